Source: an optimization exercise on an open RTL-to-GDS flow (aim: small area and a short achievable clock period). Production flows keep margins and buffers that such runs may drop. The RTL was checked by simulation tests, not by an equivalence proof against the original design. Order is by start time. A run may have started before the one above it ended, and the first run may already hold edits. The series may have gaps, and a smaller design here may also do less where the tests do not look. Power and IR drop assume default switching activity.

## design/flow/run.sh

```bash
#!/bin/bash
# synth_recipe.tcl (not shown) runs the flow's synth.tcl, then flattens the netlist and writes it again
# the make line also repeats each setting of config.mk as NAME=value (left out here)
make -C /OpenROAD-flow-scripts/flow DESIGN_CONFIG=/design/flow/config.mk WORK_HOME=/design/flow/orfs CLKGATE_MAP_FILE= SYNTH_SCRIPT=/design/flow/synth_recipe.tcl finish
```

## design/flow/config.mk

```make
export PLATFORM = sky130hd
export DESIGN_NAME = cpu_top
export DESIGN_NICKNAME = cpu_top
export VERILOG_FILES = /design/flow/design.v
export SDC_FILE = /design/flow/constraint.sdc
export NUM_CORES = 4
export LEC_CHECK = 0
export CAP_MARGIN = 20
export CORE_MARGIN = 2
export CORE_UTILIZATION = 40
export SLEW_MARGIN = 20
```

## design/flow/constraint.sdc

```tcl
create_clock -name core_clock -period 11.0 [get_ports {clk}]
set_input_delay 2.2000 -clock core_clock [delete_from_list [all_inputs] [get_ports {clk}]]
set_output_delay 2.2000 -clock core_clock [all_outputs]
set_load 0.01 [all_outputs]
```

## design/flow/design.v

```verilog
`timescale 1ns / 1ps
module pc(
    input   wire        clk,
    input   wire        rst,
    input   wire[31:0]  pc_i,
    output  reg[31:0]   pc_o
    );
    always @ (posedge clk) begin
        if(rst) begin
            pc_o <= 32'b0;
        end else begin
            pc_o <= pc_i;
        end
    end
endmodule
`timescale 1ns / 1ps
module reg_if_id(
    input   wire        clk,
    input   wire        rst,
    input   wire[31:0]  if_pc,
    input   wire[31:0]  if_instr,
    output  reg[31:0]   id_pc,
    output  reg[31:0]   id_instr
    );
    always @ (posedge clk) begin
        if(rst) begin
            id_pc <= 32'b0;
            id_instr <= 32'b0;
        end else begin
            id_pc <= if_pc;
            id_instr <= if_instr;
        end
    end
endmodule
`timescale 1ns / 1ps
module cu(
    input   wire[5:0]   cu_opcode,
    input   wire[5:0]   cu_func,
    output  wire[1:0]   cu_branch,       
    output  wire        cu_reg_dst,      
    output  wire        cu_reg_write,    
    output  wire        cu_alu_src,      
    output  wire[3:0]   cu_alu_op,       
    output  wire        cu_mem_write,    
    output  wire        cu_mem2reg,      
    output  wire        cu_sign_ext      
    );
    wire[4:0] instr_id = get_instr_id(cu_opcode, cu_func);
    function [4:0] get_instr_id(input[5:0] opcode, input[5:0] func);
    begin
        case(opcode)
            6'b001000 : get_instr_id = 11;
            6'b001001: get_instr_id = 12;
            6'b001100 : get_instr_id = 13;
            6'b001101  : get_instr_id = 14;
            6'b001110 : get_instr_id = 15;
            6'b001111  : get_instr_id = 16;
            6'b100011   : get_instr_id = 17;
            6'b101011   : get_instr_id = 18;
            6'b000100  : get_instr_id = 19;
            6'b000101  : get_instr_id = 20;
            6'b000010    : get_instr_id = 21;
            6'b000000 : begin
                case(func)
                    6'b100000   : get_instr_id = 1;
                    6'b100001  : get_instr_id = 2;
                    6'b100010   : get_instr_id = 3;
                    6'b100011  : get_instr_id = 4;
                    6'b100100   : get_instr_id = 5;
                    6'b100101    : get_instr_id = 6;
                    6'b100110   : get_instr_id = 7;
                    6'b100111   : get_instr_id = 8;
                    6'b101010   : get_instr_id = 9;
                    6'b101011  : get_instr_id = 10;
                    default     : get_instr_id = 0;
                endcase
            end
            default     : get_instr_id = 0;
        endcase
    end
    endfunction
    assign cu_branch = (instr_id==19) ? 2'b01 :
                        (instr_id==20) ? 2'b10 :
                        (instr_id==21) ? 2'b11 :
                        2'b00;
    assign cu_mem_write = (instr_id==18) ? 1 : 0;
    assign cu_mem2reg = (instr_id==17) ? 1 : 0;
    localparam [21:0] mask_reg_dst = 22'b0000000000011111111110;
    assign cu_reg_dst = mask_reg_dst[instr_id];
    localparam [21:0] mask_reg_write = 22'b0000111111111111111110;
    assign cu_reg_write = mask_reg_write[instr_id];
    localparam [21:0] mask_alu_src = 22'b0001111111100000000000;
    assign cu_alu_src = mask_alu_src[instr_id];
    localparam [21:0] mask_sign_ext = 22'b0111100000100000000000;
    assign cu_sign_ext = mask_sign_ext[instr_id];
    assign cu_alu_op = get_alu_op(instr_id);
    function [4:0] get_alu_op(input [4:0] instr_id);
    begin
        case(instr_id)
            1,2,
            11,12,
            17,18       : get_alu_op = 4'b0001;
            3,4    : get_alu_op = 4'b0010;
            5,13    : get_alu_op = 4'b0011;
            6,14      : get_alu_op = 4'b0100;
            7,15    : get_alu_op = 4'b0101;
            8             : get_alu_op = 4'b0110;
            9             : get_alu_op = 4'b0111;
            10            : get_alu_op = 4'b1000;
            16             : get_alu_op = 4'b1001;
            19,20     : get_alu_op = 4'b1010;
            21               : get_alu_op = 4'b0000;
            default             : get_alu_op = 4'b0000;
        endcase
    end
    endfunction
endmodule
`timescale 1ns / 1ps
module regfile(
    input   wire        clk,
    input   wire        rst,
    input   wire[4:0]   reg_ra1,     
    input   wire[4:0]   reg_ra2,
    input   wire        reg_we,      
    input   wire[4:0]   reg_wa,      
    input   wire[31:0]  reg_wd,      
    input   wire        ex_wreg,     
    input   wire[4:0]   ex_wdst,     
    input   wire[31:0]  ex_wdata,    
    input   wire        mem_wreg,    
    input   wire[4:0]   mem_wdst,    
    input   wire[31:0]  mem_wdata,   
    output  wire[31:0]  reg_rd1,     
    output  wire[31:0]  reg_rd2,
    input   wire        vga_en,      
    input   wire[1:0]   vga_dir,     
    output  wire[31:0]  vga_pos      
    );
    reg [31:0] regs[31:0];
    assign reg_rd1 = (ex_wreg && ex_wdst == reg_ra1) ? ex_wdata :
                     (mem_wreg && mem_wdst == reg_ra1) ? mem_wdata : regs[reg_ra1];
    assign reg_rd2 = (ex_wreg && ex_wdst == reg_ra2) ? ex_wdata :
                     (mem_wreg && mem_wdst == reg_ra2) ? mem_wdata : regs[reg_ra2];
    reg vga_en_d0, vga_en_d1;
    always @(negedge clk) begin
        vga_en_d1 <= vga_en;
        vga_en_d0 <= vga_en_d1;
    end
    integer i;
    always @(negedge clk) begin
        if (rst) begin
            for (i = 0; i <= 31; i = i + 1) regs[i] <= 32'b0;
        end
        else if (reg_we) regs[reg_wa] <= reg_wd;
        else if (!vga_en_d0 && vga_en_d1) regs[5'h6] <= {{14'b0},vga_dir} + 1'b1;
    end
    assign  vga_pos = regs[5'h1];
endmodule
`timescale 1ns / 1ps
module extension(
    input   wire[15:0]  ext_imm16,
    input   wire        ext_sign,
    output  wire[31:0]  ext_imm32
    );
assign ext_imm32 = (ext_sign==1) ? {{16{ext_imm16[15]}}, ext_imm16[15:0]} : {16'b0, ext_imm16[15:0]};
endmodule
`timescale 1ns / 1ps
module branch(
    input   wire[31:0]  br_pc,
    input   wire[31:0]  br_imm,
    input   wire[1:0]   br_op,
    input   wire[31:0]  br_rd1,
    input   wire[31:0]  br_rd2,
    output  wire        br_equal,
    output  wire[31:0]  br_tgt
    );
assign br_equal = (br_rd1==br_rd2) ? 1 : 0;
assign br_tgt = (br_op==2'b11) ? {br_pc[31:28], br_imm[25:0], 2'b00} : (br_pc + (br_imm<<2));
endmodule
`timescale 1ns / 1ps
module reg_id_ex(
    input   wire        clk,
    input   wire        rst,
    input   wire        id_reg_write,
    input   wire        id_alu_src,
    input   wire[3:0]   id_alu_op,
    input   wire        id_mem_write,
    input   wire        id_mem2reg,
    input   wire[31:0]  id_reg_rd1,
    input   wire[31:0]  id_reg_rd2,
    input   wire[4:0]   id_reg_wa,
    input   wire[31:0]  id_imm,
    output  reg         ex_reg_write,
    output  reg         ex_alu_src,
    output  reg[3:0]    ex_alu_op,
    output  reg         ex_mem_write,
    output  reg         ex_mem2reg,
    output  reg[31:0]   ex_reg_rd1,
    output  reg[31:0]   ex_reg_rd2,
    output  reg[4:0]    ex_reg_wa,
    output  reg[31:0]   ex_imm
    );
    always @ (posedge clk) begin
        if (rst) begin
            ex_reg_write <= 1'b0;
            ex_alu_src <= 1'b0;
            ex_alu_op <= 4'b0;
            ex_mem_write <= 1'b0;
            ex_mem2reg <= 1'b0;
            ex_reg_rd1 <= 32'b0;
            ex_reg_rd2 <= 32'b0;
            ex_reg_wa <= 5'b0;
            ex_imm <= 32'b0;
        end else begin
            ex_reg_write <= id_reg_write;
            ex_alu_src <= id_alu_src;
            ex_alu_op <= id_alu_op;
            ex_mem_write <= id_mem_write;
            ex_mem2reg <= id_mem2reg;
            ex_reg_rd1 <= id_reg_rd1;
            ex_reg_rd2 <= id_reg_rd2;
            ex_reg_wa <= id_reg_wa;
            ex_imm <= id_imm;
        end
    end    
endmodule
`timescale 1ns / 1ps
module alu(
    input   wire[3:0]   alu_op,
    input   wire[31:0]  alu_in1,
    input   wire[31:0]  alu_in2,
    output  wire[31:0]  alu_out
    );
    wire [31:0] in1   = alu_in1;
    wire [31:0] in2   = alu_in2;
    wire [31:0] in2_bu = (~alu_in2)+1;
    wire [31:0] result_sub = in1 + in2_bu;
    wire [31:0] o_add = in1+in2;
    wire [31:0] o_sub = result_sub;
    wire [31:0] o_and = in1&in2;
    wire [31:0] o_or = in1|in2;
    wire [31:0] o_xor = in1^in2;
    wire [31:0] o_nor = ~o_or;
    wire [31:0] o_slt = ((in1[31]&&!in2[31])||(!in1[31]&&!in2[31]&&result_sub[31])||(in1[31]&&in2[31]&&result_sub[31]));
    wire [31:0] o_sltu = (in1<in2) ;    
    wire [31:0] o_lui = {alu_in2[15:0], 16'b0};
    assign alu_out = (alu_op == 4'b0001) ? o_add[31:0] :
                     (alu_op == 4'b0010) ? o_sub[31:0] :
                     (alu_op == 4'b0011) ? o_and[31:0] :
                     (alu_op == 4'b0100) ? o_or[31:0] :
                     (alu_op == 4'b0101) ? o_xor[31:0] :
                     (alu_op == 4'b0110) ? o_nor[31:0] :
                     (alu_op == 4'b0111) ? o_slt[31:0] :
                     (alu_op == 4'b1000) ? o_sltu[31:0] :
                     (alu_op == 4'b1001) ? o_lui[31:0] :
                     32'b0;
endmodule
`timescale 1ns / 1ps
module reg_ex_mem(
    input   wire        clk,
    input   wire        rst,
    input   wire        ex_reg_write,
    input   wire        ex_mem_write,
    input   wire        ex_mem2reg,
    input   wire[31:0]  ex_alu_out,
    input   wire[31:0]  ex_mem_wd,
    input   wire[4:0]   ex_reg_wa,
    output  reg         mem_reg_write,
    output  reg         mem_mem_write,
    output  reg         mem_mem2reg,
    output  reg[31:0]   mem_alu_out,
    output  reg[31:0]   mem_mem_wd,
    output  reg[4:0]    mem_reg_wa
    );
    always@ (posedge clk) begin
        if(rst) begin
            mem_reg_wa <= 5'b0;
            mem_reg_write <= 1'b0;
            mem_mem_write <= 1'b0;
            mem_mem_wd <= 32'b0;
            mem_alu_out <= 32'b0;
            mem_mem2reg <= 1'b0;
        end else begin
            mem_reg_wa <= ex_reg_wa;
            mem_mem_wd <= ex_mem_wd;
            mem_reg_write <= ex_reg_write;
            mem_mem_write <= ex_mem_write;
            mem_alu_out <= ex_alu_out;
            mem_mem2reg <= ex_mem2reg;
        end
    end
endmodule
`timescale 1ns / 1ps
module reg_mem_wb(
    input   wire        clk,
    input   wire        rst,
    input   wire        mem_reg_write,
    input   wire        mem_mem2reg,
    input   wire[31:0]  mem_alu_out,
    input   wire[31:0]  mem_mem_rd,
    input   wire[4:0]   mem_reg_wa,
    output  reg         wb_reg_write,
    output  reg         wb_mem2reg,
    output  reg[31:0]   wb_alu_out,
    output  reg[31:0]   wb_mem_rd,
    output  reg[4:0]    wb_reg_wa
    );
    always@ (posedge clk) begin
         if(rst) begin
            wb_reg_write <= 1'b0;
            wb_mem2reg <= 1'b0;
            wb_alu_out <= 32'b0;
            wb_mem_rd <= 32'b0;
            wb_reg_wa <= 5'b0;
        end else begin
            wb_reg_write <= mem_reg_write;
            wb_mem2reg <= mem_mem2reg;
            wb_alu_out <= mem_alu_out;
            wb_mem_rd <= mem_mem_rd;
            wb_reg_wa <= mem_reg_wa;
        end 
    end
endmodule
`timescale 1ns / 1ps
module cpu_top(
    input   wire        clk,
    input   wire        rstn,
    input   wire        vga_en,      
    input   wire[1:0]   vga_dir,     
    output  wire[31:0]  vga_pos,      
    output  wire[9:0]   imem_addr,
    input   wire[31:0]  imem_rdata,
    output  wire[9:0]   dmem_addr,
    output  wire[31:0]  dmem_wdata,
    output  wire        dmem_we,
    output  wire        dmem_re,
    input   wire[31:0]  dmem_rdata
    );
wire rst = !rstn;
wire[31:0]  pc_i;
wire[31:0]  pc_o;
pc _pc(
    .clk(clk),
    .rst(rst),
    .pc_i(pc_i),
    .pc_o(pc_o)
);
wire[31:0]  if_instr;
assign imem_addr = pc_o[11:2];
assign if_instr = imem_rdata;
wire[31:0]  if_pc;
wire[31:0]  id_pc;
wire[31:0]  id_instr;
assign  if_pc = pc_o + 32'h4;
reg_if_id _reg_if_id(
    .clk(clk),
    .rst(rst),
    .if_pc(if_pc),
    .if_instr(if_instr),
    .id_pc(id_pc),
    .id_instr(id_instr)
);
wire[5:0]   opcode;      
wire[5:0]   func;
wire[1:0]   branch;
wire        reg_dst;
wire        id_reg_write;
wire        id_alu_src;
wire[3:0]   id_alu_op;
wire        id_mem_write;
wire        id_mem2reg;
wire        sign_ext;
assign opcode = id_instr[31:26];
assign func = id_instr[5:0];
cu _cu(
    .cu_opcode(opcode),
    .cu_func(func),
    .cu_branch(branch),
    .cu_reg_dst(reg_dst),
    .cu_reg_write(id_reg_write),
    .cu_alu_src(id_alu_src),
    .cu_alu_op(id_alu_op),
    .cu_mem_write(id_mem_write),
    .cu_mem2reg(id_mem2reg),
    .cu_sign_ext(sign_ext)
);
wire[4:0]   ra1;
wire[4:0]   ra2;
wire[4:0]   id_reg_wa;
wire[31:0]  id_reg_rd1;
wire[31:0]  id_reg_rd2;
wire        ex_reg_write;
wire[4:0]   ex_reg_wa;
wire[31:0]  ex_reg_wd;
wire        mem_reg_write;
wire[4:0]   mem_reg_wa;
wire[31:0]  mem_reg_wd;
wire        wb_reg_write;
wire[4:0]   wb_reg_wa;
wire[31:0]  wb_reg_wd;
assign ra1 = id_instr[25:21];
assign ra2 = id_instr[20:16];
assign id_reg_wa = (reg_dst==1) ? id_instr[15:11] : id_instr[20:16];
regfile _regfile(
    .clk(clk),
    .rst(rst),
    .reg_ra1(ra1),
    .reg_ra2(ra2),
    .reg_we(wb_reg_write),
    .reg_wa(wb_reg_wa),
    .reg_wd(wb_reg_wd),
    .ex_wreg(ex_reg_write),
    .ex_wdst(ex_reg_wa),
    .ex_wdata(ex_reg_wd),
    .mem_wreg(mem_reg_write),
    .mem_wdst(mem_reg_wa),
    .mem_wdata(mem_reg_wd),
    .reg_rd1(id_reg_rd1),
    .reg_rd2(id_reg_rd2),
    .vga_en(vga_en),
    .vga_dir(vga_dir),
    .vga_pos(vga_pos)
);
wire[15:0]  imm16;
wire[31:0]  id_imm;
assign imm16 = id_instr[15:0];
extension _extension(
    .ext_imm16(imm16),
    .ext_sign(sign_ext),
    .ext_imm32(id_imm)
);
wire branch_taken;
wire equal;
wire[31:0]  br_tgt;
assign branch_taken = (branch==2'b11) ? 1'b1 :
                    (branch==2'b01 && equal==1'b1) ? 1'b1 :
                    (branch==2'b10 && equal==1'b0) ? 1'b1 :
                    1'b0;
branch _branch(
    .br_pc(id_pc),
    .br_imm(id_imm),
    .br_op(branch),
    .br_rd1(id_reg_rd1),
    .br_rd2(id_reg_rd2),
    .br_equal(equal),
    .br_tgt(br_tgt)
);
assign pc_i = (branch_taken==1) ? br_tgt : if_pc;
wire        ex_alu_src;
wire[3:0]   ex_alu_op;
wire        ex_mem_write;
wire        ex_mem2reg;
wire[31:0]  ex_reg_rd1;
wire[31:0]  ex_reg_rd2;
wire[31:0]  ex_imm;
reg_id_ex _reg_id_ex(
    .clk(clk),
    .rst(rst),
    .id_reg_write(id_reg_write),
    .id_alu_src(id_alu_src),
    .id_alu_op(id_alu_op),
    .id_mem_write(id_mem_write),
    .id_mem2reg(id_mem2reg),
    .id_reg_rd1(id_reg_rd1),
    .id_reg_rd2(id_reg_rd2),
    .id_reg_wa(id_reg_wa),
    .id_imm(id_imm),
    .ex_reg_write(ex_reg_write),
    .ex_alu_src(ex_alu_src),
    .ex_alu_op(ex_alu_op),
    .ex_mem_write(ex_mem_write),
    .ex_mem2reg(ex_mem2reg),
    .ex_reg_rd1(ex_reg_rd1),
    .ex_reg_rd2(ex_reg_rd2),
    .ex_reg_wa(ex_reg_wa),
    .ex_imm(ex_imm)
);
wire[31:0]  alu_in2;
wire[31:0]  ex_alu_out;
assign alu_in2 = (ex_alu_src==1) ? ex_imm : ex_reg_rd2;
assign ex_reg_wd = ex_alu_out;
alu _alu(
    .alu_op(ex_alu_op),
    .alu_in1(ex_reg_rd1),
    .alu_in2(alu_in2),
    .alu_out(ex_alu_out)
);
wire        mem_mem_write;
wire        mem_mem2reg;
wire[31:0]  mem_mem_wd;
wire[31:0]  mem_alu_out;
reg_ex_mem _reg_ex_mem(
    .clk(clk),
    .rst(rst),
    .ex_reg_write(ex_reg_write),
    .ex_mem_write(ex_mem_write),
    .ex_mem2reg(ex_mem2reg),
    .ex_alu_out(ex_alu_out),
    .ex_mem_wd(ex_reg_rd2),
    .ex_reg_wa(ex_reg_wa),
    .mem_reg_write(mem_reg_write),
    .mem_mem_write(mem_mem_write),
    .mem_mem2reg(mem_mem2reg),
    .mem_alu_out(mem_alu_out),
    .mem_mem_wd(mem_mem_wd),
    .mem_reg_wa(mem_reg_wa)
);
wire[31:0]  mem_mem_rd;
assign dmem_addr = mem_alu_out[11:2];
assign dmem_wdata = mem_mem_wd;
assign dmem_we = mem_mem_write;
assign dmem_re = mem_mem2reg;
assign mem_mem_rd = dmem_rdata;
assign mem_reg_wd = (mem_mem2reg==1) ? mem_mem_rd : mem_alu_out;
wire        wb_mem2reg;
wire[31:0]  wb_alu_out;
wire[31:0]  wb_mem_rd;
reg_mem_wb _reg_mem_wb(
    .clk(clk),
    .rst(rst),
    .mem_reg_write(mem_reg_write),
    .mem_mem2reg(mem_mem2reg),
    .mem_alu_out(mem_alu_out),
    .mem_mem_rd(mem_mem_rd),
    .mem_reg_wa(mem_reg_wa),
    .wb_reg_write(wb_reg_write),
    .wb_mem2reg(wb_mem2reg),
    .wb_alu_out(wb_alu_out),
    .wb_mem_rd(wb_mem_rd),
    .wb_reg_wa(wb_reg_wa)
);
assign wb_reg_wd = (wb_mem2reg==1) ? wb_mem_rd : wb_alu_out;
endmodule
```

==> results of run 1 <==
## state kept, by name (all words and copies together) (netlist names), 10 cells and up
name                     count
_regfile.regs             1024
_reg_ex_mem.mem_alu_out     32
_reg_ex_mem.mem_mem_wd      32
_reg_id_ex.ex_reg_rd1       32
_reg_id_ex.ex_reg_rd2       32
_reg_if_id.id_instr         32
_reg_mem_wb.wb_alu_out      32
_reg_mem_wb.wb_mem_rd       32
_reg_id_ex.ex_imm           18
_pc.pc_o                    10
_reg_if_id.id_pc            10
## cell type report
type / instances / share of cell area (%)
inverter: 150 / 0.664
antenna: 6 / 0.0176
tap: 2340 / 3.43
sequential: 1316 / 43.0
clock buffer: 174 / 4.82
multi-input combinational: 3972 / 37.8
clock inverter: 1127 / 5.74
timing repair buffer: 358 / 4.52
## cells in the mapped netlist, types with 17 or more instances
cell	instances	area, um^2
sky130_fd_sc_hd__nand2_1	313	1170
sky130_fd_sc_hd__or3_1	17	106
sky130_fd_sc_hd__and2_1	179	1120
sky130_fd_sc_hd__a31oi_1	37	231
sky130_fd_sc_hd__nor4_1	32	200
sky130_fd_sc_hd__a32oi_1	18	158
sky130_fd_sc_hd__inv_1	147	552
sky130_fd_sc_hd__mux2_2	30	338
sky130_fd_sc_hd__o221ai_1	24	210
sky130_fd_sc_hd__nand2b_1	30	188
sky130_fd_sc_hd__edfxtp_1	1024	30700
sky130_fd_sc_hd__a22o_1	17	149
sky130_fd_sc_hd__nor2_1	1287	4830
sky130_fd_sc_hd__nand4_1	27	169
sky130_fd_sc_hd__a211oi_1	27	203
sky130_fd_sc_hd__ha_1	119	1490
sky130_fd_sc_hd__buf_1	33	124
sky130_fd_sc_hd__a221oi_1	20	175
sky130_fd_sc_hd__o31ai_1	20	150
sky130_fd_sc_hd__mux4_2	508	11400
sky130_fd_sc_hd__o211ai_1	34	255
sky130_fd_sc_hd__nor3_1	60	300
sky130_fd_sc_hd__nor2b_1	43	269
sky130_fd_sc_hd__and3_1	22	138
sky130_fd_sc_hd__a22oi_1	98	736
sky130_fd_sc_hd__a21o_1	18	135
sky130_fd_sc_hd__xor2_1	56	490
sky130_fd_sc_hd__o22ai_1	51	319
sky130_fd_sc_hd__xnor2_1	70	613
sky130_fd_sc_hd__o21ai_0	123	616
sky130_fd_sc_hd__buf_4	71	533
sky130_fd_sc_hd__buf_2	76	380
sky130_fd_sc_hd__nand3_1	68	340
sky130_fd_sc_hd__dfxtp_1	292	5850
sky130_fd_sc_hd__clkbuf_1	348	1310
sky130_fd_sc_hd__mux2i_1	177	1770
sky130_fd_sc_hd__a21oi_1	216	1080
## where the power goes
group          internal [W]  switching [W]  total, W  leakage, nW
registers           0.00561       0.000203   0.00581         13.0
clock network       0.00362        0.00320   0.00682         8.01
logic              0.000933        0.00166   0.00260         12.2
total                0.0102        0.00507    0.0152         33.3
## cells in the final DEF, fill, tap and decap left out, types with 46 or more instances in the layout
master	n
sky130_fd_sc_hd__a21oi_1	216
sky130_fd_sc_hd__a22oi_1	98
sky130_fd_sc_hd__and2_1	179
sky130_fd_sc_hd__buf_4	151
sky130_fd_sc_hd__clkbuf_16	164
sky130_fd_sc_hd__clkdlybuf4s50_1	153
sky130_fd_sc_hd__dfxtp_1	279
sky130_fd_sc_hd__edfxtp_1	1024
sky130_fd_sc_hd__ha_1	119
sky130_fd_sc_hd__inv_1	1196
sky130_fd_sc_hd__mux2i_1	145
sky130_fd_sc_hd__mux4_2	508
sky130_fd_sc_hd__nand2_1	267
sky130_fd_sc_hd__nand2_2	46
sky130_fd_sc_hd__nand3_1	65
sky130_fd_sc_hd__nor2_1	1285
sky130_fd_sc_hd__nor3_1	58
sky130_fd_sc_hd__o21ai_0	123
sky130_fd_sc_hd__o22ai_1	51
sky130_fd_sc_hd__xnor2_1	70
sky130_fd_sc_hd__xor2_1	56
## layer usage
layer  share of wire (%)  global-route usage [%]
met2                  46                    48.7
met3                  13                    10.6
met4                 6.5                    19.4
met5               0.045                   0.317
met1                  35                    37.9
## metrics by stage
stage | worst slack [ns] | area, um^2 | power, W | hold slack [ns]
final | 0.420 | 85200 | 0.0152 | 0.372
after global routing | 0.348 | 85200 | 0.0159 | 0.374
after CTS | 0.612 | 84800 | 0.0152 | 0.372
after detailed placement | 0.619 | 75800 | 0.00891 | 0.359
after global placement | 0.559 | 75600 | 0.00888 | 0.360
after floorplan | 0.811 | 71300 | 0.00790 | 0.336
## final timing paths
kind | from | to | slack [ns] | depth (start not counted)
min | _regfile.vga_en_d1 | _regfile.vga_en_d0 | 0.37 | 0
max | _regfile.regs[5][6] | _pc.pc_o[2] | 0.42 | 16
min reg2reg | _regfile.vga_en_d1 | _regfile.vga_en_d0 | 0.37 | 0
max reg2reg | _regfile.regs[5][6] | _pc.pc_o[2] | 0.42 | 16
## cell families (layout without fill, tap and decap cells)
| group | after synthesis | after routing | synth area share (%) |
|---|---|---|---|
| multiplexers | 727 | 727 | 19.4 |
| other | 0 | 6 | 0 |
| XOR/XNOR | 126 | 126 | 1.55 |
| adder cells (fa/ha/maj) | 123 | 123 | 2.20 |
| AO/OA/AOI/OAI | 859 | 859 | 8.18 |
| flip-flops | 1316 | 1316 | 51.3 |
| AND/OR/NAND/NOR | 2137 | 2137 | 13.1 |
| buffers and inverters | 687 | 1809 | 4.21 |
==> summary.txt, run 1 <==
* Via count at 58,800
* # H-tree levels at 4
* Chain of cells forming the critical path: mux2i_1 -> a22oi_1 -> mux2i_1 -> o311ai_0 -> buf_4 -> or3_1 -> o211ai_1 -> xnor2_1 -> o21ai_0 -> or4_1 -> a2111oi_0 -> and4_1 -> and4_4 -> and4_1 -> a32oi_1 -> o311ai_2
* Peak VDD IR at 0.180 mV
* Area taken by multi-input logic gates at 32,200 um^2
* Num CTS Buffers at 151
* CP arrival at 11.30 ns
* Total I/O pin count at 155
* Number of port buffers at 154
* Post-synth top flop: sky130_fd_sc_hd__edfxtp_1
* Worst Setup Start Kind: register
* Number of distinct library cells after synthesis at 99
* First drt pass iteration count at 8
* Share of final-layout standard cells stronger than drive strength 1 at 15.8%
* Maximum number of pins on one net before global-route repair at 119
* Headroom to the max-slew limit at 19.6%
* Number of slew-limit violations in the final report at 0
* Full die area at 182,000 um^2
* Cell at the root of the clock tree: sky130_fd_sc_hd__clkbuf_16
* HPWL reported at the end of detailed placement at 188 mm
* Worst-skew pair later-pin latency at 0.82 ns
* Sum of negative setup slack at 0 ns
* Wire length of the first global-routing pass at 409 mm
* # Max-Cap Violations at 0
* Count of antenna-violating nets left after detailed routing at 0
* Outcome: no timing/DRC/antenna violations
* Hold Vio Cnt, Final at 0
* Initial antenna violation count at 9
* Nets@finish at 7,167
* Final Instance Count excl. Fillers at 9,443
* Area added between synthesis and finish at 19.6%
* Initial core utilization at 40.3%
* HP Class: reg2reg
* Worst Path Max Fanout at 10
* Critical Setup Path Class: reg2reg
* Setup repair after global routing missed its margin: no
* Synthesis-stage register bit count at 1,316
* Buffer and inverter count on the worst path at 1
* CTS tree: yes
* Number of fill cells at 15,700
* Std cell rows at 154
* Total gr overflow at 0
* All-Layer GR Usage at 31.5%
* Routed len/inst at 30.8 um
* Synthesized netlist cell count at 5,975
* Width of the chip at 426 um
* Leakage at 33.3 nW
* Max Buffers Root-to-Sink at 3
* Data required time at the worst endpoint at 11.72 ns
* Starting DRT DRC Count at 8,591
* Setup clock skew after layout at 0.0566 ns
* Portion of the post-synthesis area used by sequential elements at 51.3%
* Share of the core filled with cells at 48.2%
* Core region area at 177,000 um^2
* DRC violation count after routing at 0
* Share of flip-flops with an asynchronous set or reset after synthesis at 0%
* Transition at the pin with the smallest max-transition slack at 1.20 ns
* Via count of the first global-routing pass at 58,900
* Critical Path Sink Type: register
* Warning count from the yosys run at 7
* Slowest cell on the critical path: sky130_fd_sc_hd__o311ai_0
* Maximum single-stage delay on the critical path at 0.86 ns
* Worst-path clk slew at 0.06 ns
* Syn_area_per_cell at 11.9 um^2
* Number of clock sinks seen by CTS at 1,316
* FF+latch area at 36,600 um^2
* Post-CTS Resized at 0
* Height of the die at 426 um
* RePlAce Congestion at 0.946
* Number of vias per cell at 6.23
* Cell count after placement at 8,119
* # Post-CTS Setup Buffers at 0
* Worst path top cell family by delay: compound AO/OA/AOI/OAI gates
* Post-synth design cell area at 71,300 um^2
* Detailed Route WL at 291 mm
* Number of flops mapped to enable cells by yosys at 1,024
* Pwr dens at 179 nW/um^2
* Hold buffers post-CTS at 0
* Setup violation total in the final timing report at 0
==> run 2, diff against run 1 <==
==> design/flow/design.v (replaced) <==
`timescale 1ns / 1ps
module rf_aoi6(
    input   wire[2:0]   s,       
    input   wire[2:0]   d,       
    output  wire        y
    );
    assign y = ~(|(s & d));
endmodule
module rf_aoi4(
    input   wire[1:0]   s,
    input   wire[1:0]   d,
    output  wire        y
    );
    assign y = ~(|(s & d));
endmodule
module rf_nand4(
    input   wire        a,
    input   wire        b,
    input   wire        c,
    input   wire        d,
    output  wire        y
    );
    assign y = ~(a & b & c & d);
endmodule
module rf_nand3(
    input   wire        a,
    input   wire        b,
    input   wire        c,
    output  wire        y
    );
    assign y = ~(a & b & c);
endmodule
module rf_or3(
    input   wire        a,
    input   wire        b,
    input   wire        c,
    output  wire        y
    );
    assign y = a | b | c;
endmodule
module rf_rdport(
    input   wire[31:0]      sel,
    input   wire[1023:0]    rf,      
    output  wire[31:0]      q
    );
    genvar b, j, i;
    generate
        for (b = 0; b < 32; b = b + 1) begin : g_bit
            wire [31:0] col;
            wire [10:0] p;
            wire [2:0]  n;
            for (j = 0; j < 32; j = j + 1) begin : g_col
                assign col[j] = rf[j*32 + b];
            end
            for (i = 0; i < 10; i = i + 1) begin : g_aoi
                rf_aoi6 u_aoi(.s(sel[3*i +: 3]), .d(col[3*i +: 3]), .y(p[i]));
            end
            rf_aoi4 u_aoi4(.s(sel[31:30]), .d(col[31:30]), .y(p[10]));
            rf_nand4 u_n0(.a(p[0]), .b(p[1]), .c(p[2]), .d(p[3]), .y(n[0]));
            rf_nand4 u_n1(.a(p[4]), .b(p[5]), .c(p[6]), .d(p[7]), .y(n[1]));
            rf_nand3 u_n2(.a(p[8]), .b(p[9]), .c(p[10]), .y(n[2]));
            rf_or3 u_or(.a(n[0]), .b(n[1]), .c(n[2]), .y(q[b]));
        end
    endgenerate
endmodule
`timescale 1ns / 1ps
module fwd_cmp(
    input   wire[31:0]  alu,     
    input   wire[31:0]  ld,      
    input   wire[31:0]  ma,      
    input   wire[31:0]  vv,      
    input   wire[31:0]  rf1,
    input   wire[31:0]  rf2,
    input   wire[4:0]   s1,      
    input   wire[4:0]   s2,
    output  wire[31:0]  op1,
    output  wire[31:0]  op2,
    output  wire[3:0]   eqp      
    );
    assign op1 = ({32{s1[0]}} & alu) | ({32{s1[1]}} & ld) | ({32{s1[2]}} & ma) |
                 ({32{s1[3]}} & vv)  | ({32{s1[4]}} & rf1);
    assign op2 = ({32{s2[0]}} & alu) | ({32{s2[1]}} & ld) | ({32{s2[2]}} & ma) |
                 ({32{s2[3]}} & vv)  | ({32{s2[4]}} & rf2);
    assign eqp[0] = (op1[7:0]   == op2[7:0]);
    assign eqp[1] = (op1[15:8]  == op2[15:8]);
    assign eqp[2] = (op1[23:16] == op2[23:16]);
    assign eqp[3] = (op1[31:24] == op2[31:24]);
endmodule
module pc_sel(
    input   wire[3:0]   eqp,
    input   wire[9:0]   pc_eq,
    input   wire[9:0]   pc_ne,
    output  wire[9:0]   pc
    );
    assign pc = (&eqp) ? pc_eq : pc_ne;
endmodule
`timescale 1ns / 1ps
module alu(
    input   wire[31:0]  a,
    input   wire[31:0]  in2x,
    input   wire        sub,
    input   wire[3:0]   rsel,
    input   wire[1:0]   lop,     
    input   wire        lui,
    output  wire[31:0]  y
    );
    wire [33:0] sum  = {1'b0, a, sub} + {1'b0, in2x, 1'b1};
    wire        b31  = in2x[31] ^ sub;
    wire        sltu = !sum[33];
    wire        slt  = (a[31] ^ b31) ? a[31] : sum[32];
    reg  [31:0] lres;
    always @(*) begin
        case (lop)
            2'b00: lres = a & in2x;
            2'b01: lres = a | in2x;
            2'b10: lres = a ^ in2x;
            default: lres = lui ? {in2x[15:0], 16'b0} : ~(a | in2x);
        endcase
    end
    assign y = ({32{rsel[0]}} & sum[32:1]) | ({32{rsel[1]}} & lres) |
               {31'b0, (rsel[2] & slt) | (rsel[3] & sltu)};
endmodule
`timescale 1ns / 1ps
module cpu_top(
    input   wire        clk,
    input   wire        rstn,
    input   wire        vga_en,      
    input   wire[1:0]   vga_dir,     
    output  wire[31:0]  vga_pos,     
    output  wire[9:0]   imem_addr,
    input   wire[31:0]  imem_rdata,
    output  wire[9:0]   dmem_addr,
    output  wire[31:0]  dmem_wdata,
    output  wire        dmem_we,
    output  wire        dmem_re,
    input   wire[31:0]  dmem_rdata
    );
wire rst = !rstn;
reg  [9:0]  pc_t, pc_f;      
reg  [3:0]  eqp;
wire [9:0]  pc;
wire [9:0]  pc4 = pc + 10'd1;
wire [9:0]  pc_if_eq, pc_if_ne;
wire [3:0]  eqp_d;
pc_sel u_pcsel(.eqp(eqp), .pc_eq(pc_t), .pc_ne(pc_f), .pc(pc));
assign imem_addr = pc;
always @(posedge clk) begin
    pc_t <= pc_if_eq;
    pc_f <= pc_if_ne;
    eqp  <= eqp_d;
end
reg         id_valid;
reg  [9:0]  id_pc;
reg  [31:0] id_instr;
always @(posedge clk) begin
    id_valid <= !rst;
    id_pc    <= pc4;
    id_instr <= imem_rdata;
end
wire [5:0]  opc = id_instr[31:26];
wire [5:0]  fn  = id_instr[5:0];
wire [4:0]  rs  = id_instr[25:21];
wire [4:0]  rt  = id_instr[20:16];
wire [4:0]  rd  = id_instr[15:11];
wire [15:0] imm = id_instr[15:0];
wire is_r    = (opc == 6'b000000);
wire r_logic = is_r && (fn[5:2] == 4'b1001);             
wire r_arith = is_r && (fn[5:2] == 4'b1000);             
wire r_slt   = is_r && (fn == 6'b101010);
wire r_sltu  = is_r && (fn == 6'b101011);
wire r_ok    = r_logic | r_arith | r_slt | r_sltu;
wire i_addi  = (opc == 6'b001000);
wire i_addiu = (opc == 6'b001001);
wire i_logic = (opc[5:2] == 4'b0011);                    
wire i_lui   = (opc == 6'b001111);
wire i_lw    = (opc == 6'b100011);
wire i_sw    = (opc == 6'b101011);
wire i_beq   = (opc == 6'b000100);
wire i_bne   = (opc == 6'b000101);
wire i_j     = (opc == 6'b000010);
wire d_rw    = id_valid & (r_ok | i_addi | i_addiu | i_logic | i_lw);
wire d_mw    = id_valid & i_sw;
wire d_m2r   = id_valid & i_lw;
wire d_beq   = id_valid & i_beq;
wire d_bne   = id_valid & i_bne;
wire d_j     = id_valid & i_j;
wire [4:0] d_wa = r_ok ? rd : rt;
wire d_alusrc = i_addi | i_addiu | i_logic | i_lw | i_sw;
wire d_immhi  = (i_addi | i_lw | i_sw) & imm[15];
wire d_sub    = (r_arith & fn[1]) | r_slt | r_sltu;
wire [3:0] d_rsel = {r_sltu, r_slt, r_logic | i_logic,
                     !(r_slt | r_sltu | r_logic | i_logic)};
wire [1:0] d_lop  = is_r ? fn[1:0] : opc[1:0];
wire       d_lui  = i_lui;
reg         ex_rw, ex_mw, ex_m2r;
reg  [4:0]  ex_wa;
reg         mem_rw, mem_mw, mem_m2r;
reg  [4:0]  mem_wa;
reg  [31:0] mem_alu, mem_sd;
wire [31:0] alu_out;
wire [31:0] mem_wd = mem_m2r ? dmem_rdata : mem_alu;    
reg         en_d, vga_pend;
wire [31:0] vga_val = {30'b0, vga_dir} + 32'd1;
reg           rst_q;
always @(posedge clk) rst_q <= rst;
wire [31:0]   wd = rst_q ? 32'b0 : mem_wd;
wire [1023:0] rf_flat;
genvar j;
generate
    for (j = 0; j < 32; j = j + 1) begin : g_rf
        reg  [31:0] r;
        wire wi = rst_q || (mem_rw && (mem_wa == j));
        if (j == 6) begin : g_v
            always @(posedge clk) begin
                if (wi)            r <= wd;
                else if (vga_pend) r <= vga_val;
            end
        end else begin : g_n
            always @(posedge clk) begin
                if (wi) r <= wd;
            end
        end
        assign rf_flat[j*32 +: 32] = r;
    end
endgenerate
always @(posedge clk) begin
    en_d     <= vga_en;
    vga_pend <= !en_d && vga_en && !mem_rw;
end
assign vga_pos = rf_flat[32 +: 32];
wire [31:0] sel1 = 32'b1 << rs;
wire [31:0] sel2 = 32'b1 << rt;
wire [31:0] rf1, rf2;
rf_rdport u_rd1(.sel(sel1), .rf(rf_flat), .q(rf1));
rf_rdport u_rd2(.sel(sel2), .rf(rf_flat), .q(rf2));
wire v1  = vga_pend && (rs == 5'd6);
wire v2  = vga_pend && (rt == 5'd6);
wire fe1 = ex_rw  && (ex_wa  == rs);
wire fe2 = ex_rw  && (ex_wa  == rt);
wire fm1 = mem_rw && (mem_wa == rs);
wire fm2 = mem_rw && (mem_wa == rt);
wire s1e = fe1;
wire s1d = !fe1 && fm1 && mem_m2r;
wire s1a = !fe1 && fm1 && !mem_m2r;
wire s1v = !fe1 && !fm1 && v1;
wire s1r = !fe1 && !fm1 && !v1;
wire s2e = fe2;
wire s2d = !fe2 && fm2 && mem_m2r;
wire s2a = !fe2 && fm2 && !mem_m2r;
wire s2v = !fe2 && !fm2 && v2;
wire s2r = !fe2 && !fm2 && !v2;
wire [31:0] op1, op2;
fwd_cmp u_fwd(.alu(alu_out), .ld(dmem_rdata), .ma(mem_alu), .vv(vga_val),
              .rf1(rf1), .rf2(rf2), .s1({s1r, s1v, s1a, s1d, s1e}),
              .s2({s2r, s2v, s2a, s2d, s2e}), .op1(op1), .op2(op2), .eqp(eqp_d));
wire [9:0] tgt = d_j ? imm[9:0] : (id_pc + imm[9:0]);
assign pc_if_eq = rst ? 10'd0 : (d_beq | d_j) ? tgt : pc4;
assign pc_if_ne = rst ? 10'd0 : (d_bne | d_j) ? tgt : pc4;
reg  [31:0] ex_a, ex_in2, ex_sd;
reg         ex_sub, ex_lui;
reg  [3:0]  ex_rsel;
reg  [1:0]  ex_lop;
always @(posedge clk) begin
    if (rst) begin
        ex_rw  <= 1'b0;
        ex_mw  <= 1'b0;
        ex_m2r <= 1'b0;
    end else begin
        ex_rw  <= d_rw;
        ex_mw  <= d_mw;
        ex_m2r <= d_m2r;
    end
    ex_wa     <= d_wa;
    ex_a      <= op1;
    ex_in2    <= (d_alusrc ? {{16{d_immhi}}, imm} : op2) ^ {32{d_sub}};
    ex_sd     <= op2;
    ex_sub    <= d_sub;
    ex_rsel   <= d_rsel;
    ex_lop    <= d_lop;
    ex_lui    <= d_lui;
end
alu u_alu(.a(ex_a), .in2x(ex_in2), .sub(ex_sub), .rsel(ex_rsel), .lop(ex_lop),
          .lui(ex_lui), .y(alu_out));
always @(posedge clk) begin
    if (rst) begin
        mem_rw  <= 1'b0;
        mem_mw  <= 1'b0;
        mem_m2r <= 1'b0;
    end else begin
        mem_rw  <= ex_rw;
        mem_mw  <= ex_mw;
        mem_m2r <= ex_m2r;
    end
    mem_wa  <= ex_wa;
    mem_alu <= alu_out;
    mem_sd  <= ex_sd;
end
assign dmem_addr  = mem_alu[11:2];
assign dmem_wdata = mem_sd;
assign dmem_we    = mem_mw;
assign dmem_re    = mem_m2r;
endmodule
--- a/design/flow/config.mk
+++ b/design/flow/config.mk
@@ -9,3 +9,4 @@
 export CORE_MARGIN = 2
 export CORE_UTILIZATION = 40
 export SLEW_MARGIN = 20
+export SYNTH_HIERARCHICAL = 1
==> summary.txt, run 2 <==
* Headroom to the max-slew limit at 9.35%
* Post-synth design cell area at 54,300 um^2
* Via count at 44,500
* Library cell with the largest summed area after synthesis: sky130_fd_sc_hd__edfxtp_1
* Initial antenna violation count at 9
* Max Buffers Root-to-Sink at 3
* HP Class: reg2reg
* Final worst path period share at 44.4%
* Worst hold stages at 0
* Critical Path Sink Type: output pin
* Total I/O pin count at 155
* Number of flops mapped to enable cells by yosys at 1,024
* Worst Setup Start Kind: register
* Sum of negative setup slack at 0 ns
* Share of the core filled with cells at 47.1%
* Total gr overflow at 0
* Worst-skew pair later-pin latency at 0.79 ns
* Syn_area_per_cell at 14.5 um^2
* Height of the die at 372 um
* Count of antenna-violating nets left after detailed routing at 0
* Via count of the first global-routing pass at 41,400
* Most frequent standard cell in the layout excluding fill and tap cells: sky130_fd_sc_hd__edfxtp_1
* Most common library cells after synthesis: sky130_fd_sc_hd__edfxtp_1, sky130_fd_sc_hd__a222oi_1, sky130_fd_sc_hd__dfxtp_1
* CTS tree: yes
* Hold buffers post-CTS at 0
* Full die area at 139,000 um^2
* Number of flip-flops in the largest register at 1,024
* CP arrival at 2.68 ns
* # H-tree levels at 4
* Worst Path Max Fanout at 10
* Number of vias per cell at 7.41
* Wire length of the first global-routing pass at 323 mm
* Share of flip-flops with an asynchronous set or reset after synthesis at 0%
* Reg2Reg Setup Slack at 6.34 ns
* DRC violation count after routing at 0
* Number of slew-limit violations in the final report at 0
* Num CTS Buffers at 135
* Width of the chip at 372 um
* HPWL reported at the end of detailed placement at 144 mm
* Achievable Freq at 205 MHz
* Std cell rows at 135
* First drt pass iteration count at 17
* All-Layer GR Usage at 33.8%
* Total chip power at 0.0140 W
* Final Instance Count excl. Fillers at 6,005
* Share of final-layout standard cells stronger than drive strength 1 at 13.6%
* Cell count after placement at 5,757
* Post-CTS Resized at 0
* Outcome: no timing/DRC/antenna violations
* Setup clock skew after layout at 0.0303 ns
* Peak VDD IR at 0.120 mV
* Routed len/inst at 40.4 um
* Largest register by flop count: g_rf.r
* Setup violation total in the final timing report at 0
* Portion of the post-synthesis area used by sequential elements at 66.0%
* # Post-CTS Setup Buffers at 0
* Setup repair after global routing missed its margin: no
* RePlAce Congestion at 0.973
* HP Start: ex_sd[5]
* Launch instance of the worst register-to-register path: id_instr[18]
* Nets@finish at 4,259
* Maximum number of pins on one net before global-route repair at 79
* Post-synth top area share at 56.7%
* Worst-path clk slew at 0.06 ns
* Critical Setup Path Class: reg2out
* Hold Vio Cnt, Final at 0
* Cell at the root of the clock tree: sky130_fd_sc_hd__clkbuf_16
* Number of distinct library cells after synthesis at 85
* Detailed Route WL at 243 mm
* Length in cells of the worst reg-to-reg path at 11
* Number of fill cells at 11,800
* Cell types occupying the most area after synthesis: sky130_fd_sc_hd__edfxtp_1, sky130_fd_sc_hd__a222oi_1, sky130_fd_sc_hd__dfxtp_1, sky130_fd_sc_hd__ha_1, sky130_fd_sc_hd__nand4_1
* # Max-Cap Violations at 0
* Post-synth top flop: sky130_fd_sc_hd__edfxtp_1
* Initial core utilization at 40.2%
* Core region area at 135,000 um^2
* Number of port buffers at 154
* Number of clock sinks seen by CTS at 1,278
* Post-route minimum period at 4.88 ns
* Pwr dens at 220 nW/um^2
* Endpoint with the worst hold slack: mem_sd[5]
* Data required time at the worst endpoint at 8.80 ns
* Capture point of the worst reg-to-reg path: eqp[3]
* Area added between synthesis and finish at 17.4%
* Warning count from the yosys run at 8
* Starting DRT DRC Count at 11,200
* Transition at the pin with the smallest max-transition slack at 1.36 ns
* Synthesis-stage register bit count at 1,278
* Highest-count cells in the layout ignoring fill and taps: sky130_fd_sc_hd__edfxtp_1, sky130_fd_sc_hd__a222oi_1, sky130_fd_sc_hd__dfxtp_1
* Synthesized netlist cell count at 3,746
* Leakage at 22.4 nW
* Most frequently used cell type in the post-synthesis netlist: sky130_fd_sc_hd__edfxtp_1
run 2: power breakdown:
group / internal [W] / switching, W
Sequential: 0.00642 / 0.000591
Clock: 0.00260 / 0.00196
Combinational: 0.000736 / 0.00171
run 2: worst max path at each step:
stage	slack, ns	startpoint	endpoint
final	6.12	eqp[0]	imem_addr[0]
after global routing	6.09	eqp[0]	imem_addr[0]
after floorplan	7.40	id_instr[19]	eqp[0]
after detailed placement	6.65	dmem_rdata[21]	g_rf[21].r[21]
after global placement	6.67	dmem_rdata[5]	g_rf[19].r[5]
after CTS	6.08	eqp[0]	imem_addr[0]
run 2: routing by layer:
layer	up-vias	wire (um)	global-route usage [%]	part of all wire, %
met5	-	139	0.385	0.057
met4	12	20300	22.8	8.4
met1	21800	80100	40.2	33
met2	4494	102000	49.6	42
met3	1052	40000	14.2	16
li1	17200	-	-	-
run 2: per-module statistics from Yosys, one instance, submodules excluded, excerpt:
module    times used  area [um^2]  flops+latches  cells inside
rf_aoi6          640         10.0              0             1
cpu_top            1        39800           1278          1889
rf_aoi4           64         12.5              0             1
alu                1         3800              0           620
rf_or3            64         6.26              0             1
fwd_cmp            1         1850              0           266
rf_nand4         128         6.26              0             1
rf_nand3          64         5.00              0             1
pc_sel             1          134              0            11
run 2: cell families (layout without fill, tap and decap cells):
logic type	after synthesis	after routing	synth area share, %
compound gates	1177	1177	19.5
mux	76	76	1.51
fa+ha+maj	77	77	1.80
buf+inv	230	643	1.81
xor+xnor	114	114	1.84
other cells	1	66	0.00691
flops	1278	1278	66.0
simple gates	793	793	7.52
run 2: critical path, stage by stage, from the launching register on:
cell and delay (ns):
sky130_fd_sc_hd__dfxtp_1 0.46, sky130_fd_sc_hd__nand4_4 0.38, sky130_fd_sc_hd__mux2_2 0.46, sky130_fd_sc_hd__clkdlybuf4s50_1 0.57
run 2: layout make-up:
type	instances	area (um^2)	share of cell area [%]
Sequential cell	1278	35800	56.3
Tap cell	1781	2230	3.50
Timing Repair Buffer	300	2650	4.15
Multi-Input combinational cell	2295	18300	28.7
Inverter	103	387	0.607
Clock inverter	64	564	0.886
Clock buffer	176	3760	5.91
Antenna cell	8	20.0	0.0314
run 2: stage by stage:
stage | hold WS [ns] | instance area (um^2) | setup slack, ns
after floorplan | 0.310 | 54500 | 7.40
after global placement | 0.312 | 59300 | 6.67
after detailed placement | 0.312 | 59300 | 6.65
after CTS | 0.326 | 63600 | 6.08
after global routing | 0.331 | 63700 | 6.09
final | 0.325 | 63700 | 6.12
==> run 3, diff against run 2 <==
==> design/flow/flow/run.sh (new file) <==
#!/bin/bash
set -e
export BUFFER_PORTS_ARGS="-buffer_cell sky130_fd_sc_hd__buf_2"
bash standard.sh > standard_flow.log 2>&1
==> design/flow/standard.sh (new file) <==
#!/bin/bash
# synth_recipe.tcl (not shown) runs the flow's synth.tcl, then flattens the netlist and writes it again
# the make line also repeats each setting of config.mk as NAME=value (left out here)
make -C /OpenROAD-flow-scripts/flow DESIGN_CONFIG=/design/flow/config.mk WORK_HOME=/design/flow/orfs CLKGATE_MAP_FILE= SYNTH_SCRIPT=/design/flow/synth_recipe.tcl "${@:-finish}"
removed: design/flow/run.sh
==> summary.txt, run 3 <==
* DP Area at 58,500 um^2
* Maximum number of pins on one net before global-route repair at 51
* Num CTS Buffers at 134
* Wire length of the first global-routing pass at 298 mm
* Cell types occupying the most area after synthesis: sky130_fd_sc_hd__edfxtp_1, sky130_fd_sc_hd__a222oi_1, sky130_fd_sc_hd__dfxtp_1, sky130_fd_sc_hd__ha_1, sky130_fd_sc_hd__nand4_1
* Headroom to the max-slew limit at 24.1%
* Post-CTS Resized at 0
* Routed len/inst at 36.3 um
* Number of port buffers at 154
* Initial antenna violation count at 39
* Data required time at the worst endpoint at 8.80 ns
* Detailed Route WL at 218 mm
* Outcome: no timing/DRC/antenna violations
* Height of the die at 372 um
* Synthesis-stage register bit count at 1,278
* Worst Path Max Fanout at 10
* Number of vias per cell at 7.08
* Worst Setup Start Kind: register
* Final worst path period share at 39.8%
* # H-tree levels at 4
* Achievable Freq at 229 MHz
* CTS tree: yes
* Critical Setup Path Class: reg2out
* Initial core utilization at 40.2%
* Count of antenna-violating nets left after detailed routing at 0
* HPWL reported at the end of detailed placement at 133 mm
* Library cell with the largest summed area after synthesis: sky130_fd_sc_hd__edfxtp_1
* Area added between synthesis and finish at 15.5%
* Post-synth design cell area at 54,300 um^2
* Total gr overflow at 0
* Portion of total power attributed to sequential cells at 50.6%
* Full die area at 139,000 um^2
* Internal power summed over all cells at 0.00953 W
* Setup repair after global routing missed its margin: no
* Synthesized netlist cell count at 3,746
* Adder-Cell Fraction of Synth Area at 1.80%
* Complex-gate fraction of the synthesized area at 19.5%
* Mux cell area share after synthesis at 1.51%
* Leakage at 22.4 nW
* Syn_area_per_cell at 14.5 um^2
* Number of slew-limit violations in the final report at 0
* Clock power frac at 31.9%
* CP arrival at 2.18 ns
* Std cell rows at 135
* Hold buffers post-CTS at 0
* Number of distinct library cells after synthesis at 85
* Max Buffers Root-to-Sink at 3
* Core region area at 135,000 um^2
* Number of flip-flops in the largest register at 1,024
* Post-synth top area share at 56.7%
* Sum of negative setup slack at 0 ns
* Worst-path clk slew at 0.06 ns
* HP Class: reg2reg
* Most frequent standard cell in the layout excluding fill and tap cells: sky130_fd_sc_hd__edfxtp_1
* First drt pass iteration count at 14
* Largest register by flop count: g_rf.r
* Switching Fraction at 30.9%
* Critical Path Sink Type: output pin
* DRC violation count after routing at 0
* Width of the chip at 372 um
* Via count at 42,500
* Nets@finish at 4,255
* Number of clock sinks seen by CTS at 1,278
* Combinational power share at 17.5%
* Pwr dens at 220 nW/um^2
* Cell at the root of the clock tree: sky130_fd_sc_hd__clkbuf_16
* Hold slack at 0.324 ns
* Post-synth top flop: sky130_fd_sc_hd__edfxtp_1
* Most common library cells after synthesis: sky130_fd_sc_hd__edfxtp_1, sky130_fd_sc_hd__a222oi_1, sky130_fd_sc_hd__dfxtp_1
* XOR/XNOR Fraction of Synth Area at 1.84%
* Transition at the pin with the smallest max-transition slack at 1.13 ns
* Hold Vio Cnt, Final at 0
* Post-route minimum period at 4.38 ns
* Via count of the first global-routing pass at 39,100
* Most frequently used cell type in the post-synthesis netlist: sky130_fd_sc_hd__edfxtp_1
* # Max-Cap Violations at 0
* All-Layer GR Usage at 30.4%
* Highest-count cells in the layout ignoring fill and taps: sky130_fd_sc_hd__edfxtp_1, sky130_fd_sc_hd__a222oi_1, sky130_fd_sc_hd__dfxtp_1
* Peak VDD IR at 0.154 mV
* Number of flops mapped to enable cells by yosys at 1,024
* Main combinational cell family by area after synthesis: compound AO/OA/AOI/OAI gates
* Total I/O pin count at 155
* Area of all placed cells without fillers at 62,700 um^2
* RePlAce Congestion at 0.964
* Share of flip-flops with an asynchronous set or reset after synthesis at 0%
* # Post-CTS Setup Buffers at 0
* Setup clock skew after layout at 0.0276 ns
* Setup violation total in the final timing report at 0
* Warning count from the yosys run at 8
* Fraction of the mapped netlist area in simple logic gates at 7.52%
* Switching Power at 0.00425 W
* Share of final-layout standard cells stronger than drive strength 1 at 17.1%
* Starting DRT DRC Count at 10,200
* Worst-skew pair later-pin latency at 0.80 ns
* Portion of the post-synthesis area used by sequential elements at 66.0%
* Total chip power at 0.0138 W
-- run 3: Yosys stat by module (local to each module, per instance), a selection --
module / area, um^2 / cells / flip-flops and latches
alu: 3800 / 620 / 0
cpu_top: 39800 / 1889 / 1278
fwd_cmp: 1850 / 266 / 0
pc_sel: 134 / 11 / 0
rf_aoi4: 12.5 / 1 / 0
rf_aoi6: 10.0 / 1 / 0
rf_nand3: 5.00 / 1 / 0
rf_nand4: 6.26 / 1 / 0
rf_or3: 6.26 / 1 / 0
-- run 3: layout make-up --
| type | instances | area [um^2] |
|---|---|---|
| fillers | 11900 | 72400 |
| flip-flops and latches | 1278 | 35800 |
| multi-input cells | 2295 | 18200 |
| clock buffers | 178 | 3680 |
| well taps | 1781 | 2230 |
| repair buffers | 297 | 1840 |
| clock inverters | 59 | 502 |
| inverters | 103 | 387 |
| diodes | 16 | 40.0 |
-- run 3: routing by layer --
metal | share of wire [%] | wire [um] | GRT usage (%)
met1 | 36 | 77900 | 40.3
met2 | 43 | 93100 | 44.6
met3 | 15 | 33100 | 8.99
met4 | 6.3 | 13700 | 16.8
met5 | 0.048 | 104 | 0
-- run 3: worst max-delay path, stage by stage, from the launching register on --
cell                      delay [ns]
sky130_fd_sc_hd__dfxtp_1        0.40
sky130_fd_sc_hd__nand4_4        0.32
sky130_fd_sc_hd__mux2_2         0.47
sky130_fd_sc_hd__buf_2          0.17
-- run 3: kinds of logic (layout without fill, tap and decap cells) --
group	Yosys count	count (layout)
adder cells (fa/ha/maj)	77	77
flip-flops	1278	1278
AND/OR/NAND/NOR	793	793
buffers and inverters	230	637
XOR/XNOR	114	114
other	1	74
multiplexers	76	76
AO/OA/AOI/OAI	1177	1177
-- run 3: path summary, 6_finish.rpt --
kind / start / endpoint / slack (ns) / depth (start not counted)
worst max-delay path: eqp[0] / imem_addr[0] / 6.62 / 3
worst min-delay path: ex_sd[12] / mem_sd[12] / 0.32 / 0
worst max register to register: ex_a[0] / eqp[3] / 6.76 / 14
worst min register to register: ex_sd[12] / mem_sd[12] / 0.32 / 0
-- run 3: power groups by stage --
stage	clock [W]	sequential, W	combinational [W]
final	0.00439	0.00697	0.00241
after global routing	0.00462	0.00705	0.00251
after CTS	0.00442	0.00695	0.00231
after detailed placement	0	0.00704	0.00230
after global placement	0	0.00701	0.00227
after floorplan	0	0.00687	0.00127
-- run 3: per-stage QoR --
step,setup WS (ns),std cells,util (%)
after global placement,6.98,5754,43.3
after floorplan,7.40,3803,-
final,6.62,6007,46.4
after CTS,6.56,5991,46.4
after global routing,6.58,5995,46.4
after detailed placement,6.91,5754,43.3
==> run 4, diff against run 3 <==
==> design/flow/design.v (replaced) <==
`timescale 1ns / 1ps
module rf_aoi6(
    input   wire[2:0]   s,       
    input   wire[2:0]   d,       
    output  wire        y
    );
    assign y = ~(|(s & d));
endmodule
module rf_aoi4(
    input   wire[1:0]   s,
    input   wire[1:0]   d,
    output  wire        y
    );
    assign y = ~(|(s & d));
endmodule
module rf_nand4(
    input   wire        a,
    input   wire        b,
    input   wire        c,
    input   wire        d,
    output  wire        y
    );
    assign y = ~(a & b & c & d);
endmodule
module rf_nand3(
    input   wire        a,
    input   wire        b,
    input   wire        c,
    output  wire        y
    );
    assign y = ~(a & b & c);
endmodule
module rf_rdport(
    input   wire[31:0]      sel,
    input   wire[1023:0]    rf,      
    output  wire[31:0]      q0,
    output  wire[31:0]      q1,
    output  wire[31:0]      q2
    );
    genvar b, j, i;
    generate
        for (b = 0; b < 32; b = b + 1) begin : g_bit
            wire [31:0] col;
            wire [10:0] p;
            for (j = 0; j < 32; j = j + 1) begin : g_col
                assign col[j] = rf[j*32 + b];
            end
            for (i = 0; i < 10; i = i + 1) begin : g_aoi
                rf_aoi6 u_aoi(.s(sel[3*i +: 3]), .d(col[3*i +: 3]), .y(p[i]));
            end
            rf_aoi4 u_aoi4(.s(sel[31:30]), .d(col[31:30]), .y(p[10]));
            rf_nand4 u_n0(.a(p[0]), .b(p[1]), .c(p[2]), .d(p[3]), .y(q0[b]));
            rf_nand4 u_n1(.a(p[4]), .b(p[5]), .c(p[6]), .d(p[7]), .y(q1[b]));
            rf_nand3 u_n2(.a(p[8]), .b(p[9]), .c(p[10]), .y(q2[b]));
        end
    endgenerate
endmodule
`timescale 1ns / 1ps
module fw_aoi222(
    input   wire        a1,
    input   wire        a2,
    input   wire        b1,
    input   wire        b2,
    input   wire        c1,
    input   wire        c2,
    output  wire        y
    );
    assign y = ~((a1 & a2) | (b1 & b2) | (c1 & c2));
endmodule
module fw_aoi22(
    input   wire        a1,
    input   wire        a2,
    input   wire        b1,
    input   wire        b2,
    output  wire        y
    );
    assign y = ~((a1 & a2) | (b1 & b2));
endmodule
module fw_nor3(
    input   wire        a,
    input   wire        b,
    input   wire        c,
    output  wire        y
    );
    assign y = ~(a | b | c);
endmodule
module fw_nor2(
    input   wire        a,
    input   wire        b,
    output  wire        y
    );
    assign y = ~(a | b);
endmodule
module fw_nand2(
    input   wire        a,
    input   wire        b,
    output  wire        y
    );
    assign y = ~(a & b);
endmodule
module fw_nand3(
    input   wire        a,
    input   wire        b,
    input   wire        c,
    output  wire        y
    );
    assign y = ~(a & b & c);
endmodule
module fw_nand4(
    input   wire        a,
    input   wire        b,
    input   wire        c,
    input   wire        d,
    output  wire        y
    );
    assign y = ~(a & b & c & d);
endmodule
module fw_xor(
    input   wire        a,
    input   wire        b,
    output  wire        y
    );
    assign y = a ^ b;
endmodule
module fw_inv(
    input   wire        a,
    output  wire        y
    );
    assign y = ~a;
endmodule
module fw_op(
    input   wire[4:0]   s,
    input   wire[3:0]   re,      
    input   wire[31:0]  sum,
    input   wire        slt,
    input   wire        sltu,
    input   wire[31:0]  lr,
    input   wire[31:0]  ld,
    input   wire[31:0]  ma,
    input   wire[2:0]   vv,
    input   wire[31:0]  q0,
    input   wire[31:0]  q1,
    input   wire[31:0]  q2,
    output  wire[31:0]  op
    );
    wire es = s[0] & re[0];
    wire e2 = s[0] & re[2];
    wire e3 = s[0] & re[3];
    genvar i;
    generate
        for (i = 0; i < 32; i = i + 1) begin : g_b
            wire ta, tb, tc;
            fw_aoi222 u_a(.a1(es), .a2(sum[i]), .b1(s[1]), .b2(ld[i]),
                          .c1(s[2]), .c2(ma[i]), .y(ta));
            fw_nor3 u_b(.a(q0[i]), .b(q1[i]), .c(q2[i]), .y(tb));
            if (i < 3) begin : g_v
                fw_aoi22 u_c(.a1(s[0]), .a2(lr[i]), .b1(s[3]), .b2(vv[i]), .y(tc));
            end else begin : g_n
                fw_nand2 u_c(.a(s[0]), .b(lr[i]), .y(tc));
            end
            if (i == 0) begin : g_s
                wire td;
                fw_aoi22 u_d(.a1(e2), .a2(slt), .b1(e3), .b2(sltu), .y(td));
                fw_nand4 u_o(.a(ta), .b(tb), .c(tc), .d(td), .y(op[i]));
            end else begin : g_o
                fw_nand3 u_o(.a(ta), .b(tb), .c(tc), .y(op[i]));
            end
        end
    endgenerate
endmodule
module fw_eq(
    input   wire[31:0]  a,
    input   wire[31:0]  b,
    output  wire        eq0,
    output  wire        eq1,
    output  wire        eqn0,
    output  wire        eqn1
    );
    wire [31:0] x;
    wire [10:0] g;       
    wire [2:0]  h;       
    genvar i;
    generate
        for (i = 0; i < 32; i = i + 1) begin : g_x
            fw_xor u_x(.a(a[i]), .b(b[i]), .y(x[i]));
        end
        for (i = 0; i < 10; i = i + 1) begin : g_g
            fw_nor3 u_g(.a(x[3*i]), .b(x[3*i+1]), .c(x[3*i+2]), .y(g[i]));
        end
    endgenerate
    fw_nor2 u_g10(.a(x[30]), .b(x[31]), .y(g[10]));
    fw_nand4 u_h0(.a(g[0]), .b(g[1]), .c(g[2]), .d(g[3]), .y(h[0]));
    fw_nand4 u_h1(.a(g[4]), .b(g[5]), .c(g[6]), .d(g[7]), .y(h[1]));
    fw_nand3 u_h2(.a(g[8]), .b(g[9]), .c(g[10]), .y(h[2]));
    fw_nor3 u_e0(.a(h[0]), .b(h[1]), .c(h[2]), .y(eq0));
    fw_nor3 u_e1(.a(h[0]), .b(h[1]), .c(h[2]), .y(eq1));
    fw_inv u_n0(.a(eq0), .y(eqn0));
    fw_inv u_n1(.a(eq1), .y(eqn1));
endmodule
module pc_sel(
    input   wire[1:0]   eq,      
    input   wire[1:0]   eqn,     
    input   wire[9:0]   pc_eq,
    input   wire[9:0]   pc_ne,
    output  wire[9:0]   pc_next
    );
    genvar i;
    generate
        for (i = 0; i < 10; i = i + 1) begin : g_b
            wire t, f;
            fw_nand2 u_t(.a(eq[i / 5]), .b(pc_eq[i]), .y(t));
            fw_nand2 u_f(.a(eqn[i / 5]), .b(pc_ne[i]), .y(f));
            fw_nand2 u_o(.a(t), .b(f), .y(pc_next[i]));
        end
    endgenerate
endmodule
`timescale 1ns / 1ps
module ks_pg(
    input   wire        a,
    input   wire        b,
    output  wire        gn,
    output  wire        pn
    );
    assign gn = ~(a & b);
    assign pn = ~(a | b);
endmodule
module ks_np(
    input   wire        ghn,     
    input   wire        phn,
    input   wire        gln,     
    input   wire        pln,
    output  wire        g,
    output  wire        p
    );
    assign g = ~(ghn & (phn | gln));
    assign p = ~(phn | pln);
endmodule
module ks_pn(
    input   wire        gh,
    input   wire        ph,
    input   wire        gl,
    input   wire        pl,
    output  wire        gn,
    output  wire        pn
    );
    assign gn = ~(gh | (ph & gl));
    assign pn = ~(ph & pl);
endmodule
module ks_inv(
    input   wire        a,
    output  wire        y
    );
    assign y = ~a;
endmodule
module ks_xor(
    input   wire        a,
    input   wire        b,
    output  wire        y
    );
    assign y = a ^ b;
endmodule
module alu_slt(
    input   wire        x,
    input   wire        c,
    input   wire        a,
    output  wire        y
    );
    assign y = x ? ~c : a;
endmodule
module add32(
    input   wire[31:0]  a,
    input   wire[31:0]  b,
    input   wire        ci,
    output  wire[31:0]  s,
    output  wire        x31,     
    output  wire        c31,     
    output  wire        con      
    );
    wire [32:0] g [0:6];
    wire [32:0] p [0:6];
    wire [31:0] x;
    genvar i, l;
    generate
        ks_inv u_ci(.a(ci), .y(g[0][0]));
        assign p[0][0] = 1'b1;               
        for (i = 0; i < 32; i = i + 1) begin : g_pg
            ks_pg u_pg(.a(a[i]), .b(b[i]), .gn(g[0][i+1]), .pn(p[0][i+1]));
            ks_xor u_x(.a(a[i]), .b(b[i]), .y(x[i]));
        end
        for (l = 1; l <= 6; l = l + 1) begin : g_lv
            for (i = 0; i <= 32; i = i + 1) begin : g_pos
                if (i >= (1 << (l - 1))) begin : g_c
                    if (l % 2 == 1) begin : g_np
                        ks_np u(.ghn(g[l-1][i]), .phn(p[l-1][i]),
                                .gln(g[l-1][i - (1 << (l - 1))]),
                                .pln(p[l-1][i - (1 << (l - 1))]),
                                .g(g[l][i]), .p(p[l][i]));
                    end else begin : g_pn
                        ks_pn u(.gh(g[l-1][i]), .ph(p[l-1][i]),
                                .gl(g[l-1][i - (1 << (l - 1))]),
                                .pl(p[l-1][i - (1 << (l - 1))]),
                                .gn(g[l][i]), .pn(p[l][i]));
                    end
                end else begin : g_t
                    ks_inv u(.a(g[l-1][i]), .y(g[l][i]));
                    assign p[l][i] = 1'b0;
                end
            end
        end
        for (i = 0; i < 32; i = i + 1) begin : g_s
            ks_xor u_s(.a(x[i]), .b(g[5][i]), .y(s[i]));
        end
    endgenerate
    assign con = g[6][32];
    assign x31 = x[31];
    assign c31 = g[5][31];
endmodule
module alu(
    input   wire[31:0]  a,
    input   wire[31:0]  in2x,
    input   wire        sub,
    input   wire[3:0]   rsel,
    input   wire[1:0]   lop,     
    input   wire        lui,
    output  wire[31:0]  sum,     
    output  wire        slt,
    output  wire        sltu,
    output  wire[31:0]  lr,      
    output  wire[31:0]  y
    );
    wire        x31, c31;
    add32 u_add(.a(a), .b(in2x), .ci(sub), .s(sum), .x31(x31), .c31(c31), .con(sltu));
    alu_slt u_slt(.x(x31), .c(c31), .a(a[31]), .y(slt));
    reg  [31:0] lres;
    always @(*) begin
        case (lop)
            2'b00: lres = a & in2x;
            2'b01: lres = a | in2x;
            2'b10: lres = a ^ in2x;
            default: lres = lui ? {in2x[15:0], 16'b0} : ~(a | in2x);
        endcase
    end
    assign lr = {32{rsel[1]}} & lres;
    assign y  = ({32{rsel[0]}} & sum) | lr | {31'b0, (rsel[2] & slt) | (rsel[3] & sltu)};
endmodule
`timescale 1ns / 1ps
module cpu_top(
    input   wire        clk,
    input   wire        rstn,
    input   wire        vga_en,      
    input   wire[1:0]   vga_dir,     
    output  wire[31:0]  vga_pos,     
    output  wire[9:0]   imem_addr,
    input   wire[31:0]  imem_rdata,
    output  wire[9:0]   dmem_addr,
    output  wire[31:0]  dmem_wdata,
    output  wire        dmem_we,
    output  wire        dmem_re,
    input   wire[31:0]  dmem_rdata
    );
wire rst = !rstn;
reg  [9:0]  pc;
wire [9:0]  pc4 = pc + 10'd1;
wire [9:0]  pc_if_eq, pc_if_ne;      
wire [9:0]  pc_next;
wire [1:0]  eq, eqn;
assign imem_addr = pc;
always @(posedge clk) begin
    pc <= pc_next;
end
reg         id_valid;
reg  [9:0]  id_pc;
reg  [5:0]  id_op;
reg  [20:0] id_lo;           
wire [31:0] id_instr = {id_op, 5'b0, id_lo};
reg  [3:0]  lo1, lo2;        
reg  [7:0]  hi1, hi2;        
reg  [4:0]  s1, s2;          
wire [4:0]  f_rs = imem_rdata[25:21];
wire [4:0]  f_rt = imem_rdata[20:16];
wire [4:0]  s1_d, s2_d;
always @(posedge clk) begin
    id_valid <= !rst;
    id_pc    <= pc4;
    id_op    <= imem_rdata[31:26];
    id_lo    <= imem_rdata[20:0];
    lo1      <= 4'b1 << f_rs[1:0];
    hi1      <= 8'b1 << f_rs[4:2];
    lo2      <= 4'b1 << f_rt[1:0];
    hi2      <= 8'b1 << f_rt[4:2];
    s1       <= s1_d;
    s2       <= s2_d;
end
wire [5:0]  opc = id_instr[31:26];
wire [5:0]  fn  = id_instr[5:0];
wire [4:0]  rt  = id_instr[20:16];
wire [4:0]  rd  = id_instr[15:11];
wire [15:0] imm = id_instr[15:0];
wire is_r    = (opc == 6'b000000);
wire r_logic = is_r && (fn[5:2] == 4'b1001);             
wire r_arith = is_r && (fn[5:2] == 4'b1000);             
wire r_slt   = is_r && (fn == 6'b101010);
wire r_sltu  = is_r && (fn == 6'b101011);
wire r_ok    = r_logic | r_arith | r_slt | r_sltu;
wire i_addi  = (opc == 6'b001000);
wire i_addiu = (opc == 6'b001001);
wire i_logic = (opc[5:2] == 4'b0011);                    
wire i_lui   = (opc == 6'b001111);
wire i_lw    = (opc == 6'b100011);
wire i_sw    = (opc == 6'b101011);
wire i_beq   = (opc == 6'b000100);
wire i_bne   = (opc == 6'b000101);
wire i_j     = (opc == 6'b000010);
wire d_rw    = id_valid & (r_ok | i_addi | i_addiu | i_logic | i_lw);
wire d_mw    = id_valid & i_sw;
wire d_m2r   = id_valid & i_lw;
wire d_beq   = id_valid & i_beq;
wire d_bne   = id_valid & i_bne;
wire d_j     = id_valid & i_j;
wire [4:0] d_wa = r_ok ? rd : rt;
wire d_alusrc = i_addi | i_addiu | i_logic | i_lw | i_sw;
wire d_immhi  = (i_addi | i_lw | i_sw) & imm[15];
wire d_sub    = (r_arith & fn[1]) | r_slt | r_sltu;
wire [3:0] d_rsel = {r_sltu, r_slt, r_logic | i_logic,
                     !(r_slt | r_sltu | r_logic | i_logic)};
wire [1:0] d_lop  = is_r ? fn[1:0] : opc[1:0];
wire       d_lui  = i_lui;
reg         ex_rw, ex_mw, ex_m2r;
reg  [4:0]  ex_wa;
reg         mem_rw, mem_mw, mem_m2r, wsel;
reg  [4:0]  mem_wa;
reg  [31:0] mem_alu, mem_sd;
wire [31:0] alu_out, alu_sum, alu_lr;
wire        alu_slt, alu_sltu;
wire [31:0] mem_wd = wsel ? dmem_rdata : mem_alu;       
reg         en_d, vga_pend;
wire [31:0] vga_val = {30'b0, vga_dir} + 32'd1;
reg           rst_q;
always @(posedge clk) rst_q <= rst;
wire [31:0]   wd = rst_q ? 32'b0 : mem_wd;
wire [1023:0] rf_flat;
genvar j;
generate
    for (j = 0; j < 32; j = j + 1) begin : g_rf
        reg  [31:0] r;
        wire wi = rst_q || (mem_rw && (mem_wa == j));
        if (j == 6) begin : g_v
            always @(posedge clk) begin
                if (wi)            r <= wd;
                else if (vga_pend) r <= vga_val;
            end
        end else begin : g_n
            always @(posedge clk) begin
                if (wi) r <= wd;
            end
        end
        assign rf_flat[j*32 +: 32] = r;
    end
endgenerate
always @(posedge clk) begin
    en_d     <= vga_en;
    vga_pend <= n_vga;
end
assign vga_pos = rf_flat[32 +: 32];
wire [31:0] sel1, sel2;
generate
    for (j = 0; j < 32; j = j + 1) begin : g_sel
        assign sel1[j] = hi1[j / 4] & lo1[j % 4] & s1[4];
        assign sel2[j] = hi2[j / 4] & lo2[j % 4] & s2[4];
    end
endgenerate
wire [31:0] r1q0, r1q1, r1q2, r2q0, r2q1, r2q2;
rf_rdport u_rd1(.sel(sel1), .rf(rf_flat), .q0(r1q0), .q1(r1q1), .q2(r1q2));
rf_rdport u_rd2(.sel(sel2), .rf(rf_flat), .q0(r2q0), .q1(r2q1), .q2(r2q2));
wire n_ex_rw   = !rst && d_rw;
wire n_mem_rw  = !rst && ex_rw;
wire n_mem_m2r = !rst && ex_m2r;
wire n_vga     = !en_d && vga_en && !mem_rw;        
wire fe1 = n_ex_rw  && (d_wa  == f_rs);
wire fe2 = n_ex_rw  && (d_wa  == f_rt);
wire fm1 = n_mem_rw && (ex_wa == f_rs);
wire fm2 = n_mem_rw && (ex_wa == f_rt);
wire v1  = n_vga && (f_rs == 5'd6);
wire v2  = n_vga && (f_rt == 5'd6);
assign s1_d = {!fe1 && !fm1 && !v1, !fe1 && !fm1 && v1,
               !fe1 && fm1 && !n_mem_m2r, !fe1 && fm1 && n_mem_m2r, fe1};
assign s2_d = {!fe2 && !fm2 && !v2, !fe2 && !fm2 && v2,
               !fe2 && fm2 && !n_mem_m2r, !fe2 && fm2 && n_mem_m2r, fe2};
wire [31:0] op1, op2;
fw_op u_op1(.s(s1), .re(ex_rsel), .sum(alu_sum), .slt(alu_slt), .sltu(alu_sltu),
            .lr(alu_lr), .ld(dmem_rdata),
            .ma(mem_alu), .vv(vga_val[2:0]), .q0(r1q0), .q1(r1q1), .q2(r1q2), .op(op1));
fw_op u_op2(.s(s2), .re(ex_rsel), .sum(alu_sum), .slt(alu_slt), .sltu(alu_sltu),
            .lr(alu_lr), .ld(dmem_rdata),
            .ma(mem_alu), .vv(vga_val[2:0]), .q0(r2q0), .q1(r2q1), .q2(r2q2), .op(op2));
fw_eq u_eq(.a(op1), .b(op2), .eq0(eq[0]), .eq1(eq[1]), .eqn0(eqn[0]), .eqn1(eqn[1]));
pc_sel u_pcsel(.eq(eq), .eqn(eqn), .pc_eq(pc_if_eq), .pc_ne(pc_if_ne), .pc_next(pc_next));
wire [9:0] tgt = d_j ? imm[9:0] : (id_pc + imm[9:0]);
assign pc_if_eq = rst ? 10'd0 : (d_beq | d_j) ? tgt : pc4;
assign pc_if_ne = rst ? 10'd0 : (d_bne | d_j) ? tgt : pc4;
reg  [31:0] ex_a, ex_in2, ex_sd;
reg         ex_sub, ex_lui;
reg  [3:0]  ex_rsel;
reg  [1:0]  ex_lop;
always @(posedge clk) begin
    if (rst) begin
        ex_rw  <= 1'b0;
        ex_mw  <= 1'b0;
        ex_m2r <= 1'b0;
    end else begin
        ex_rw  <= d_rw;
        ex_mw  <= d_mw;
        ex_m2r <= d_m2r;
    end
    ex_wa     <= d_wa;
    ex_a      <= op1;
    ex_in2    <= (d_alusrc ? {{16{d_immhi}}, imm} : op2) ^ {32{d_sub}};
    ex_sd     <= op2;
    ex_sub    <= d_sub;
    ex_rsel   <= d_rsel;
    ex_lop    <= d_lop;
    ex_lui    <= d_lui;
end
alu u_alu(.a(ex_a), .in2x(ex_in2), .sub(ex_sub), .rsel(ex_rsel), .lop(ex_lop),
          .lui(ex_lui), .sum(alu_sum), .slt(alu_slt), .sltu(alu_sltu),
          .lr(alu_lr), .y(alu_out));
always @(posedge clk) begin
    if (rst) begin
        mem_rw  <= 1'b0;
        mem_mw  <= 1'b0;
        mem_m2r <= 1'b0;
    end else begin
        mem_rw  <= ex_rw;
        mem_mw  <= ex_mw;
        mem_m2r <= ex_m2r;
    end
    wsel    <= ex_m2r;
    mem_wa  <= ex_wa;
    mem_alu <= alu_out;
    mem_sd  <= ex_sd;
end
assign dmem_addr  = mem_alu[11:2];
assign dmem_wdata = mem_sd;
assign dmem_we    = mem_mw;
assign dmem_re    = mem_m2r;
endmodule
==> design/flow/flow/run.sh (replaced) <==
#!/bin/bash
set -e
export BUFFER_PORTS_ARGS="-buffer_cell sky130_fd_sc_hd__buf_2"
export SETUP_SLACK_MARGIN=7.5
bash standard.sh > standard_flow.log 2>&1
--- a/design/flow/config.mk
+++ b/design/flow/config.mk
@@ -7,6 +7,6 @@
 export LEC_CHECK = 0
 export CAP_MARGIN = 20
 export CORE_MARGIN = 2
-export CORE_UTILIZATION = 40
+export CORE_UTILIZATION = 60
 export SLEW_MARGIN = 20
 export SYNTH_HIERARCHICAL = 1
==> summary.txt, run 4 <==
* Outcome: no timing/DRC/antenna violations
* Routed len/inst at 35.5 um
* Maximum number of pins on one net before global-route repair at 75
* Hold slack at 0.325 ns
* CTS tree: yes
* Critical Setup Path Class: reg2reg
* Setup clock skew after layout at 0.0372 ns
* Total I/O pin count at 155
* Height of the die at 311 um
* Synthesized netlist cell count at 4,021
* Worst Setup Start Kind: register
* Total gr overflow at 0
* Leakage at 23.5 nW
* Hold buffers post-CTS at 0
* Final Instance Count excl. Fillers at 5,768
* Achievable Freq at 258 MHz
* Share of final-layout standard cells stronger than drive strength 1 at 23.3%
* Starting DRT DRC Count at 9,421
* Sum of negative setup slack at 0 ns
* DP Area at 59,900 um^2
* Max Buffers Root-to-Sink at 3
* Number of slew-limit violations in the final report at 0
* Setup violation total in the final timing report at 0
* Headroom to the max-slew limit at 27.4%
* Number of vias per cell at 7.69
* Worst setup startpoint: s2[4]
* Via count of the first global-routing pass at 42,300
* Number of fill cells at 6,555
* DRC violation count after routing at 0
* Core region area at 93,500 um^2
* Post-synth design cell area at 56,600 um^2
* Worst-skew pair later-pin latency at 0.76 ns
* Capture point of the worst reg-to-reg path: pc[4]
* HP Class: reg2reg
* Via count at 44,300
* Number of flip-flops in the largest register at 1,024
* Std cell rows at 112
* Launch instance of the worst register-to-register path: s2[4]
* Initial core utilization at 60.6%
* Area of all placed cells without fillers at 65,400 um^2
* Area added between synthesis and finish at 15.5%
* Worst setup path end: pc[4]
* # Max-Cap Violations at 0
* Reg2Reg Setup Slack at 7.12 ns
* Peak VDD IR at 0.189 mV
* Worst Path Max Fanout at 32
* Detailed Route WL at 205 mm
* Num CTS Buffers at 135
* Warning count from the yosys run at 9
* Width of the chip at 311 um
* Setup repair after global routing missed its margin: yes
* Wire length of the first global-routing pass at 288 mm
* Largest register by flop count: g_rf.r
* First drt pass iteration count at 13
* Cell at the root of the clock tree: sky130_fd_sc_hd__clkbuf_16
* # H-tree levels at 4
* Syn_area_per_cell at 14.1 um^2
* Highest-count cells in the layout ignoring fill and taps: sky130_fd_sc_hd__edfxtp_1, sky130_fd_sc_hd__a222oi_1, sky130_fd_sc_hd__nand2_1
* All-Layer GR Usage at 41.0%
* Most frequent standard cell in the layout excluding fill and tap cells: sky130_fd_sc_hd__edfxtp_1
* Worst hold stages at 0
* Nets@finish at 4,548
* HPWL reported at the end of detailed placement at 124 mm
* CP arrival at 4.51 ns
* Critical Path Sink Type: register
* Hold Vio Cnt, Final at 0
* Transition at the pin with the smallest max-transition slack at 1.09 ns
* Number of clock sinks seen by CTS at 1,294
* RePlAce Congestion at 0.934
* Length in cells of the worst reg-to-reg path at 15
* Full die area at 96,900 um^2
* Final worst path period share at 35.2%
* Pwr dens at 216 nW/um^2
* Worst-path clk slew at 0.06 ns
* Initial antenna violation count at 5
* Cell count after placement at 5,467
* Number of port buffers at 154
* Data required time at the worst endpoint at 11.63 ns
* Post-route minimum period at 3.88 ns
* Count of antenna-violating nets left after detailed routing at 0
run 4: worst min path at each step:
stage                         start         end  slack [ns]
final                     ex_sd[26]  mem_sd[26]        0.33
after global routing       ex_sd[7]   mem_sd[7]        0.33
after CTS                 ex_sd[26]  mem_sd[26]        0.33
after detailed placement  ex_sd[26]  mem_sd[26]        0.31
after global placement     ex_sd[7]   mem_sd[7]        0.31
after floorplan            ex_sd[0]   mem_sd[0]        0.31
run 4: per-layer routing:
layer / vias up / part of all wire [%] / global-route usage, %
li1: 18100 / - / -
met1: 21600 / 34 / 53.2
met2: 3879 / 45 / 63.0
met3: 768 / 16 / 13.0
met4: 2 / 5.3 / 19.1
met5: - / 0.0054 / 0
run 4: cell type report:
cell class              instances  area [um^2]  area share [%]
diodes                          9         22.5          0.0344
inverters                     115          432           0.660
clock buffers                 179         3640            5.57
multi-input cells            2519        20500            31.3
repair buffers                338         2470            3.78
clock inverters                60          493           0.754
flip-flops and latches       1294        36300            55.5
well taps                    1254         1570            2.40
run 4: power by group:
group	switching, W	leakage [nW]	internal, W
Combinational	0.00184	8.73	0.000805
Clock	0.00192	2.01	0.00245
Sequential	0.000636	12.7	0.00650
Total	0.00439	23.5	0.00975
run 4: timing repair:
| item | 4_1_cts | 5_1_grt |
|---|---|---|
| endpoints found under the setup margin | 64 | 43 |
| setup buffers | 36 | 15 |
| cloned | 0 | 1 |
| pin swaps | 59 | 71 |
| resized for setup | 215 | 62 |
run 4: per-stage QoR:
step | power, W | worst slack, ns | util, %
floorplan | 0.00846 | 7.21 | -
global placement | 0.00948 | 6.48 | 64.0
detailed placement | 0.00957 | 6.39 | 64.0
CTS | 0.0140 | 7.30 | 69.5
global route | 0.0146 | 7.17 | 70.0
finish | 0.0141 | 7.12 | 70.0
run 4: critical path, stage by stage (launching register included):
cell	delay [ns]
sky130_fd_sc_hd__dfxtp_4	0.40
sky130_fd_sc_hd__buf_4	0.20
sky130_fd_sc_hd__and3_1	0.19
sky130_fd_sc_hd__buf_12	0.18
sky130_fd_sc_hd__a222oi_1	0.33
sky130_fd_sc_hd__nand4_1	0.42
sky130_fd_sc_hd__nor3_4	0.44
sky130_fd_sc_hd__nand3_2	0.15
sky130_fd_sc_hd__xor2_1	0.20
sky130_fd_sc_hd__nor3_2	0.31
sky130_fd_sc_hd__nand4_1	0.14
sky130_fd_sc_hd__buf_4	0.20
sky130_fd_sc_hd__nor3_4	0.31
sky130_fd_sc_hd__inv_2	0.11
sky130_fd_sc_hd__nand2_1	0.07
sky130_fd_sc_hd__nand2_1	0.05
==> run 5, diff against run 4 <==
--- a/design/flow/design.v
+++ b/design/flow/design.v
@@ -6,12 +6,15 @@
     );
     assign y = ~(|(s & d));
 endmodule
-module rf_aoi4(
+module rf_grp(
+    input   wire        p8,
+    input   wire        p9,
     input   wire[1:0]   s,
     input   wire[1:0]   d,
     output  wire        y
     );
-    assign y = ~(|(s & d));
+    wire p10 = ~(|(s & d));
+    assign y = ~(p8 & p9 & p10);
 endmodule
 module rf_nand4(
     input   wire        a,
@@ -22,14 +25,6 @@
     );
     assign y = ~(a & b & c & d);
 endmodule
-module rf_nand3(
-    input   wire        a,
-    input   wire        b,
-    input   wire        c,
-    output  wire        y
-    );
-    assign y = ~(a & b & c);
-endmodule
 module rf_rdport(
     input   wire[31:0]      sel,
     input   wire[1023:0]    rf,      
@@ -48,10 +43,9 @@
             for (i = 0; i < 10; i = i + 1) begin : g_aoi
                 rf_aoi6 u_aoi(.s(sel[3*i +: 3]), .d(col[3*i +: 3]), .y(p[i]));
             end
-            rf_aoi4 u_aoi4(.s(sel[31:30]), .d(col[31:30]), .y(p[10]));
             rf_nand4 u_n0(.a(p[0]), .b(p[1]), .c(p[2]), .d(p[3]), .y(q0[b]));
             rf_nand4 u_n1(.a(p[4]), .b(p[5]), .c(p[6]), .d(p[7]), .y(q1[b]));
-            rf_nand3 u_n2(.a(p[8]), .b(p[9]), .c(p[10]), .y(q2[b]));
+            rf_grp u_n2(.p8(p[8]), .p9(p[9]), .s(sel[31:30]), .d(col[31:30]), .y(q2[b]));
         end
     endgenerate
 endmodule
@@ -272,13 +266,12 @@
     input   wire[31:0]  b,
     input   wire        ci,
     output  wire[31:0]  s,
-    output  wire        x31,     
+    output  wire[31:0]  x,       
     output  wire        c31,     
     output  wire        con      
     );
     wire [32:0] g [0:6];
     wire [32:0] p [0:6];
-    wire [31:0] x;
     genvar i, l;
     generate
         ks_inv u_ci(.a(ci), .y(g[0][0]));
@@ -312,7 +305,6 @@
         end
     endgenerate
     assign con = g[6][32];
-    assign x31 = x[31];
     assign c31 = g[5][31];
 endmodule
 module alu(
@@ -328,16 +320,17 @@
     output  wire[31:0]  lr,      
     output  wire[31:0]  y
     );
-    wire        x31, c31;
-    add32 u_add(.a(a), .b(in2x), .ci(sub), .s(sum), .x31(x31), .c31(c31), .con(sltu));
-    alu_slt u_slt(.x(x31), .c(c31), .a(a[31]), .y(slt));
+    wire [31:0] x;
+    wire        c31;
+    add32 u_add(.a(a), .b(in2x), .ci(sub), .s(sum), .x(x), .c31(c31), .con(sltu));
+    alu_slt u_slt(.x(x[31]), .c(c31), .a(a[31]), .y(slt));
     reg  [31:0] lres;
     always @(*) begin
         case (lop)
-            2'b00: lres = a & in2x;
-            2'b01: lres = a | in2x;
-            2'b10: lres = a ^ in2x;
-            default: lres = lui ? {in2x[15:0], 16'b0} : ~(a | in2x);
+            2'b00: lres = a & ~x;
+            2'b01: lres = a | x;
+            2'b10: lres = x;
+            default: lres = lui ? {in2x[15:0], 16'b0} : ~(a | x);
         endcase
     end
     assign lr = {32{rsel[1]}} & lres;
==> design/flow/flow/run.sh (replaced) <==
#!/bin/bash
set -e
export BUFFER_PORTS_ARGS="-buffer_cell sky130_fd_sc_hd__buf_2"
export SETUP_SLACK_MARGIN=7.3
bash standard.sh > standard_flow.log 2>&1
==> summary.txt, run 5 <==
* Worst Path Max Fanout at 16
* Full die area at 94,200 um^2
* CP arrival at 4.60 ns
* Capture point of the worst reg-to-reg path: pc[4]
* Buffer and inverter count on the worst path at 3
* Num CTS Buffers at 134
* DRC violation count after routing at 0
* Worst setup path end: pc[4]
* Setup clock skew after layout at 0.0397 ns
* Routed len/inst at 38.4 um
* Std cell rows at 111
* Number of gates on the worst path with buffers counted at 14
* HPWL reported at the end of detailed placement at 124 mm
* Slowest cell on the critical path: sky130_fd_sc_hd__nor3_2
* Setup repair after global routing missed its margin: yes
* Data required time at the worst endpoint at 11.69 ns
* Area added between synthesis and finish at 16.4%
* Outcome: no timing/DRC/antenna violations
* Number of flip-flops in the largest register at 1,024
* Top metal layer carrying routed signals: met5
* Detailed Route WL at 209 mm
* Worst-skew pair later-pin latency at 0.76 ns
* Cell at the root of the clock tree: sky130_fd_sc_hd__clkbuf_16
* Highest-count cells in the layout ignoring fill and taps: sky130_fd_sc_hd__edfxtp_1, sky130_fd_sc_hd__a222oi_1, sky130_fd_sc_hd__dfxtp_1
* # H-tree levels at 4
* Number of clock sinks seen by CTS at 1,294
* Critical Path Sink Type: register
* Max Buffers Root-to-Sink at 3
* # Max-Cap Violations at 0
* Worst Setup Start Kind: register
* Wire length of the first global-routing pass at 284 mm
* Height of the die at 307 um
* Reg2Reg Setup Slack at 7.10 ns
* CTS tree: yes
* Syn_area_per_cell at 14.5 um^2
* Setup violation total in the final timing report at 0
* Achievable Freq at 256 MHz
* Most frequent standard cell in the layout excluding fill and tap cells: sky130_fd_sc_hd__edfxtp_1
* Number of vias per cell at 8.08
* Largest register by flop count: g_rf.r
* Final worst path period share at 35.5%
* Initial core utilization at 60.3%
* Number of fill cells at 6,088
* Hold Vio Cnt, Final at 0
* HP Class: reg2reg
* Warning count from the yosys run at 9
* Number of slew-limit violations in the final report at 0
* Worst path top cell family by delay: simple AND/OR/NAND/NOR gates
* Length in cells of the worst reg-to-reg path at 14
* Maximum single-stage delay on the critical path at 0.56 ns
* Leakage at 22.9 nW
* Chain of cells forming the critical path: buf_6 -> and3_4 -> buf_12 -> a222oi_1 -> nand4_1 -> nor3_2 -> nand3_1 -> xor2_1 -> nor3_2 -> nand4_1 -> nor3_4 -> buf_4 -> nand2_1 -> nand2_1
* All-Layer GR Usage at 41.8%
* Share of final-layout standard cells stronger than drive strength 1 at 23.3%
* Via count at 44,000
* Routed metal-1 wire length at 68.8 mm
* RePlAce Congestion at 0.995
* Core region area at 91,200 um^2
* Maximum number of pins on one net before global-route repair at 52
* Starting DRT DRC Count at 11,400
* Initial antenna violation count at 9
* Post-synth design cell area at 55,000 um^2
* Count of antenna-violating nets left after detailed routing at 0
* Synthesized netlist cell count at 3,793
* Post-route minimum period at 3.90 ns
* Total gr overflow at 0
* Via count of the first global-routing pass at 41,600
* Critical Setup Path Class: reg2reg
* Detailed route wirelength on metal3 at 35.1 mm
* Worst-path clk slew at 0.06 ns
* Transition at the pin with the smallest max-transition slack at 1.16 ns
* Total I/O pin count at 155
* Area taken by multi-input logic gates at 19,100 um^2
* Nets@finish at 4,232
* Routed length on met2 at 94.0 mm
* Pwr dens at 223 nW/um^2
* Number of port buffers at 154
* Worst setup startpoint: s1[4]
* Width of the chip at 307 um
* Launch instance of the worst register-to-register path: s1[4]
* Peak VDD IR at 0.186 mV
* Hold buffers post-CTS at 0
* Hold slack at 0.331 ns
* FF+latch area at 36,200 um^2
* First drt pass iteration count at 13
* Sum of negative setup slack at 0 ns
* Headroom to the max-slew limit at 22.4%
==> run 5: cell types whose count changed in the layout (fill, tap and decap cells not counted), sizes merged, moves of 16 or more <==
cell | previous run | this run
and3 | 88 | 72
nor3 | 131 | 156
ha | 75 | 11
inv | 122 | 74
buf | 337 | 298
mux2 | 3 | 37
o221ai | 0 | 16
nand2 | 261 | 227
o31ai | 41 | 7
nor2b | 55 | 10
o21ai | 156 | 137
o221a | 0 | 16
a21o | 4 | 37
==> run 5: area by class of cell <==
cell class,count,area share [%]
Multi-Input combinational cell,2341,29.9
Inverter,68,0.399
Antenna cell,6,0.0234
Clock buffer,166,5.63
Clock inverter,74,1.22
Sequential cell,1294,56.5
Timing Repair Buffer,312,3.98
Tap cell,1186,2.32
==> run 5: timing repair <==
| action | 4_1_cts | 5_1_grt |
|---|---|---|
| gates cloned | 0 | 14 |
| pin swaps | 30 | 86 |
| gates resized for setup | 84 | 191 |
| setup endpoints to repair | 14 | 13 |
| setup buffers | 7 | 11 |
==> run 5: worst min-delay path by stage <==
stage	startpoint	to	slack, ns	depth (start not counted)
detailed placement	ex_sd[10]	mem_sd[10]	0.32	0
CTS	ex_sd[3]	mem_sd[3]	0.33	0
global placement	ex_sd[3]	mem_sd[3]	0.31	0
finish	ex_sd[8]	mem_sd[8]	0.33	0
global route	ex_sd[3]	mem_sd[3]	0.33	0
floorplan	ex_sd[0]	mem_sd[0]	0.31	0
==> run 5: worst reg2reg max path, cell delays in order, from the launching register on <==
cell,delay [ns]
sky130_fd_sc_hd__dfxtp_4,0.38
sky130_fd_sc_hd__buf_6,0.15
sky130_fd_sc_hd__and3_4,0.22
sky130_fd_sc_hd__buf_12,0.18
sky130_fd_sc_hd__a222oi_1,0.41
sky130_fd_sc_hd__nand4_1,0.50
sky130_fd_sc_hd__nor3_2,0.56
sky130_fd_sc_hd__nand3_1,0.21
sky130_fd_sc_hd__xor2_1,0.19
sky130_fd_sc_hd__nor3_2,0.23
sky130_fd_sc_hd__nand4_1,0.25
sky130_fd_sc_hd__nor3_4,0.27
sky130_fd_sc_hd__buf_4,0.17
sky130_fd_sc_hd__nand2_1,0.05
sky130_fd_sc_hd__nand2_1,0.07
==> run 5: metrics by stage <==
stage	instances	area, um^2	total power [W]	utilization [%]	setup slack, ns
2_1_floorplan	3793	55100	0.00844	-	7.21
3_3_place_gp	5167	58100	0.00937	63.7	6.55
3_5_place_dp	5168	58100	0.00952	63.7	6.45
4_1_cts	5415	62900	0.0141	68.9	7.30
5_1_grt	5445	64000	0.0146	70.2	7.13
6_report	5447	64000	0.0143	70.2	7.10
==> run 5: power by group <==
group          internal, W  switching, W  total [W]
sequential         0.00649      0.000613    0.00710
combinational     0.000767       0.00184    0.00260
clock              0.00261       0.00196    0.00457
==> run 5: per-layer routing <==
| metal | up-vias | global-route usage [%] |
|---|---|---|
| met3 | 817 | 14.4 |
| met2 | 4184 | 65.0 |
| met5 | - | 0 |
| met1 | 21600 | 53.9 |
| li1 | 17400 | - |
| met4 | 8 | 17.5 |
==> run 6, diff against run 5 <==
--- a/design/flow/config.mk
+++ b/design/flow/config.mk
@@ -8,5 +8,7 @@
 export CAP_MARGIN = 20
 export CORE_MARGIN = 2
 export CORE_UTILIZATION = 60
+export CTS_CLUSTER_DIAMETER = 70
+export CTS_CLUSTER_SIZE = 26
 export SLEW_MARGIN = 20
 export SYNTH_HIERARCHICAL = 1
==> summary.txt, run 6 <==
* First drt pass iteration count at 15
* Setup clock skew after layout at 0.0432 ns
* Highest-count cells in the layout ignoring fill and taps: sky130_fd_sc_hd__edfxtp_1, sky130_fd_sc_hd__a222oi_1, sky130_fd_sc_hd__dfxtp_1
* Number of vias per cell at 8.13
* Height of the die at 307 um
* Critical Setup Path Class: reg2reg
* Total chip power at 0.0127 W
* Number of port buffers at 154
* Internal power summed over all cells at 0.00859 W
* Number of slew-limit violations in the final report at 0
* Post-synth design cell area at 55,000 um^2
* Share of final-layout standard cells stronger than drive strength 1 at 21.5%
* Final worst path period share at 35.7%
* Combinational power share at 20.3%
* Portion of total power attributed to sequential cells at 55.7%
* Total I/O pin count at 155
* DP Area at 58,100 um^2
* Data required time at the worst endpoint at 11.62 ns
* Setup repair after global routing missed its margin: yes
* Critical Path Sink Type: register
* Hold Vio Cnt, Final at 0
* CP arrival at 4.55 ns
* Leakage at 21.8 nW
* Worst-skew pair later-pin latency at 0.69 ns
* Detailed Route WL at 205 mm
* All-Layer GR Usage at 41.2%
* Nets@finish at 4,168
* Via count of the first global-routing pass at 40,700
* Number of fill cells at 6,347
* Via count at 43,300
* Sum of negative setup slack at 0 ns
* Largest register by flop count: g_rf.r
* Area added between synthesis and finish at 12.2%
* Area taken by multi-input logic gates at 19,100 um^2
* Most frequent standard cell in the layout excluding fill and tap cells: sky130_fd_sc_hd__edfxtp_1
* HPWL reported at the end of detailed placement at 124 mm
* Starting DRT DRC Count at 11,000
* Initial core utilization at 60.3%
* Headroom to the max-slew limit at 22.2%
* Wire length of the first global-routing pass at 280 mm
* CTS tree: yes
* Total gr overflow at 0
* Number of clock sinks seen by CTS at 1,294
* RePlAce Congestion at 0.995
* Worst hold stages at 0
* Initial antenna violation count at 8
* Chain of cells forming the critical path: buf_12 -> and3_4 -> buf_4 -> clkbuf_16 -> a222oi_1 -> nand4_1 -> nor3_2 -> nand3_1 -> xor2_1 -> nor3_2 -> nand4_1 -> nor3_4 -> buf_4 -> nand2_1 -> nand2_1
* Length in cells of the worst reg-to-reg path at 15
* Hold slack at 0.339 ns
* # H-tree levels at 3
* Worst Setup Start Kind: register
* Switching Power at 0.00412 W
* Number of flip-flops in the largest register at 1,024
* Warning count from the yosys run at 9
* Post-route minimum period at 3.93 ns
* Setup violation total in the final timing report at 0
* Maximum number of pins on one net before global-route repair at 52
* Area of all placed cells without fillers at 61,800 um^2
* Syn_area_per_cell at 14.5 um^2
* Reg2Reg Setup Slack at 7.07 ns
* Clock power frac at 24.0%
* Width of the chip at 307 um
* Achievable Freq at 255 MHz
* DRC violation count after routing at 0
* Count of antenna-violating nets left after detailed routing at 0
* Std cell rows at 111
* Core region area at 91,200 um^2
* Outcome: no timing/DRC/antenna violations
* Synthesized netlist cell count at 3,793
* Peak VDD IR at 0.208 mV
* Slowest cell on the critical path: sky130_fd_sc_hd__nor3_2
* Max Buffers Root-to-Sink at 3
* HP Class: reg2reg
* Maximum single-stage delay on the critical path at 0.57 ns
* Worst Path Max Fanout at 16
* Hold buffers post-CTS at 0
* Full die area at 94,200 um^2
* Cell at the root of the clock tree: sky130_fd_sc_hd__clkbuf_16
* Routed len/inst at 38.5 um
* Pwr dens at 206 nW/um^2
* Transition at the pin with the smallest max-transition slack at 1.17 ns
* # Max-Cap Violations at 0
* Switching Fraction at 32.4%
* FF+latch area at 36,200 um^2
* Worst-path clk slew at 0.09 ns
* Num CTS Buffers at 70
## run 6: changes by cell type in the layout (fill, tap and decap cells not counted), moves of 5 or more
cell                        change
sky130_fd_sc_hd__clkinv_2      -20
sky130_fd_sc_hd__clkinv_1      -19
sky130_fd_sc_hd__nand2_2        -6
sky130_fd_sc_hd__and3_1         +5
sky130_fd_sc_hd__clkbuf_1      -17
sky130_fd_sc_hd__buf_6          -5
sky130_fd_sc_hd__clkbuf_8       -6
sky130_fd_sc_hd__and3_4         -5
sky130_fd_sc_hd__inv_8          +5
sky130_fd_sc_hd__buf_4         +13
sky130_fd_sc_hd__clkbuf_16     -67
sky130_fd_sc_hd__bufinv_16      -9
sky130_fd_sc_hd__nand2_1        +7
## run 6: path summary, 6_finish.rpt
kind | end | from
max | pc[4] | s1[4]
max reg2reg | pc[4] | s1[4]
min | mem_sd[31] | ex_sd[31]
min reg2reg | mem_sd[31] | ex_sd[31]
## run 6: per-layer routing
layer / part of all wire [%] / GRT usage [%]
met2: 45 / 64.0
met4: 5.7 / 16.8
met3: 17 / 13.3
met5: 0 / 0
met1: 33 / 53.8
## run 6: per-stage QoR
step	utilization [%]	cells	setup WS (ns)
floorplan	-	3793	7.21
finish	67.7	5324	7.07
CTS	66.6	5286	7.30
detailed placement	63.7	5168	6.45
global placement	63.7	5167	6.55
global route	67.7	5321	7.10
## run 6: power groups by stage
| stage | clock (W) | combinational (W) | sequential [W] |
|---|---|---|---|
| global route | 0.00322 | 0.00268 | 0.00716 |
| floorplan | 0 | 0.00148 | 0.00696 |
| CTS | 0.00305 | 0.00241 | 0.00705 |
| global placement | 0 | 0.00230 | 0.00707 |
| finish | 0.00305 | 0.00258 | 0.00708 |
| detailed placement | 0 | 0.00236 | 0.00715 |
## run 6: worst max-delay path, delay by kind of cell (launching register included)
| family | cells | cell delay [ns] |
|---|---|---|
| and+or+nand+nor | 9 | 2.16 |
| buffers and inverters | 4 | 0.70 |
| AOI/OAI and AO/OA | 1 | 0.40 |
| DFF | 1 | 0.37 |
| xor gates and xnor gates | 1 | 0.21 |
## run 6: timing repair
item | in CTS | in global routing
setup buffers | 3 | 20
cloned | 0 | 9
resized for setup | 85 | 125
pin swaps | 26 | 57
setup endpoints to repair | 10 | 10
## run 6: layout make-up
type | count | share of cell area [%]
antenna | 8 | 0.0324
timing repair buffer | 312 | 3.90
tap | 1186 | 2.40
sequential | 1294 | 58.6
clock buffer | 80 | 3.07
inverter | 68 | 0.413
clock inverter | 35 | 0.681
multi-input combinational | 2341 | 30.9
==> run 7, diff against run 6 <==
--- a/design/flow/design.v
+++ b/design/flow/design.v
@@ -70,6 +70,15 @@
     );
     assign y = ~((a1 & a2) | (b1 & b2));
 endmodule
+module fw_oai31(
+    input   wire        a1,
+    input   wire        a2,
+    input   wire        a3,
+    input   wire        b1,
+    output  wire        y
+    );
+    assign y = ~((a1 | a2 | a3) & b1);
+endmodule
 module fw_nor3(
     input   wire        a,
     input   wire        b,
@@ -146,7 +155,7 @@
             wire ta, tb, tc;
             fw_aoi222 u_a(.a1(es), .a2(sum[i]), .b1(s[1]), .b2(ld[i]),
                           .c1(s[2]), .c2(ma[i]), .y(ta));
-            fw_nor3 u_b(.a(q0[i]), .b(q1[i]), .c(q2[i]), .y(tb));
+            fw_oai31 u_b(.a1(q0[i]), .a2(q1[i]), .a3(q2[i]), .b1(s[4]), .y(tb));
             if (i < 3) begin : g_v
                 fw_aoi22 u_c(.a1(s[0]), .a2(lr[i]), .b1(s[3]), .b2(vv[i]), .y(tc));
             end else begin : g_n
@@ -366,8 +375,7 @@
 reg  [5:0]  id_op;
 reg  [20:0] id_lo;           
 wire [31:0] id_instr = {id_op, 5'b0, id_lo};
-reg  [3:0]  lo1, lo2;        
-reg  [7:0]  hi1, hi2;        
+reg  [31:0] sel1, sel2;      
 reg  [4:0]  s1, s2;          
 wire [4:0]  f_rs = imem_rdata[25:21];
 wire [4:0]  f_rt = imem_rdata[20:16];
@@ -377,10 +385,8 @@
     id_pc    <= pc4;
     id_op    <= imem_rdata[31:26];
     id_lo    <= imem_rdata[20:0];
-    lo1      <= 4'b1 << f_rs[1:0];
-    hi1      <= 8'b1 << f_rs[4:2];
-    lo2      <= 4'b1 << f_rt[1:0];
-    hi2      <= 8'b1 << f_rt[4:2];
+    sel1     <= 32'b1 << f_rs;
+    sel2     <= 32'b1 << f_rt;
     s1       <= s1_d;
     s2       <= s2_d;
 end
@@ -455,13 +461,6 @@
     vga_pend <= n_vga;
 end
 assign vga_pos = rf_flat[32 +: 32];
-wire [31:0] sel1, sel2;
-generate
-    for (j = 0; j < 32; j = j + 1) begin : g_sel
-        assign sel1[j] = hi1[j / 4] & lo1[j % 4] & s1[4];
-        assign sel2[j] = hi2[j / 4] & lo2[j % 4] & s2[4];
-    end
-endgenerate
 wire [31:0] r1q0, r1q1, r1q2, r2q0, r2q1, r2q2;
 rf_rdport u_rd1(.sel(sel1), .rf(rf_flat), .q0(r1q0), .q1(r1q1), .q2(r1q2));
 rf_rdport u_rd2(.sel(sel2), .rf(rf_flat), .q0(r2q0), .q1(r2q1), .q2(r2q2));
==> design/flow/flow/run.sh (replaced) <==
#!/bin/bash
set -e
export BUFFER_PORTS_ARGS="-buffer_cell sky130_fd_sc_hd__buf_2"
export SETUP_SLACK_MARGIN=7.4
bash standard.sh > standard_flow.log 2>&1
==> summary.txt, run 7 <==
* Largest register by flop count: g_rf.r
* Worst-skew pair later-pin latency at 0.70 ns
* Maximum number of pins on one net before global-route repair at 37
* HP Class: reg2reg
* Setup repair after global routing missed its margin: yes
* Setup clock skew after layout at 0.0406 ns
* Via count at 43,300
* Number of gates on the worst path with buffers counted at 12
* Highest-count cells in the layout ignoring fill and taps: sky130_fd_sc_hd__edfxtp_1, sky130_fd_sc_hd__a222oi_1, sky130_fd_sc_hd__dfxtp_1
* Worst setup startpoint: sel2[3]
* Synthesized netlist cell count at 3,827
* Area added between synthesis and finish at 12.8%
* Setup violation total in the final timing report at 0
* Pwr dens at 208 nW/um^2
* Peak VDD IR at 0.147 mV
* Number of port buffers at 154
* Initial core utilization at 60.7%
* CP arrival at 4.23 ns
* Leakage at 21.9 nW
* Total I/O pin count at 155
* Critical Setup Path Class: reg2reg
* Via count of the first global-routing pass at 41,200
* Number of fill cells at 6,382
* Number of clock sinks seen by CTS at 1,334
* Launch instance of the worst register-to-register path: sel2[3]
* Warning count from the yosys run at 9
* Worst hold stages at 0
* Worst-path clk slew at 0.09 ns
* Syn_area_per_cell at 14.6 um^2
* Internal power summed over all cells at 0.00881 W
* Starting DRT DRC Count at 10,800
* Combinational power share at 21.4%
* Std cell rows at 111
* Total gr overflow at 0
* Headroom to the max-slew limit at 22.8%
* Most frequent CP cell: sky130_fd_sc_hd__nand2_1
* Sum of negative setup slack at 0 ns
* Slowest cell on the critical path: sky130_fd_sc_hd__a222oi_1
* Number of flip-flops in the largest register at 1,024
* All-Layer GR Usage at 41.4%
* Capture point of the worst reg-to-reg path: pc[5]
* Number of slew-limit violations in the final report at 0
* Post-synth design cell area at 55,800 um^2
* Worst setup path end: pc[5]
* Core region area at 91,900 um^2
* Post-Place Worst Slack at 6.42 ns
* Chain of cells forming the critical path: buf_4 -> a222oi_1 -> nand4_1 -> o31ai_4 -> nand3_1 -> xor2_1 -> nor3_2 -> nand3_4 -> nor3_4 -> inv_2 -> nand2_1 -> nand2_1
* HPWL reported at the end of detailed placement at 125 mm
* CTS tree: yes
* Detailed Route WL at 203 mm
* Most frequent standard cell in the layout excluding fill and tap cells: sky130_fd_sc_hd__edfxtp_1
* Outcome: no timing/DRC/antenna violations
* Routed len/inst at 37.5 um
* Critical Path Sink Type: register
* Achievable Freq at 272 MHz
* Cell at the root of the clock tree: sky130_fd_sc_hd__clkbuf_16
* Maximum single-stage delay on the critical path at 0.59 ns
* Reg2Reg Setup Slack at 7.32 ns
* Share of final-layout standard cells stronger than drive strength 1 at 23.5%
* Width of the chip at 309 um
* Buffer and inverter count on the worst path at 2
* Length in cells of the worst reg-to-reg path at 12
* Full die area at 95,500 um^2
* Wire length of the first global-routing pass at 285 mm
* Hold Vio Cnt, Final at 0
* Portion of total power attributed to sequential cells at 55.4%
* Switching Fraction at 32.6%
* Clock power frac at 23.2%
* Count of antenna-violating nets left after detailed routing at 0
* Transition at the pin with the smallest max-transition slack at 1.16 ns
* First drt pass iteration count at 15
* Max Buffers Root-to-Sink at 3
* Worst path top cell family by delay: simple AND/OR/NAND/NOR gates
* DRC violation count after routing at 0
* Nets@finish at 4,212
* RePlAce Congestion at 1.03
* Total chip power at 0.0131 W
* HP Start: ex_sd[7]
* Final worst path period share at 33.4%
* Post-route minimum period at 3.68 ns
* Height of the die at 309 um
* Setup ws final at 7.32 ns
* Worst Path Max Fanout at 32
* Data required time at the worst endpoint at 11.56 ns
* # H-tree levels at 3
* # Max-Cap Violations at 0
* Worst Setup Start Kind: register
* Switching Power at 0.00426 W
* Num CTS Buffers at 71
* Initial antenna violation count at 9
* Number of vias per cell at 7.97
run 7: cell types whose count changed in the layout (fill, tap and decap cells not counted), sizes merged, moves of 4 or more:
cell	before	now
o31ai	7	71
nor3b	10	4
nand2	227	236
nor2	165	218
nor2b	10	6
dfxtp	270	310
inv	85	89
nor3	156	89
nand3b	1	5
xor2	122	117
and3	72	10
buf	302	318
clkinv	11	7
run 7: how the worst min path moves through the flow:
stage,endpoint
5_1_grt,mem_sd[6]
3_3_place_gp,mem_sd[8]
2_1_floorplan,mem_sd[0]
4_1_cts,mem_sd[5]
3_5_place_dp,mem_sd[5]
6_report,mem_sd[7]
run 7: power by group through the flow:
stage | clock network, W | registers, W | logic, W
after floorplan | 0 | 0.00713 | 0.00149
after global placement | 0 | 0.00720 | 0.00236
after global routing | 0.00321 | 0.00732 | 0.00291
after detailed placement | 0 | 0.00729 | 0.00242
after CTS | 0.00304 | 0.00719 | 0.00249
final | 0.00303 | 0.00724 | 0.00280
run 7: metrics by stage:
step / hold WS (ns) / instances / instance area, um^2 / util, %
final: 0.336 / 5432 / 62900 / 68.5
after global routing: 0.342 / 5429 / 62900 / 68.4
after CTS: 0.333 / 5402 / 61700 / 67.1
after detailed placement: 0.312 / 5266 / 59000 / 64.2
after global placement: 0.312 / 5265 / 59000 / 64.2
after floorplan: 0.310 / 3827 / 55900 / -
run 7: routing by layer:
metal	vias to the layer above	track usage (%)	share of wire (%)
li1	17300	-	-
met1	21100	52.9	33
met2	4055	64.4	45
met3	775	14.1	17
met4	6	18.3	5.4
met5	-	0	0.021
run 7: layout make-up:
cell class | instances | area, um^2 | area share, %
Tap cell | 1243 | 1560 | 2.47
Multi-Input combinational cell | 2339 | 19600 | 31.2
Clock inverter | 34 | 387 | 0.614
Timing Repair Buffer | 318 | 2120 | 3.36
Antenna cell | 8 | 20.0 | 0.0318
Sequential cell | 1334 | 37100 | 58.9
Inverter | 67 | 251 | 0.400
Clock buffer | 89 | 1890 | 3.01
run 7: worst reg2reg max path: stages, from the launching register on:
cell	delay, ns
sky130_fd_sc_hd__dfxtp_2	0.32
sky130_fd_sc_hd__buf_4	0.29
sky130_fd_sc_hd__a222oi_1	0.63
sky130_fd_sc_hd__nand4_1	0.38
sky130_fd_sc_hd__o31ai_4	0.52
sky130_fd_sc_hd__nand3_1	0.24
sky130_fd_sc_hd__xor2_1	0.24
sky130_fd_sc_hd__nor3_2	0.20
sky130_fd_sc_hd__nand3_4	0.20
sky130_fd_sc_hd__nor3_4	0.29
sky130_fd_sc_hd__inv_2	0.10
sky130_fd_sc_hd__nand2_1	0.07
sky130_fd_sc_hd__nand2_1	0.06
run 7: repair_timing:
item / CTS / global route
hold endpoints to repair: 0 / 0
hold buffers: 0 / 0
setup buffers: 13 / 22
resized for setup: 96 / 215
endpoints found under the setup margin: 16 / 18
pin swaps: 12 / 126
==> run 8, diff against run 7 <==
--- a/design/flow/design.v
+++ b/design/flow/design.v
@@ -25,6 +25,14 @@
     );
     assign y = ~(a & b & c & d);
 endmodule
+module rf_hold(
+    input   wire        we,
+    input   wire        d,
+    input   wire        q,
+    output  wire        y
+    );
+    assign y = we ? d : q;
+endmodule
 module rf_rdport(
     input   wire[31:0]      sel,
     input   wire[1023:0]    rf,      
@@ -448,6 +456,15 @@
                 if (wi)            r <= wd;
                 else if (vga_pend) r <= vga_val;
             end
+        end else if (j == 1) begin : g_p
+            wire [31:0] nx;
+            genvar b;
+            for (b = 0; b < 32; b = b + 1) begin : g_h
+                rf_hold u_hold(.we(wi), .d(wd[b]), .q(r[b]), .y(nx[b]));
+            end
+            always @(posedge clk) begin
+                r <= nx;
+            end
         end else begin : g_n
             always @(posedge clk) begin
                 if (wi) r <= wd;
==> summary.txt, run 8 <==
* Setup repair after global routing missed its margin: yes
* Number of port buffers at 154
* Pwr dens at 210 nW/um^2
* Cell at the root of the clock tree: sky130_fd_sc_hd__clkbuf_16
* Switching Power at 0.00434 W
* Wire length of the first global-routing pass at 286 mm
* Transition at the pin with the smallest max-transition slack at 1.22 ns
* Post-Place Worst Slack at 6.31 ns
* Cell count after placement at 5,325
* First drt pass iteration count at 13
* Final Instance Count excl. Fillers at 5,476
* Num CTS Buffers at 74
* Length in cells of the worst reg-to-reg path at 12
* Switching Fraction at 32.8%
* Achievable Freq at 272 MHz
* Capture point of the worst reg-to-reg path: pc[4]
* Post-route minimum period at 3.67 ns
* Worst Setup Start Kind: register
* HP Start: ex_sd[2]
* Most frequent standard cell in the layout excluding fill and tap cells: sky130_fd_sc_hd__edfxtp_1
* Data required time at the worst endpoint at 11.63 ns
* Share of final-layout standard cells stronger than drive strength 1 at 23.9%
* Syn_area_per_cell at 14.5 um^2
* Width of the chip at 310 um
* Critical Path Sink Type: register
* Detailed Route WL at 203 mm
* Number of clock sinks seen by CTS at 1,334
* CTS tree: yes
* Nets@finish at 4,246
* Std cell rows at 112
* HPWL reported at the end of detailed placement at 126 mm
* CP arrival at 4.30 ns
* Reg2Reg Setup Slack at 7.33 ns
* Endpoint with the worst hold slack: mem_sd[2]
* Combinational power share at 21.1%
* Number of slew-limit violations in the final report at 0
* Launch instance of the worst register-to-register path: sel2[2]
* Setup clock skew after layout at 0.0402 ns
* RePlAce Congestion at 0.983
* Number of flip-flops in the largest register at 1,024
* Worst-skew pair later-pin latency at 0.71 ns
* DRC violation count after routing at 0
* Leakage at 22.0 nW
* Largest register by flop count: g_rf.r
* Worst-path clk slew at 0.10 ns
* Worst Path Max Fanout at 32
* Critical Setup Path Class: reg2reg
* Hold buffers post-CTS at 0
* Final worst path period share at 33.4%
* Peak VDD IR at 0.165 mV
* Via count at 43,600
* All-Layer GR Usage at 41.3%
* Total I/O pin count at 155
* Worst hold stages at 0
* # Max-Cap Violations at 0
* Warning count from the yosys run at 9
* Highest-count cells in the layout ignoring fill and taps: sky130_fd_sc_hd__edfxtp_1, sky130_fd_sc_hd__a222oi_1, sky130_fd_sc_hd__dfxtp_1
* Headroom to the max-slew limit at 18.9%
* HP Class: reg2reg
* Setup ws final at 7.33 ns
* Height of the die at 310 um
* Hold Vio Cnt, Final at 0
* Full die area at 96,100 um^2
* Routed len/inst at 37.1 um
* Via count of the first global-routing pass at 41,700
* Core region area at 93,000 um^2
* Internal power summed over all cells at 0.00888 W
* Starting DRT DRC Count at 10,100
* Count of antenna-violating nets left after detailed routing at 0
* Max Buffers Root-to-Sink at 3
* Clock power frac at 23.9%
* Initial core utilization at 60.4%
* Number of vias per cell at 7.96
* Post-synth design cell area at 56,200 um^2
* Maximum number of pins on one net before global-route repair at 47
* Sum of negative setup slack at 0 ns
* Portion of total power attributed to sequential cells at 55.0%
* Initial antenna violation count at 13
* Setup violation total in the final timing report at 0
* Outcome: no timing/DRC/antenna violations
* # H-tree levels at 3
* Synthesized netlist cell count at 3,880
* Area added between synthesis and finish at 12.2%
* Total gr overflow at 0
* Number of fill cells at 6,652
==> run 8: metal layers <==
layer	global-route usage (%)	up-vias	share of wire [%]
met3	13.4	740	16
met1	53.5	21400	34
met4	19.3	8	5.2
met5	0	-	0.023
li1	-	17500	-
met2	63.4	3897	45
==> run 8: power groups by stage <==
stage                     clock network [W]  logic [W]  registers (W)
final                               0.00316    0.00279        0.00727
after global routing                0.00334    0.00292        0.00735
after CTS                           0.00317    0.00255        0.00722
after detailed placement                  0    0.00250        0.00732
after global placement                    0    0.00244        0.00723
after floorplan                           0    0.00155        0.00715
==> run 8: how the worst max path moves through the flow <==
stage | start | end | slack [ns]
2_1_floorplan | mem_wa[3] | g_rf[25].r[0] | 7.19
3_3_place_gp | dmem_rdata[23] | pc[8] | 6.41
3_5_place_dp | dmem_rdata[22] | pc[6] | 6.31
4_1_cts | sel1[21] | pc[4] | 7.40
5_1_grt | ex_a[11] | pc[4] | 7.27
6_report | sel2[2] | pc[4] | 7.33
==> run 8: layout make-up <==
type	count	area [um^2]	share of cell area, %
Inverter	65	244	0.387
Multi-Input combinational cell	2392	20100	31.9
Timing Repair Buffer	298	1930	3.07
Tap cell	1254	1570	2.49
Sequential cell	1334	36800	58.3
Clock buffer	83	1930	3.05
Clock inverter	41	505	0.801
Antenna cell	9	22.5	0.0357
==> run 8: what timing repair did <==
item,in CTS,in global routing
pin swaps,13,84
setup endpoints to repair,14,11
buffers inserted,4,14
resized for setup,95,182
==> run 8: stage by stage <==
stage	area, um^2	total power (W)	utilization (%)	hold slack (ns)
after floorplan	56300	0.00870	-	0.310
after CTS	62100	0.0129	66.7	0.333
after global routing	63100	0.0136	67.8	0.335
after global placement	59300	0.00967	63.7	0.313
after detailed placement	59300	0.00982	63.8	0.312
final	63100	0.0132	67.8	0.334
==> run 8: worst max-delay path, stage by stage, from the launching register on <==
cell                       delay (ns)
sky130_fd_sc_hd__dfxtp_1         0.31
sky130_fd_sc_hd__buf_4           0.30
sky130_fd_sc_hd__a222oi_1        0.42
sky130_fd_sc_hd__nand4_1         0.33
sky130_fd_sc_hd__o31ai_2         0.63
sky130_fd_sc_hd__nand3_1         0.27
sky130_fd_sc_hd__xor2_1          0.22
sky130_fd_sc_hd__nor2_1          0.23
sky130_fd_sc_hd__nand3_4         0.22
sky130_fd_sc_hd__nor3_4          0.31
sky130_fd_sc_hd__buf_6           0.15
sky130_fd_sc_hd__nand2_1         0.05
sky130_fd_sc_hd__nand2_1         0.08
==> run 9, diff against run 8 <==
--- a/design/flow/design.v
+++ b/design/flow/design.v
@@ -160,22 +160,22 @@
     genvar i;
     generate
         for (i = 0; i < 32; i = i + 1) begin : g_b
-            wire ta, tb, tc;
-            fw_aoi222 u_a(.a1(es), .a2(sum[i]), .b1(s[1]), .b2(ld[i]),
-                          .c1(s[2]), .c2(ma[i]), .y(ta));
+            wire te, ta, tb, tc;
+            fw_nand2 u_e(.a(es), .b(sum[i]), .y(te));
             fw_oai31 u_b(.a1(q0[i]), .a2(q1[i]), .a3(q2[i]), .b1(s[4]), .y(tb));
-            if (i < 3) begin : g_v
+            if (i == 0) begin : g_s
+                fw_aoi222 u_a(.a1(s[1]), .a2(ld[i]), .b1(s[2]), .b2(ma[i]),
+                              .c1(e2), .c2(slt), .y(ta));
+                fw_aoi222 u_c(.a1(s[0]), .a2(lr[i]), .b1(s[3]), .b2(vv[i]),
+                              .c1(e3), .c2(sltu), .y(tc));
+            end else if (i < 3) begin : g_v
+                fw_aoi22 u_a(.a1(s[1]), .a2(ld[i]), .b1(s[2]), .b2(ma[i]), .y(ta));
                 fw_aoi22 u_c(.a1(s[0]), .a2(lr[i]), .b1(s[3]), .b2(vv[i]), .y(tc));
             end else begin : g_n
+                fw_aoi22 u_a(.a1(s[1]), .a2(ld[i]), .b1(s[2]), .b2(ma[i]), .y(ta));
                 fw_nand2 u_c(.a(s[0]), .b(lr[i]), .y(tc));
             end
-            if (i == 0) begin : g_s
-                wire td;
-                fw_aoi22 u_d(.a1(e2), .a2(slt), .b1(e3), .b2(sltu), .y(td));
-                fw_nand4 u_o(.a(ta), .b(tb), .c(tc), .d(td), .y(op[i]));
-            end else begin : g_o
-                fw_nand3 u_o(.a(ta), .b(tb), .c(tc), .y(op[i]));
-            end
+            fw_nand4 u_o(.a(te), .b(ta), .c(tb), .d(tc), .y(op[i]));
         end
     endgenerate
 endmodule
==> summary.txt, run 9 <==
* Outcome: no timing/DRC/antenna violations
* Height of the die at 311 um
* Number of slew-limit violations in the final report at 0
* Worst hold stages at 0
* Worst Path Max Fanout at 32
* Count of antenna-violating nets left after detailed routing at 0
* Achievable Freq at 269 MHz
* Worst-skew pair later-pin latency at 0.68 ns
* Most frequent standard cell in the layout excluding fill and tap cells: sky130_fd_sc_hd__edfxtp_1
* HPWL reported at the end of detailed placement at 126 mm
* Endpoint with the worst hold slack: mem_sd[5]
* # H-tree levels at 3
* Highest-count cells in the layout ignoring fill and taps: sky130_fd_sc_hd__edfxtp_1, sky130_fd_sc_hd__a222oi_1, sky130_fd_sc_hd__nand2_1
* Worst Setup Start Kind: register
* Length in cells of the worst reg-to-reg path at 13
* Number of port buffers at 154
* Detailed Route WL at 205 mm
* Warning count from the yosys run at 9
* Number of clock sinks seen by CTS at 1,334
* Critical Path Sink Type: register
* Max Buffers Root-to-Sink at 3
* Cell at the root of the clock tree: sky130_fd_sc_hd__clkbuf_16
* Setup clock skew after layout at 0.0371 ns
* Launch instance of the worst register-to-register path: sel2[17]
* Transition at the pin with the smallest max-transition slack at 1.14 ns
* Post-Place Worst Slack at 6.50 ns
* Global Route met3 Usage at 13.1%
* Share of final-layout standard cells stronger than drive strength 1 at 23.4%
* CP arrival at 4.33 ns
* Full die area at 96,900 um^2
* Setup violation total in the final timing report at 0
* Capture point of the worst reg-to-reg path: pc[8]
* Syn_area_per_cell at 14.4 um^2
* Maximum number of pins on one net before global-route repair at 50
* Largest register by flop count: g_rf.r
* Leakage at 22.0 nW
* CTS tree: yes
* Initial core utilization at 60.6%
* Final worst path period share at 33.8%
* Core region area at 93,500 um^2
* Critical Setup Path Class: reg2reg
* Via count at 43,700
* # Max-Cap Violations at 0
* Hold buffers post-CTS at 0
* RePlAce Congestion at 1.03
* Peak VDD IR at 0.154 mV
* Total gr overflow at 0
* Std cell rows at 112
* Initial antenna violation count at 11
* Headroom to the max-slew limit at 23.8%
* Setup ws final at 7.28 ns
* Buffer and inverter count on the worst path at 3
* All-Layer GR Usage at 40.6%
* Number of flip-flops in the largest register at 1,024
* First drt pass iteration count at 13
* Number of vias per cell at 7.89
* Post-synth design cell area at 56,600 um^2
* Data required time at the worst endpoint at 11.61 ns
* Maximum single-stage delay on the critical path at 0.48 ns
* Synthesized netlist cell count at 3,942
* Starting DRT DRC Count at 10,400
* Width of the chip at 311 um
* DRC violation count after routing at 0
* Wire length of the first global-routing pass at 287 mm
* Most frequent CP cell: sky130_fd_sc_hd__nand4_1
* Met1 capacity usage during global routing at 52.9%
* Setup repair after global routing missed its margin: yes
* Slowest cell on the critical path: sky130_fd_sc_hd__nand4_1
* Global routing's busiest layer: met2
* HP Class: reg2reg
* DP Area at 59,800 um^2
* Num CTS Buffers at 73
* Reg2Reg Setup Slack at 7.28 ns
* Chain of cells forming the critical path: buf_8 -> a222oi_1 -> nand4_1 -> o31ai_4 -> nand4_1 -> xor2_1 -> nor3_2 -> nand4_1 -> buf_4 -> nor3_4 -> buf_4 -> nand2_1 -> nand2_1
* Nets@finish at 4,304
* Worst-path clk slew at 0.09 ns
* Routed len/inst at 36.9 um
* Met2 Use GR at 62.2%
* Share of the core filled with cells at 67.9%
* HP Start: ex_sd[5]
* Area added between synthesis and finish at 12.0%
* Sum of negative setup slack at 0 ns
* Total I/O pin count at 155
* Post-route minimum period at 3.72 ns
* Worst path top cell family by delay: simple AND/OR/NAND/NOR gates
* Pwr dens at 209 nW/um^2
* Area of all placed cells without fillers at 63,400 um^2
* Via count of the first global-routing pass at 42,100
* Hold Vio Cnt, Final at 0
[run 9: power by group]
part / internal, W / total, W / switching, W
combinational: 0.000884 / 0.00276 / 0.00188
clock: 0.00145 / 0.00319 / 0.00174
sequential: 0.00662 / 0.00727 / 0.000658
total: 0.00895 / 0.0132 / 0.00428
[run 9: timing repair]
item / 4_1_cts / 5_1_grt
setup endpoints to repair: 13 / 12
gates resized for setup: 64 / 153
setup buffers: 3 / 10
pin swaps: 8 / 88
[run 9: cell type report]
type / instances / area, um^2
diodes: 11 / 27.5
clock buffers: 98 / 2080
clock inverters: 33 / 435
fillers: 6619 / 30000
inverters: 65 / 244
multi-input cells: 2454 / 20400
flip-flops and latches: 1334 / 36700
well taps: 1254 / 1570
repair buffers: 295 / 1970
[run 9: stage by stage]
step           hold slack (ns)  cells  total power (W)
3_3_place_gp             0.312   5387          0.00971
4_1_cts                  0.335   5523           0.0130
3_5_place_dp             0.314   5389          0.00986
5_1_grt                  0.339   5538           0.0136
6_report                 0.333   5544           0.0132
2_1_floorplan            0.310   3942          0.00873
[run 9: worst max-delay path by stage]
| stage | from | slack (ns) | endpoint | cells past startpoint |
|---|---|---|---|---|
| 2_1_floorplan | mem_wa[3] | 7.19 | g_rf[25].r[0] | 4 |
| 3_3_place_gp | dmem_rdata[22] | 6.60 | pc[9] | 10 |
| 3_5_place_dp | dmem_rdata[23] | 6.50 | pc[5] | 10 |
| 4_1_cts | ex_a[2] | 7.40 | pc[8] | 16 |
| 5_1_grt | sel2[12] | 7.36 | pc[8] | 13 |
| 6_report | sel2[17] | 7.28 | pc[8] | 13 |
[run 9: routing by layer]
| metal | routed length, um | share of wire, % |
|---|---|---|
| met5 | 147 | 0.072 |
| met4 | 10000 | 4.9 |
| met3 | 32800 | 16 |
| met2 | 92200 | 45 |
| met1 | 69500 | 34 |
[run 9: worst reg2reg max path: cells and delay by family (launching register included)]
family                    cells  cell delay, ns
and+or+nand+nor               7            1.57
buffers and inverters         3            0.58
DFF                           1            0.33
xor gates and xnor gates      1            0.24
AOI/OAI and AO/OA             2            0.95
==> run 10, diff against run 9 <==
==> design/flow/flow/run.sh (replaced) <==
#!/bin/bash
set -e
export BUFFER_PORTS_ARGS="-buffer_cell sky130_fd_sc_hd__buf_2"
export SETUP_SLACK_MARGIN=7.5
bash standard.sh > standard_flow.log 2>&1
==> summary.txt, run 10 <==
* Setup repair after global routing missed its margin: yes
* # Max-Cap Violations at 0
* Number of vias per cell at 7.87
* Hold slack at 0.335 ns
* Transition at the pin with the smallest max-transition slack at 1.17 ns
* Maximum single-stage delay on the critical path at 0.50 ns
* Slowest cell on the critical path: sky130_fd_sc_hd__o31ai_4
* Width of the chip at 311 um
* Number of port buffers at 154
* Sum of negative setup slack at 0 ns
* Nets@finish at 4,313
* All-Layer GR Usage at 40.9%
* First drt pass iteration count at 13
* Achievable Freq at 264 MHz
* Number of slew-limit violations in the final report at 0
* Total gr overflow at 0
* DP Area at 59,800 um^2
* CTS tree: yes
* Height of the die at 311 um
* Worst-path clk slew at 0.10 ns
* Full die area at 96,900 um^2
* Via count at 43,600
* Number of clock sinks seen by CTS at 1,334
* Worst-skew pair later-pin latency at 0.69 ns
* Synthesized netlist cell count at 3,942
* Hold Vio Cnt, Final at 0
* Initial core utilization at 60.6%
* Area added between synthesis and finish at 11.7%
* Maximum number of pins on one net before global-route repair at 50
* Core region area at 93,500 um^2
* Endpoint with the worst hold slack: mem_sd[18]
* Max Buffers Root-to-Sink at 3
* RePlAce Congestion at 1.01
* Detailed Route WL at 206 mm
* Number of fill cells at 6,558
* Worst Setup Start Kind: register
* Wire length of the first global-routing pass at 288 mm
* Most frequent standard cell in the layout excluding fill and tap cells: sky130_fd_sc_hd__edfxtp_1
* Routed len/inst at 37.1 um
* Post-synth design cell area at 56,600 um^2
* Launch instance of the worst register-to-register path: sel2[21]
* Headroom to the max-slew limit at 22.2%
* Critical Setup Path Class: reg2reg
* Warning count from the yosys run at 9
* Cell at the root of the clock tree: sky130_fd_sc_hd__clkbuf_16
* Peak VDD IR at 0.150 mV
* Most frequent CP cell: sky130_fd_sc_hd__nand4_1
* Starting DRT DRC Count at 9,681
* HP Class: reg2reg
* FF+latch area at 36,800 um^2
* Post-route minimum period at 3.79 ns
* Largest register by flop count: g_rf.r
* Final worst path period share at 34.4%
* Share of final-layout standard cells stronger than drive strength 1 at 23.5%
* Via count of the first global-routing pass at 42,100
* Syn_area_per_cell at 14.4 um^2
* # H-tree levels at 3
* Leakage at 22.0 nW
* Total I/O pin count at 155
* Pwr dens at 207 nW/um^2
* Area taken by multi-input logic gates at 20,200 um^2
* HPWL reported at the end of detailed placement at 126 mm
* DRC violation count after routing at 0
* Num CTS Buffers at 70
* Setup violation total in the final timing report at 0
* Reg2Reg Setup Slack at 7.21 ns
* Initial antenna violation count at 12
* Chain of cells forming the critical path: buf_12 -> buf_12 -> a222oi_1 -> nand4_1 -> o31ai_4 -> nand4_1 -> xor2_1 -> nor3_2 -> nand4_1 -> buf_6 -> nor3_4 -> inv_2 -> nand2_1 -> nand2_1
* Worst Path Max Fanout at 13
* Outcome: no timing/DRC/antenna violations
* Count of antenna-violating nets left after detailed routing at 0
* Worst hold stages at 0
* Highest-count cells in the layout ignoring fill and taps: sky130_fd_sc_hd__edfxtp_1, sky130_fd_sc_hd__a222oi_1, sky130_fd_sc_hd__nand2_1
* CP arrival at 4.36 ns
* Length in cells of the worst reg-to-reg path at 14
* Number of flip-flops in the largest register at 1,024
* Data required time at the worst endpoint at 11.57 ns
* Setup clock skew after layout at 0.0392 ns
* Hold buffers post-CTS at 0
* Critical Path Sink Type: register
* HP Start: ex_sd[18]
* Capture point of the worst reg-to-reg path: pc[8]
* Std cell rows at 112
* Area of all placed cells without fillers at 63,300 um^2
## run 10: cell type report
class | instances | share of cell area, %
Clock buffer | 94 | 3.04
Inverter | 65 | 0.386
Tap cell | 1254 | 2.48
Timing Repair Buffer | 307 | 3.45
Sequential cell | 1334 | 58.1
Antenna cell | 9 | 0.0356
Clock inverter | 29 | 0.577
Multi-Input combinational cell | 2454 | 31.9
## run 10: layer usage
metal / global-route usage [%] / up-vias / wire, um
met2: 62.8 / 3835 / 92200
met3: 14.1 / 770 / 32800
li1: - / 17600 / -
met5: 0 / - / 94
met4: 18.8 / 14 / 11000
met1: 52.5 / 21400 / 69700
## run 10: how the worst max path moves through the flow
stage	from	depth (start not counted)	slack, ns	end
after global placement	dmem_rdata[22]	10	6.54	pc[9]
after global routing	sel2[21]	13	7.29	pc[8]
after detailed placement	dmem_rdata[21]	10	6.51	pc[8]
final	sel2[21]	14	7.21	pc[8]
after floorplan	mem_wa[3]	4	7.19	g_rf[25].r[0]
after CTS	vga_dir[1]	11	7.46	pc[8]
## run 10: critical path: cells and delay by family, from the launching register on
kind                   cells  cell delay [ns]
AO/OA/AOI/OAI              2             0.85
AND/OR/NAND/NOR            7             1.57
buffers and inverters      4             0.60
flip-flops                 1             0.38
XOR/XNOR                   1             0.24
## run 10: report_power, final
part           leakage, nW  internal [W]  total (W)  switching, W
Clock                 1.11       0.00135    0.00305       0.00171
Sequential            13.0       0.00662    0.00727      0.000647
Combinational         7.85      0.000887    0.00277       0.00188
## run 10: through the flow
stage | total power, W | utilization [%] | setup WS [ns] | cells
detailed placement | 0.00986 | 64.0 | 6.51 | 5387
finish | 0.0131 | 67.7 | 7.21 | 5546
global route | 0.0135 | 67.7 | 7.29 | 5539
CTS | 0.0129 | 67.1 | 7.46 | 5524
global placement | 0.00971 | 63.9 | 6.54 | 5386
floorplan | 0.00873 | - | 7.19 | 3942
## run 10: repair_timing
| action | 4_1_cts | 5_1_grt |
|---|---|---|
| gates resized for setup | 137 | 88 |
| cloned | 0 | 3 |
| buffers inserted | 14 | 10 |
| endpoints found under the setup margin | 40 | 24 |
| pin swaps | 54 | 51 |
==> run 11, diff against run 10 <==
--- a/design/flow/design.v
+++ b/design/flow/design.v
@@ -25,14 +25,6 @@
     );
     assign y = ~(a & b & c & d);
 endmodule
-module rf_hold(
-    input   wire        we,
-    input   wire        d,
-    input   wire        q,
-    output  wire        y
-    );
-    assign y = we ? d : q;
-endmodule
 module rf_rdport(
     input   wire[31:0]      sel,
     input   wire[1023:0]    rf,      
@@ -456,15 +448,6 @@
                 if (wi)            r <= wd;
                 else if (vga_pend) r <= vga_val;
             end
-        end else if (j == 1) begin : g_p
-            wire [31:0] nx;
-            genvar b;
-            for (b = 0; b < 32; b = b + 1) begin : g_h
-                rf_hold u_hold(.we(wi), .d(wd[b]), .q(r[b]), .y(nx[b]));
-            end
-            always @(posedge clk) begin
-                r <= nx;
-            end
         end else begin : g_n
             always @(posedge clk) begin
                 if (wi) r <= wd;
==> design/flow/flow/run.sh (replaced) <==
#!/bin/bash
set -e
export BUFFER_PORTS_ARGS="-buffer_cell sky130_fd_sc_hd__buf_2"
export SETUP_SLACK_MARGIN=7.4
bash standard.sh > standard_flow.log 2>&1
==> summary.txt, run 11 <==
* Maximum single-stage delay on the critical path at 0.51 ns
* Setup repair after global routing missed its margin: yes
* FF+latch area at 37,000 um^2
* Worst path top cell family by delay: simple AND/OR/NAND/NOR gates
* Setup violation total in the final timing report at 0
* Highest-count cells in the layout ignoring fill and taps: sky130_fd_sc_hd__edfxtp_1, sky130_fd_sc_hd__a222oi_1, sky130_fd_sc_hd__nand2_1
* Number of gates on the worst path with buffers counted at 12
* RePlAce Congestion at 0.975
* Core region area at 93,200 um^2
* Worst-path clk slew at 0.10 ns
* Pwr dens at 208 nW/um^2
* Starting DRT DRC Count at 10,500
* Total I/O pin count at 155
* Share of final-layout standard cells stronger than drive strength 1 at 22.3%
* Setup clock skew after layout at 0.0342 ns
* Buffer and inverter count on the worst path at 2
* Via count at 43,400
* Largest register by flop count: g_rf.r
* Area added between synthesis and finish at 11.6%
* Met1 capacity usage during global routing at 54.9%
* Initial core utilization at 60.4%
* Hold slack at 0.325 ns
* Maximum number of pins on one net before global-route repair at 52
* First drt pass iteration count at 14
* # H-tree levels at 3
* Achievable Freq at 274 MHz
* Headroom to the max-slew limit at 26.7%
* Synthesized netlist cell count at 3,889
* Count of antenna-violating nets left after detailed routing at 0
* Length in cells of the worst reg-to-reg path at 12
* Std cell rows at 112
* Global Route met3 Usage at 12.3%
* Number of vias per cell at 7.92
* Worst Path Max Fanout at 32
* Cell at the root of the clock tree: sky130_fd_sc_hd__clkbuf_16
* Outcome: no timing/DRC/antenna violations
* Number of fill cells at 6,570
* Setup ws final at 7.35 ns
* Nets@finish at 4,257
* Post-route minimum period at 3.65 ns
* Peak VDD IR at 0.182 mV
* Critical Path Sink Type: register
* HPWL reported at the end of detailed placement at 127 mm
* Full die area at 96,200 um^2
* Post-Place Worst Slack at 6.57 ns
* Max Buffers Root-to-Sink at 3
* Via count of the first global-routing pass at 41,100
* Height of the die at 310 um
* Hold Vio Cnt, Final at 0
* Global routing's busiest layer: met2
* Wire length of the first global-routing pass at 286 mm
* Worst Setup Start Kind: register
* Critical Setup Path Class: reg2reg
* Detailed Route WL at 205 mm
* Initial antenna violation count at 12
* Warning count from the yosys run at 9
* Most frequent standard cell in the layout excluding fill and tap cells: sky130_fd_sc_hd__edfxtp_1
* Post-synth design cell area at 56,300 um^2
* Worst-skew pair later-pin latency at 0.70 ns
* Number of flip-flops in the largest register at 1,024
* CP arrival at 4.27 ns
* All-Layer GR Usage at 41.5%
* Width of the chip at 310 um
* Total gr overflow at 0
* Worst hold stages at 0
* Hold buffers post-CTS at 0
* Met2 Use GR at 64.3%
* Chain of cells forming the critical path: buf_4 -> a222oi_1 -> nand4_1 -> o31ai_4 -> nand4_1 -> xor2_1 -> nor3_2 -> nand3_4 -> nor3_4 -> buf_4 -> nand2_1 -> nand2_1
* Routed len/inst at 37.4 um
* Number of slew-limit violations in the final report at 0
* HP Class: reg2reg
* Slowest cell on the critical path: sky130_fd_sc_hd__o31ai_4
* Leakage at 21.7 nW
* Syn_area_per_cell at 14.5 um^2
* Final worst path period share at 33.2%
* Transition at the pin with the smallest max-transition slack at 1.10 ns
* Number of port buffers at 154
* Num CTS Buffers at 74
* CTS tree: yes
* Data required time at the worst endpoint at 11.62 ns
* # Max-Cap Violations at 0
* Area taken by multi-input logic gates at 19,500 um^2
* Number of clock sinks seen by CTS at 1,334
* DRC violation count after routing at 0
* Sum of negative setup slack at 0 ns
## run 11: changes by cell type in the layout (fill, tap and decap cells not counted), sizes merged, moves of 6 or more
cell	previous run	this run
edfxtp	992	1024
nor3	83	89
nor2	237	218
inv	83	89
xor2	110	117
mux2	65	36
clkbuf	98	85
nand2b	18	12
xnor2	61	49
dfxtp	342	310
## run 11: final cells by class
class                           count  share of cell area, %
Clock inverter                     40                  0.763
Multi-Input combinational cell   2401                   31.1
Clock buffer                       85                   3.10
Timing Repair Buffer              298                   3.12
Sequential cell                  1334                   59.0
Antenna cell                        6                 0.0239
Tap cell                         1254                   2.50
Inverter                           67                  0.400
## run 11: path summary, 6_finish.rpt
path | from | end | slack, ns
worst max-delay path | sel2[11] | pc[8] | 7.35
worst min-delay path | ex_sd[8] | mem_sd[8] | 0.33
worst max register to register | sel2[11] | pc[8] | 7.35
worst min register to register | ex_sd[8] | mem_sd[8] | 0.33
## run 11: timing repair
item / 4_1_cts / 5_1_grt
pin swaps: 3 / 54
endpoints found under the setup margin: 17 / 16
gates resized for setup: 37 / 137
setup buffers: 9 / 7
## run 11: through the flow
stage / power, W / instance area (um^2) / utilization, % / instances
floorplan: 0.00866 / 56300 / - / 3889
global placement: 0.00960 / 59400 / 63.8 / 5338
detailed placement: 0.00975 / 59400 / 63.8 / 5338
CTS: 0.0128 / 62100 / 66.6 / 5472
global route: 0.0134 / 62800 / 67.4 / 5484
finish: 0.0131 / 62800 / 67.4 / 5485
## run 11: metal layers
metal  routed length [um]  part of all wire, %
met5                  167                0.081
met2                92500                   45
met4                10600                  5.2
met1                69300                   34
met3                32600                   16
## run 11: power by group
part	internal [W]	switching [W]	total, W	leakage [nW]
Combinational	0.000808	0.00185	0.00266	7.51
Sequential	0.00663	0.000623	0.00725	13.0
Clock	0.00138	0.00177	0.00315	1.18
Total	0.00882	0.00425	0.0131	21.7

port drivers added, routing unchanged:
Ports are ideal in the flow. The routed layouts listed here were re-timed in OpenROAD. Step 1: set_driving_cell puts a clkbuf_16 on clk and a buf_2 on each other input, an assumption about the parent block. Step 2 also shifts input and output timing later by t, the mid clock arrival at the registers, as if the neighbouring blocks saw the same clock. Three values: no drivers, after step 1, after step 2; two values: the first two.
run | t (ns) | slack for setup (ns) | cell pins on the clock port's net
run 2 | 0.863 | 6.121 / 6.036 / 6.344 | 1
run 3 | 0.865 | 6.624 / 6.546 / 6.759 | 1
run 4 | 0.822 | 7.123 / 7.123 / 6.693 | 1
run 5 | 0.824 | 7.096 / 7.096 / 6.717 | 1
run 6 | 0.742 | 7.073 / 7.073 / 6.690 | 1
run 7 | 0.751 | 7.321 / 7.284 / 6.673 | 1
run 8 | 0.768 | 7.329 / 7.329 / 6.723 | 1
run 9 | 0.737 | 7.277 / 7.277 / 6.686 | 1
run 10 | 0.750 | 7.212 / 7.212 / 6.788 | 1
run 11 | 0.750 | 7.349 / 7.300 / 6.731 | 1
After both steps setup and hold are still met in every run listed. For run 7, which loses most, drivers alone change the setup slack by -0.037 ns; drivers and shift together by -0.648 ns.
